From an optimization exercise on the open Yosys and OpenROAD flow, aimed at small area; shortcuts taken in it are not production practice.
Only simulation tests tie the RTL to the original design; equivalence was not proved.
Runs are listed by start time; runs that overlapped did not see each other's results, and the first one shown may already differ from the original design.
Not every run is shown, and edits may drop behaviour that the tests do not exercise.

--- design.v ---
module IP_Iact_DATA_Spad_BRAM (
	input			clka,
	input			rsta,
	input			wea,
	input	[7:0]	addra,
	input	[12:0]	dina,
	output reg [12:0] douta
);
reg [12:0] mem [0:199];
always @(posedge clka) begin
	if (wea) mem[addra] <= dina;
end
always @(posedge clka) begin
	if (rsta)		douta <= 13'd0;
	else if (wea)	douta <= dina;
	else			douta <= mem[addra];
end
endmodule
module IP_Weight_DATA_Spad_BRAM (
	input			clka,
	input			rsta,
	input			wea,
	input	[6:0]	addra,
	input	[11:0]	dina,
	output reg [11:0] douta
);
reg [11:0] mem [0:126];
always @(posedge clka) begin
	if (wea) mem[addra] <= dina;
end
always @(posedge clka) begin
	if (rsta)		douta <= 12'd0;
	else if (wea)	douta <= dina;
	else			douta <= mem[addra];
end
endmodule
module IP_Psum_DATA_Spad_BRAM (
	input			clka,
	input			wea,
	input	[4:0]	addra,
	input	[20:0]	dina,
	input			clkb,
	input			rstb,
	input	[4:0]	addrb,
	output reg [20:0] doutb
);
reg [20:0] mem [0:31];
always @(posedge clka) begin
	if (wea) mem[addra] <= dina;
end
always @(posedge clkb) begin
	if (rstb)	doutb <= 21'd0;
	else		doutb <= mem[addrb];
end
endmodule
module PE_data_FIFO #(
	parameter DATA_IN_WIDTH = 4
	)
(
	input        				clock,
	input        				reset,
	output       				data_in_ready, 
	input        				data_in_valid,
	input  [DATA_IN_WIDTH-1:0] 	data_in,
	output       				data_out_valid, 
	output [DATA_IN_WIDTH-1:0] 	data_out
);
localparam BUFFER_DEPTH = 4;
reg [DATA_IN_WIDTH-1:0] buffer [0:BUFFER_DEPTH-1];
reg maybe_full;
reg [1:0] buffer_read_addr;
reg [1:0] buffer_write_addr;
wire [DATA_IN_WIDTH-1:0] buffer_data_out;
wire ptr_match 	= (buffer_write_addr == buffer_read_addr) ? 1'b1 : 1'b0;
wire empty 		= ptr_match & ~maybe_full;
wire write_en 	= empty ? 1'b0 : data_in_valid;
wire read_en  	= empty ? 1'b0 : data_out_valid;
assign buffer_data_out 	= buffer[buffer_read_addr];
assign data_in_ready 	= 1'b1;
assign data_out_valid 	= data_in_valid | (~empty);
assign data_out 		= empty ? data_in : buffer_data_out;
integer i;
always@(posedge clock) begin
	if(reset) begin
		for(i=0; i<BUFFER_DEPTH; i=i+1) begin
			buffer[i] <= 'd0;
		end
	end
	else if(~empty & data_in_valid) begin
		buffer[buffer_write_addr] <= data_in;
	end
end
always@(posedge clock) begin
	if(reset) begin
		buffer_write_addr <= 'd0;
	end 
	else if(write_en) begin
		buffer_write_addr <= buffer_write_addr + 'd1;
	end
end
always@(posedge clock) begin	
	if(reset) begin
		buffer_read_addr <= 'd0;
	end 
	else if(read_en) begin
		buffer_read_addr <= buffer_read_addr + 'd1;
	end
end
always@(posedge clock) begin
	if(reset) begin
		maybe_full <= 1'b0;
	end 
	else if(write_en != read_en) begin
		if(empty) begin
			maybe_full <= 1'b0;
		end 
		else begin
			maybe_full <= data_in_valid;
		end
	end
end
endmodule
module PE_psum_FIFO(
	input         			clock,
	input         			reset,
	output        			data_in_ready,
	input         			data_in_valid,
	input 	signed [20:0] 	data_in,
	input         			data_out_ready,
	output        			data_out_valid,
	output 	signed [20:0] 	data_out
);
localparam BUFFER_DEPTH = 4;
reg signed [20:0] buffer [0:BUFFER_DEPTH-1];
reg [1:0] buffer_read_addr;
reg [1:0] buffer_write_addr;
reg maybe_full;
wire ptr_match 		= (buffer_write_addr == buffer_read_addr) ? 1'b1 : 1'b0;
wire empty 			= 'd1;  
wire full  			= ptr_match &  maybe_full;
wire data_in_shake  = data_in_ready  & data_in_valid;
wire data_out_shake = data_out_ready & data_out_valid;
wire write_en 		= empty ? (~data_out_ready & data_in_shake) : data_in_shake;
wire read_en  		= empty ? 1'b0 : data_out_shake;
wire signed [20:0] buffer_data_out_wire = buffer[buffer_read_addr];
assign data_in_ready 	= data_out_ready | ~full;
assign data_out_valid 	= data_in_valid  | ~empty;
assign data_out 		= empty ? data_in : buffer_data_out_wire;
integer i;
always@(posedge clock) begin
	if(reset) begin
		for(i=0; i<BUFFER_DEPTH; i=i+1) begin
			buffer[i] <= 21'sd0;
		end
	end
    else if (write_en) begin
		buffer[buffer_write_addr] <= data_in;
    end
end
always@(posedge clock) begin
    if (reset) begin
		buffer_write_addr <= 2'd0;
    end 
	else if (write_en) begin
		buffer_write_addr <= buffer_write_addr + 2'd1;
    end
end	
always@(posedge clock) begin
    if (reset) begin
		buffer_read_addr <= 2'd0;
    end 
	else if (read_en) begin
		buffer_read_addr <= buffer_read_addr + 2'd1;
    end
end
always@(posedge clock) begin
    if (reset) begin
		maybe_full <= 1'b0;
    end 
	else if (write_en != read_en) begin
		if (empty) begin
			if (data_out_ready) begin
				maybe_full <= 1'b0;
			end 
			else begin
				maybe_full <= data_in_shake;
			end
		end 
		else begin
			maybe_full <= data_in_shake;
		end
    end
end
endmodule
module Former_Address_Spad(
	input        		clock,
	input        		reset,
	output       		data_in_ready,
	input        		data_in_valid,
	input  		[7:0] 	data_in,
	output 	 	[7:0] 	data_out,		 
	input        		write_en,
	output       		write_fin,
	input       		index_inc 		 
);
localparam SPAD_DEPTH = 12;
localparam SPAD_WIDTH = 8;
reg [SPAD_WIDTH-1:0] 	Iact_Address_Spad [0:SPAD_DEPTH-1];  
reg [3:0] 				data_write_addr;
reg [3:0] 				data_read_addr; 
wire  data_in_shake		= data_in_ready & data_in_valid & write_en; 
wire  read_fin 			= (data_out == 'd0) & index_inc; 
assign write_fin 		= (data_in == 'd0) & data_in_shake; 
assign data_in_ready 	= 1'b1; 
assign data_out 	 	= Iact_Address_Spad[data_read_addr]; 
integer i;
always@(posedge clock) begin
	if(reset) begin
		for(i=0; i<SPAD_DEPTH; i=i+1) begin
			Iact_Address_Spad[i] <= 'd0;
		end
	end
	else if(data_in_shake) begin
		Iact_Address_Spad[data_write_addr] <= data_in;
	end
end
always@(posedge clock) begin
	if(reset) begin 
		data_write_addr <= 'd0; 
	end 
	else if(data_in_shake) begin 
		if(write_fin) begin 
			data_write_addr <= 'd0;
		end 
		else begin
			data_write_addr <= data_write_addr + 'd1;
		end
	end
end
always@(posedge clock) begin  
	if(reset) begin
		data_read_addr <= 'd0; 
	end 
	else if(index_inc) begin 
		if(read_fin) begin 
			data_read_addr <= 'd0; 
		end 
		else begin
			data_read_addr <= data_read_addr + 'd1; 
		end
	end
end
endmodule
module Former_Data_Spad(
	input         		clock,
	input         		reset,
	output        		data_in_ready,
	input         		data_in_valid,
	input  		[12:0] 	data_in,
	output 		[12:0] 	data_out,		 
	output 		[7:0]  	column_num,		 
	input        		write_en,
	output        		write_fin,
	input         		index_inc 		 
);
localparam SPAD_DEPTH = 200;
localparam SPAD_WIDTH = 13;
reg [7:0] spad_write_addr;
reg [7:0] spad_read_addr; 
wire  data_in_shake = data_in_ready & data_in_valid & write_en; 
wire  read_fin 	 	= (data_out == 'd0) & index_inc; 
wire [7:0] next_data_read_addr = index_inc ? (read_fin ? 'd0 : (spad_read_addr + 'd1)) : spad_read_addr;
assign write_fin 	= (data_in  == 'd0) & data_in_shake; 
assign data_in_ready= 1'b1; 
assign column_num 	= spad_read_addr; 
always @(posedge clock) begin
	if (reset) begin
		spad_write_addr <= 'd0;
	end 
	else if (data_in_shake) begin 
		if (write_fin) begin 
			spad_write_addr <= 'd0;
		end 
		else begin
			spad_write_addr <= spad_write_addr + 'd1; 
		end
	end
end
always @(posedge clock) begin
	if (reset) begin 
		spad_read_addr <= 'd0; 
	end 
	else begin 
		spad_read_addr <= next_data_read_addr;
	end
end
wire 			IP_BRAM_write_en	= data_in_shake;
wire			IP_BRAM_read_en		= 'd1;
wire 	[7:0]	IP_BRAM_write_addr	= spad_write_addr;
wire 	[7:0]	IP_BRAM_read_addr	= next_data_read_addr;
wire	[12:0]	IP_BRAM_data_in		= data_in;
wire	[12:0]	IP_BRAM_data_out;
assign data_out	= IP_BRAM_data_out;
Iact_DATA_Spad_BRAM Iact_DATA_Spad_BRAM_inst (
    .clk			(clock					),
	.reset			(reset					),
	.write_en       (IP_BRAM_write_en       ),
	.read_en        (IP_BRAM_read_en        ),
	.write_addr     (IP_BRAM_write_addr     ),
	.read_addr      (IP_BRAM_read_addr      ),
	.data_in        (IP_BRAM_data_in        ),
	.data_out       (IP_BRAM_data_out       )
);
endmodule
module Iact_DATA_Spad_BRAM(
    input 			clk,
	input			reset,
	input 			write_en,
	input			read_en,
	input 	[7:0]	write_addr,
	input 	[7:0]	read_addr,
	input	[12:0]	data_in,
	output	[12:0]	data_out
);
wire		wr;
wire [7:0] 	addra;
wire [12:0] dina;
wire [12:0] douta;
IP_Iact_DATA_Spad_BRAM u0 (   	
  .clka		(clk	),    	
  .rsta		(reset	),
  .wea		(wr		),      	
  .addra	(addra	),  	
  .dina		(dina	),    	
  .douta	(douta	)  	
);
reg	[6:0]	clear_count;
reg 		clear_flag;
always @(posedge clk) begin
	if (reset) begin
		clear_flag <= 'd1; 
	end
	else if(clear_count == 'd99) begin
		clear_flag <= 'd0; 
	end
end
always @(posedge clk) begin
	if (reset) begin
		clear_count <= 'd0; 
	end
	else if(clear_flag) begin
		clear_count <= (clear_count == 'd99) ? 'd0 : (clear_count + 'd1); 
	end
end
assign wr		= write_en | clear_flag;
assign addra 	= write_en ? write_addr	: (clear_flag ? clear_count : read_addr);
assign dina 	= write_en ? data_in 	: 'd0;
assign data_out = ~write_en	? douta		: 'd0;
endmodule
module Later_Address_Spad(
	input        		clock,
	input        		reset,
	output       		data_in_ready,
	input        		data_in_valid,
	input  		[6:0] 	data_in,
	output 		[6:0]	data_out,			 
	input        		write_en,
	output       		write_fin,
	input  		[4:0] 	read_idx,
	input        		read_idx_en,
	input        		addr_read_inc
);
localparam SPAD_DEPTH = 32;
localparam SPAD_WIDTH = 7;
reg [SPAD_WIDTH-1:0] 	Weight_Address_Spad [0:SPAD_DEPTH-1];  
reg [4:0] 				spad_write_addr;
reg [4:0] 				spad_read_addr;
wire  data_in_shake = data_in_ready & data_in_valid & write_en;
wire  read_fin   	= (data_out == 'd0) & addr_read_inc;
assign write_fin 		= (data_in == 'd0) & data_in_shake;
assign data_in_ready	= 1'd1;
assign data_out  		= Weight_Address_Spad[spad_read_addr];
integer i;
always @(posedge clock) begin
	if (reset) begin
		for(i=0; i<SPAD_DEPTH; i=i+1) begin
			Weight_Address_Spad[i] <= 7'd127;
		end
	end
	else if(data_in_shake) begin
		Weight_Address_Spad[spad_write_addr] <= data_in;
	end
end
always @(posedge clock) begin
    if (reset) begin
		spad_write_addr <= 'd0;
    end 
	else if (data_in_shake) begin
		if (write_fin) begin
			spad_write_addr <= 'd0;
		end 
		else begin
			spad_write_addr <= spad_write_addr + 'd1;
		end
    end
end
always @(posedge clock) begin	
    if (reset) begin
		spad_read_addr <= 'd0;
    end 
	else if (read_idx_en) begin
		spad_read_addr <= read_idx;
    end 
	else if (addr_read_inc) begin
		if (read_fin) begin
			spad_read_addr <= 'd0;
		end 
		else begin
			spad_read_addr <= spad_read_addr + 'd1;
		end
    end
end
endmodule
module Later_Data_Spad(
	input         		clock,
	input         		reset,
	output        		data_in_ready,
	input         		data_in_valid,
	input  		[11:0] 	data_in,
	output 		[11:0] 	data_out,		 
	output reg 	[6:0]  	column_num,		 
	input         		write_en,
	output        		write_fin,
	input         		read_en,
	input  		[6:0]  	read_idx,
	input         		index_inc,
	input         		read_idx_en
);
localparam SPAD_DEPTH = 100;
localparam SPAD_WIDTH = 12;
reg [6:0] spad_write_addr;
reg [6:0] spad_read_addr;
wire  data_in_shake = data_in_ready & data_in_valid & write_en;
wire  read_fin   	= (data_out == 'd0) & index_inc;
wire [6:0] next_data_read_addr = read_en ? column_num : spad_read_addr;
assign write_fin 		= (data_in == 'd0) & data_in_shake;
assign data_in_ready 	= 1'd1;
always @(posedge clock) begin
	if(reset) begin
		spad_read_addr <= 'd0;
	end
	else begin 
		spad_read_addr <= next_data_read_addr;
	end
end
always @(posedge clock) begin
	if (reset) begin
		spad_write_addr <= 'd0;
	end 
	else if (data_in_shake) begin
		if (write_fin) begin
			spad_write_addr <= 'd0;
		end 
		else begin
			spad_write_addr <= spad_write_addr + 'd1;
		end
	end
end
always @(posedge clock) begin	
	if (reset) begin
		column_num <= 'd0;
	end 
	else if (read_idx_en) begin
		column_num <= read_idx;
	end 
	else if (index_inc) begin
		if (read_fin) begin
			column_num <= 'd0;
		end 
		else begin
			column_num <= column_num + 'd1;
		end
	end
end
wire 			IP_BRAM_write_en	= data_in_shake;
wire			IP_BRAM_read_en		= 'd1;
wire 	[6:0]	IP_BRAM_write_addr	= spad_write_addr;
wire 	[6:0]	IP_BRAM_read_addr	= next_data_read_addr;
wire	[11:0]	IP_BRAM_data_in		= data_in;
wire	[11:0]	IP_BRAM_data_out;
assign data_out	= IP_BRAM_data_out;
Weight_DATA_Spad_BRAM Weight_DATA_Spad_BRAM_inst (
    .clk			(clock					),
	.reset			(reset					),
	.write_en       (IP_BRAM_write_en       ),
	.read_en        (IP_BRAM_read_en        ),
	.write_addr     (IP_BRAM_write_addr     ),
	.read_addr      (IP_BRAM_read_addr      ),
	.data_in        (IP_BRAM_data_in        ),
	.data_out       (IP_BRAM_data_out       )
);
endmodule
module Weight_DATA_Spad_BRAM (
    input 			clk,
	input			reset,
	input 			write_en,
	input			read_en,
	input 	[6:0]	write_addr,
	input 	[6:0]	read_addr,
	input	[11:0]	data_in,
	output	[11:0]	data_out
);
wire		wr;
wire [6:0] 	addra;
wire [11:0] dina;
wire [11:0] douta;
IP_Weight_DATA_Spad_BRAM u0 (   	
  .clka		(clk	),    	
  .rsta		(reset	),
  .wea		(wr		),      	
  .addra	(addra	),  	
  .dina		(dina	),    	
  .douta	(douta	)  	
);
reg	[6:0]	clear_count;
reg 		clear_flag;
always @(posedge clk) begin
	if (reset) begin
		clear_flag <= 'd1; 
	end
	else if(clear_count == 'd99) begin
		clear_flag <= 'd0; 
	end
end
always @(posedge clk) begin
	if (reset) begin
		clear_count <= 'd0; 
	end
	else if(clear_flag) begin
		clear_count <= (clear_count == 'd99) ? 'd0 : (clear_count + 'd1); 
	end
end
assign wr		= write_en | clear_flag;
assign addra 	= wr ? (clear_flag ? clear_count : write_addr) : read_addr;
assign dina 	= clear_flag ? 'd0 : data_in;
assign data_out = douta;
endmodule
module Psum_Spad (
	input         			clock,
	input         			reset,
	output        			psum_in_ready,
	input         			psum_in_valid,
	input 	signed 	[20:0] 	psum_in,
	input         			psum_out_ready,
	output        			psum_out_vaild,
	output 	signed 	[20:0] 	psum_out,
	input  			[4:0]  	read_idx,
	input  			[4:0]  	write_idx,
	input					psum_spad_clear	
);
localparam SPAD_DEPTH = 32;  
localparam SPAD_WIDTH = 21;
wire  data_in_shake = psum_in_ready & psum_in_valid;
assign psum_in_ready 	= ~psum_out_ready; 
assign psum_out_vaild 	= ~psum_in_valid; 
wire					IP_BRAM_reset		= reset | psum_spad_clear;
wire 					IP_BRAM_write_en	= data_in_shake;
wire 			[4:0]	IP_BRAM_write_addr	= write_idx;
wire 			[4:0]	IP_BRAM_read_addr	= read_idx;
wire	signed	[20:0]	IP_BRAM_data_in		= psum_in;
wire	signed	[20:0]	IP_BRAM_data_out;
assign psum_out	= IP_BRAM_data_out;
Psum_DATA_Spad_BRAM Psum_DATA_Spad_BRAM_inst (
    .clk			(clock					),
	.reset			(IP_BRAM_reset			),
	.write_en       (IP_BRAM_write_en       ),
	.write_addr     (IP_BRAM_write_addr     ),
	.read_addr      (IP_BRAM_read_addr      ),
	.data_in        (IP_BRAM_data_in        ),
	.data_out       (IP_BRAM_data_out       )
);
endmodule
module Psum_DATA_Spad_BRAM (
    input 					clk,
	input					reset,
	input 					write_en,
	input 			[4:0]	write_addr,
	input 			[4:0]	read_addr,
	input	signed	[20:0]	data_in,
	output	signed	[20:0]	data_out
);
wire					wr;
wire 			[4:0] 	addra;
wire	signed	[20:0] 	dina;
wire 			[4:0] 	addrb;
wire	signed	[20:0] 	doutb;
IP_Psum_DATA_Spad_BRAM u0 (   	
  .clka		(clk	),  
  .wea		(wr		),     	
  .addra	(addra	),  	
  .dina		(dina	),  
  .clkb		(clk	),  
  .rstb		(reset	),     
  .addrb	(addrb	),  	  
  .doutb	(doutb	)  	
);
reg			[4:0] 	clear_count;
reg 				clear_flag;
reg					wr_reg;
reg	signed	[20:0] 	data_out_reg;
always @(posedge clk) begin
	if (reset) begin
		clear_flag <= 'd1; 
	end
	else if(clear_count == 'd31) begin
		clear_flag <= 'd0; 
	end
end
always @(posedge clk) begin
	if (reset) begin
		clear_count <= 'd0; 
	end
	else if(clear_flag) begin
		clear_count <= clear_count + 'd1; 
	end
end
always @(posedge clk) begin
	if (reset) begin
		wr_reg <= 'd0; 
	end
	else begin
		wr_reg <= wr; 
	end
end
always @(posedge clk) begin
	if (reset) begin
		data_out_reg <= 'd0; 
	end
	else begin
		data_out_reg <= doutb; 
	end
end
assign addra 	= clear_flag ? clear_count : write_addr;
assign addrb 	= read_addr;
assign dina 	= clear_flag ? 'd0 : data_in;
assign wr		= write_en | clear_flag;
assign data_out = wr_reg ? data_out_reg : doutb;
endmodule
module Processing_Element_Controller (
	input   clock,
	input   reset,
	output  mac_en,
	output  from_top_psum_enq_en,
	output  from_top_do_load_en,
	input   from_top_cal_fin,
	input   top_psum_enq_en,
	input   top_do_load_en,
	output  top_cal_fin,
	input   top_write_fin
);
localparam IDLE = 2'b00;
localparam LOAD = 2'b01;
localparam CAL  = 2'b10;
reg [1:0] PE_state, next_PE_state;
assign mac_en 				= (PE_state == CAL) ? 1'b1 : 1'b0;
assign from_top_psum_enq_en = top_psum_enq_en;
assign from_top_do_load_en  = top_do_load_en;
assign top_cal_fin 			= from_top_cal_fin & (PE_state == CAL);
always@(*) begin
	case(PE_state)
		IDLE    : next_PE_state = top_do_load_en 	? LOAD : IDLE;
		LOAD    : next_PE_state = top_write_fin 	? CAL  : LOAD;
		CAL     : next_PE_state = from_top_cal_fin 	? IDLE : CAL;
		default : next_PE_state = IDLE;
	endcase
end
always@(posedge clock) begin
    if(reset) begin
		PE_state <= IDLE;
	end
	else begin
		PE_state <= next_PE_state;
	end
end
endmodule
module Processing_Element_core (
	input         			clock,
	input         			reset,
	output        			psum_in_ready,	
	input         			psum_in_valid,
	input 	signed 	[20:0] 	psum_in,
	input  			       	psum_out_ready,
	output 			       	psum_out_valid,
	output 	signed	[20:0] 	psum_out,
	input  			       	former_address_in_valid,
	input  			[7:0]  	former_address_in,
	input  			       	former_data_in_valid,
	input  			[12:0] 	former_data_in,
	input  			       	later_address_in_valid,
	input  			[6:0]  	later_address_in,
	input  			       	later_data_in_valid,
	input  			[11:0] 	later_data_in,
	input         			mac_en,
	input         			psum_enq_en,
	input         			load_en,
	output        			cal_fin,
	output 			       	former_address_write_fin,
	output 			       	former_data_write_fin,
	output 			       	later_address_write_fin,
	output 			       	later_data_write_fin,
	output 			       	psum_acc_fin,
	input			[4:0]	PSUM_DEPTH,
	input					psum_spad_clear
);
wire					Psum_Spad_psum_in_ready; 
wire					Psum_Spad_psum_in_valid; 
wire	signed [20:0] 	Psum_Spad_psum_in; 
wire  					Psum_Spad_psum_out_ready; 
wire  					Psum_Spad_psum_out_valid; 
wire 	signed	[20:0] 	Psum_Spad_psum_out; 
wire 			[4:0] 	Psum_Spad_read_idx; 
wire 			[4:0] 	Psum_Spad_write_idx; 
wire 			[7:0] 	former_address_spad_data_out;
wire 			 		former_address_spad_data_in_ready; 
wire 			 		former_address_spad_data_in_valid; 
wire 			[7:0] 	former_address_spad_data_in; 
wire 			 		former_address_spad_write_en; 
wire 			 		former_address_spad_write_fin;
wire 			 		former_address_spad_idx_inc;
wire 			[7:0] 	former_data_spad_col_num; 
wire 			[12:0] 	former_data_spad_data_out;
wire 			 		former_data_spad_data_in_ready; 
wire 			 		former_data_spad_data_in_valid; 
wire 			[12:0] 	former_data_spad_data_in; 
wire 			 		former_data_spad_write_en; 
wire 			 		former_data_spad_write_fin;
wire 			 		former_data_spad_idx_inc;
wire 			[6:0] 	later_address_spad_data_out; 
wire 			 		later_address_spad_data_in_ready;
wire 			 		later_address_spad_data_in_valid;
wire 			[6:0] 	later_address_spad_data_in; 
wire 			 		later_address_spad_write_en; 
wire 			 		later_address_spad_write_fin;
wire 			[4:0] 	later_address_spad_read_idx;
wire 			 		later_address_spad_idx_inc; 
wire 			 		later_address_spad_read_idx_en; 
wire 			[6:0] 	later_data_spad_col_num;
wire 			[11:0] 	later_data_spad_data_out;
wire 			 		later_data_spad_data_in_ready; 
wire 			 		later_data_spad_data_in_valid; 
wire 			[11:0] 	later_data_spad_data_in; 
wire 			 		later_data_spad_write_en; 
wire 			 		later_data_spad_write_fin;
wire 			 		later_data_spad_read_en; 
wire 			[6:0] 	later_data_spad_read_idx; 
wire 			 		later_data_spad_read_idx_inc;
wire 			 		later_data_spad_read_idx_en;
Psum_Spad Psum_Spad_inst ( 
	.clock			(clock						),
	.reset			(reset						),
	.psum_in_ready	(Psum_Spad_psum_in_ready	),
	.psum_in_valid	(Psum_Spad_psum_in_valid	),
	.psum_in		(Psum_Spad_psum_in			),
	.psum_out_ready	(Psum_Spad_psum_out_ready	),
	.psum_out_vaild	(Psum_Spad_psum_out_valid	),
	.psum_out		(Psum_Spad_psum_out			),
	.read_idx		(Psum_Spad_read_idx			),
	.write_idx		(Psum_Spad_write_idx		),
	.psum_spad_clear(psum_spad_clear			)
);
Former_Address_Spad Former_Address_Spad_inst ( 
	.clock			(clock								),
	.reset			(reset								),
	.data_out		(former_address_spad_data_out		),
	.data_in_ready	(former_address_spad_data_in_ready	),
	.data_in_valid	(former_address_spad_data_in_valid	),
	.data_in		(former_address_spad_data_in		),
	.write_en		(former_address_spad_write_en		),
	.write_fin		(former_address_spad_write_fin		),
	.index_inc		(former_address_spad_idx_inc		)
);
Former_Data_Spad Former_Data_Spad_inst ( 
	.clock			(clock								),
	.reset			(reset								),
	.column_num		(former_data_spad_col_num			),
	.data_out		(former_data_spad_data_out			),
	.data_in_ready	(former_data_spad_data_in_ready		),
	.data_in_valid	(former_data_spad_data_in_valid		),
	.data_in		(former_data_spad_data_in			),
	.write_en		(former_data_spad_write_en			),
	.write_fin		(former_data_spad_write_fin			),
	.index_inc		(former_data_spad_idx_inc			)
);
Later_Address_Spad Later_Address_Spad_inst ( 
	.clock			(clock								),
	.reset			(reset								),
	.data_out		(later_address_spad_data_out		),
	.data_in_ready	(later_address_spad_data_in_ready	),
	.data_in_valid	(later_address_spad_data_in_valid	),
	.data_in		(later_address_spad_data_in			),
	.write_en		(later_address_spad_write_en		),
	.write_fin		(later_address_spad_write_fin		),
	.read_idx		(later_address_spad_read_idx		),
	.addr_read_inc	(later_address_spad_idx_inc			),
	.read_idx_en	(later_address_spad_read_idx_en		)
);
Later_Data_Spad Later_Data_Spad_inst (
	.clock			(clock							),
	.reset			(reset							),
	.column_num		(later_data_spad_col_num		),
	.data_out		(later_data_spad_data_out		),
	.data_in_ready	(later_data_spad_data_in_ready	),
	.data_in_valid	(later_data_spad_data_in_valid	),
	.data_in		(later_data_spad_data_in		),
	.write_en		(later_data_spad_write_en		),
	.write_fin		(later_data_spad_write_fin		),
	.read_en		(later_data_spad_read_en		),
	.read_idx		(later_data_spad_read_idx		),
	.index_inc		(later_data_spad_read_idx_inc	),
	.read_idx_en	(later_data_spad_read_idx_en	)
);
parameter WEIGHT_MATRIX_ROW = 4;
localparam IDLE 				= 3'd0;			 
localparam READ_FORMER_ADDRESS 	= 3'd1;			 
localparam READ_FORMER_DATA 	= 3'd2;			 
localparam READ_LATER_ADDRESS 	= 3'd3;			 
localparam READ_LATER_DATA_1 	= 3'd4;			 
localparam READ_LATER_DATA_2 	= 3'd5;			 
localparam DO_MAC 				= 3'd6;			 
localparam WRITE_BACK 			= 3'd7;			 
reg 		[2:0]	PE_state, next_PE_state;	 
reg 		[3:0] 	former_matrix_col_reg; 
reg 				former_matrix_inc_reg;
reg  				former_data_first_read_reg; 
reg 				later_data_first_read_reg; 
reg signed 	[20:0]	product_reg;    						 
reg signed 	[20:0] 	psum_load_reg;							 
reg  				psum_load_state;						 
reg 		[4:0] 	psum_read_idx_reg, next_psum_read_idx;	 
wire IDLE_wire 					= PE_state == IDLE;
wire READ_FORMER_ADDRESS_wire 	= PE_state == READ_FORMER_ADDRESS;
wire READ_FORMER_DATA_wire 		= PE_state == READ_FORMER_DATA;
wire READ_LATER_ADDRESS_wire 	= PE_state == READ_LATER_ADDRESS;
wire READ_LATER_DATA_1_wire 	= PE_state == READ_LATER_DATA_1;
wire READ_LATER_DATA_2_wire 	= PE_state == READ_LATER_DATA_2;
wire DO_MAC_wire 				= PE_state == DO_MAC;			
wire WRITE_BACK_wire 			= PE_state == WRITE_BACK;		
wire 		[4:0] 	former_matrix_row_wire	= former_data_spad_data_out	[4:0];
wire signed [7:0] 	former_matrix_data_wire	= former_data_spad_data_out	[12:5];
wire 		[3:0] 	later_matrix_row_wire	= later_data_spad_data_out	[3:0];  
wire signed [7:0] 	later_matrix_data_wire	= later_data_spad_data_out	[11:4];
wire former_zero_col_wire  					= former_address_spad_data_out 	== 8'd255;
wire later_zero_col_wire					= later_address_spad_data_out	== 7'd127;
wire read_later_zero_col_wire 				= former_matrix_row_wire == later_address_spad_data_out;
wire later_matrix_read_first_col_wire 		= former_matrix_row_wire == 5'd0; 
wire signed [20:0]	product_wire 			= (later_matrix_row_wire == 'd15) ? 'sd0 : (later_matrix_data_wire * former_matrix_data_wire);   
wire signed [20:0] 	psum_load_wire 		 	= Psum_Spad_psum_out;
wire signed [20:0] 	psum_acc_result_wire 	= psum_load_state ? (psum_load_wire + psum_in) : (psum_load_reg + product_reg);
wire 		[4:0]  	psum_write_idx_wire  	= later_matrix_row_wire + (former_matrix_col_reg-1) * WEIGHT_MATRIX_ROW; 
wire				psum_read_fin_wire		= psum_read_idx_reg == PSUM_DEPTH;
wire former_data_spad_idx_inc_wire 			= former_address_spad_data_out == (former_data_spad_col_num + 'd1);
wire Iact_Data_Spad_read_fin_wire			= (former_matrix_data_wire == 'd0) & (~former_data_first_read_reg);
wire later_data_spad_read_fin_wire   		= (later_matrix_data_wire == 'd0); 
wire later_data_spad_idx_inc_wire   		= (later_address_spad_data_out == (later_data_spad_col_num + 'd1)) | later_data_spad_read_fin_wire;
wire later_address_spad_read_fin_wire 		= (later_address_spad_data_out == 'd0) ? 1'b1 : 1'b0;
wire Psum_Spad_read_valid_wire 				= psum_in_valid & psum_load_state;
wire Psum_Spad_read_idx_inc_wire 			= psum_out_ready & psum_out_valid;
wire Psum_Spad_read_fin_wire 				= (READ_FORMER_DATA_wire 	& Iact_Data_Spad_read_fin_wire)	|
											  (WRITE_BACK_wire 			& Iact_Data_Spad_read_fin_wire) | 
											  (psum_read_fin_wire 		& Psum_Spad_read_idx_inc_wire);
assign cal_fin 						= Iact_Data_Spad_read_fin_wire & ~IDLE_wire;
assign psum_in_ready 				= psum_out_ready & psum_load_state;
assign psum_out_valid 				= Psum_Spad_psum_out_ready & Psum_Spad_psum_out_valid & Psum_Spad_read_valid_wire;
assign psum_out 					= psum_acc_result_wire;
assign psum_acc_fin 				= Psum_Spad_read_fin_wire & psum_load_state;
assign former_address_write_fin		= former_address_spad_write_fin;
assign former_data_write_fin 		= former_data_spad_write_fin;
assign later_address_write_fin 		= later_address_spad_write_fin;
assign later_data_write_fin 		= later_data_spad_write_fin;
assign Psum_Spad_psum_in_valid 				= WRITE_BACK_wire;
assign Psum_Spad_psum_in 					= WRITE_BACK_wire ? psum_acc_result_wire : 21'sd0;
assign Psum_Spad_psum_out_ready 			= DO_MAC_wire | Psum_Spad_read_valid_wire;
assign Psum_Spad_read_idx 					= next_psum_read_idx;
assign Psum_Spad_write_idx 					= psum_write_idx_wire;
assign former_address_spad_data_in_valid	= former_address_in_valid;
assign former_address_spad_data_in 			= former_address_in;
assign former_address_spad_write_en 		= load_en;
assign former_address_spad_idx_inc 			= (READ_FORMER_ADDRESS_wire && former_zero_col_wire) 												|| 
											  (READ_LATER_ADDRESS_wire 	&& former_data_spad_idx_inc_wire	&& later_zero_col_wire) 			|| 
											  (WRITE_BACK_wire 			&& former_data_spad_idx_inc_wire	&& later_data_spad_idx_inc_wire) 	|| 
											  (~IDLE_wire 				&& cal_fin);
assign former_data_spad_data_in_valid 		= former_data_in_valid;
assign former_data_spad_data_in 			= former_data_in;
assign former_data_spad_write_en 			= load_en;	
assign former_data_spad_idx_inc 			= (READ_FORMER_ADDRESS_wire && (~former_zero_col_wire | ~former_data_spad_idx_inc_wire) && (~former_data_first_read_reg)) 	|| 
											  (READ_LATER_ADDRESS_wire 	&& later_zero_col_wire && (~former_data_spad_idx_inc_wire)) 									|| 
											  (WRITE_BACK_wire 			&& later_data_spad_idx_inc_wire && (~former_data_spad_idx_inc_wire)) 							|| 
											  (~IDLE_wire 				&& Iact_Data_Spad_read_fin_wire);
assign later_address_spad_data_in_valid		= later_address_in_valid;
assign later_address_spad_data_in 			= later_address_in;
assign later_address_spad_write_en 			= load_en;
assign later_address_spad_read_idx 			= (READ_FORMER_DATA_wire & later_data_first_read_reg 	& (~later_matrix_read_first_col_wire)) ? (former_matrix_row_wire - 4'd1) : former_matrix_row_wire;
assign later_address_spad_read_idx_en 		= (READ_FORMER_DATA_wire 	| READ_LATER_ADDRESS_wire) 	& later_data_first_read_reg;
assign later_address_spad_idx_inc 			= (READ_LATER_DATA_1_wire 	| DO_MAC_wire) 				& later_zero_col_wire;
assign later_data_spad_data_in_valid 		= later_data_in_valid;
assign later_data_spad_data_in 				= later_data_in;
assign later_data_spad_write_en 			= load_en;
assign later_data_spad_read_en 				= READ_LATER_DATA_1_wire;
assign later_data_spad_read_idx 			= later_matrix_read_first_col_wire ? 'd0 : later_address_spad_data_out;
assign later_data_spad_read_idx_en 			= (READ_LATER_ADDRESS_wire) & later_data_first_read_reg 	& (~later_zero_col_wire);
assign later_data_spad_read_idx_inc 		= (READ_LATER_ADDRESS_wire 	& (~later_zero_col_wire) 		& (~later_data_first_read_reg)) | 
											  (WRITE_BACK_wire 			& (~later_data_spad_idx_inc_wire));
wire former_address_read_done_wire	= ~(former_data_spad_idx_inc_wire & former_zero_col_wire);
wire former_data_read_done_wire 	= Iact_Data_Spad_read_fin_wire;
wire later_data_read_done 			= later_data_spad_idx_inc_wire 	| later_address_spad_read_fin_wire;
wire former_one_col_read_done		= former_data_spad_idx_inc_wire | later_address_spad_read_fin_wire;
always@(*) begin
	case(PE_state)
		IDLE 				: next_PE_state = mac_en 						? READ_FORMER_ADDRESS 	: IDLE;
		READ_FORMER_ADDRESS : next_PE_state = former_address_read_done_wire ? READ_FORMER_DATA 		: READ_FORMER_ADDRESS;
		READ_FORMER_DATA 	: next_PE_state = former_data_read_done_wire 	? IDLE 					: READ_LATER_ADDRESS;
		READ_LATER_ADDRESS 	: next_PE_state = ~later_zero_col_wire 			? READ_LATER_DATA_1 	: 
											  former_data_spad_idx_inc_wire ? READ_FORMER_ADDRESS 	: READ_FORMER_DATA;
		READ_LATER_DATA_1 	: next_PE_state = READ_LATER_DATA_2;
		READ_LATER_DATA_2 	: next_PE_state = DO_MAC;
		DO_MAC 				: next_PE_state = WRITE_BACK;
		WRITE_BACK 	        : next_PE_state = former_data_read_done_wire 	? IDLE 					: 
											  ~later_data_read_done 		? READ_LATER_DATA_1 	: 
											  former_one_col_read_done 		? READ_FORMER_ADDRESS 	: READ_FORMER_DATA;
		default				: next_PE_state = IDLE;
	endcase
end
always@(posedge clock) begin
	if(reset) begin
		PE_state <= IDLE;
	end
	else begin
		PE_state <= next_PE_state;
	end
end	
always@(posedge clock) begin
	if(reset) begin
		former_matrix_inc_reg <= 1'b0;
	end
	else if(READ_FORMER_ADDRESS_wire)begin
		former_matrix_inc_reg <= former_zero_col_wire;
	end
end
always@(posedge clock) begin
	if(reset) begin
		former_matrix_col_reg <= 'd0;
	end
	else if(psum_enq_en)begin
		former_matrix_col_reg <= 'd0;
	end
	else if(READ_FORMER_ADDRESS_wire)begin
		former_matrix_col_reg <= former_matrix_col_reg + former_matrix_inc_reg + 'd1;
	end
end
always@(posedge clock) begin
	if(reset) begin
		former_data_first_read_reg <= 1'b1;
	end 
	else begin
		if(READ_FORMER_DATA_wire | WRITE_BACK_wire) begin
			former_data_first_read_reg <= Iact_Data_Spad_read_fin_wire | former_data_first_read_reg;
		end
		else if(READ_LATER_ADDRESS_wire) begin
			former_data_first_read_reg <= 1'b0;
		end
	end
end	
always@(posedge clock) begin
	if(reset) begin
		later_data_first_read_reg <= 1'b1;
	end 
	else begin
	    if(IDLE_wire) begin
			later_data_first_read_reg <= mac_en | later_data_first_read_reg;
		end
		else if(READ_LATER_ADDRESS_wire) begin
			later_data_first_read_reg <= later_zero_col_wire | later_data_first_read_reg;
		end
		else if(WRITE_BACK_wire && !Iact_Data_Spad_read_fin_wire) begin
			later_data_first_read_reg <= later_data_spad_idx_inc_wire | later_address_spad_read_fin_wire;
		end
	end
end
always@(posedge clock) begin	
	if(reset) begin
		product_reg <= 21'sd0;
	end 
	else begin
		if(DO_MAC_wire) begin
			product_reg <= product_wire;	 
		end
	end
end
always@(posedge clock) begin
	if(reset) begin
		psum_load_reg <= 21'sd0;
	end 
	else begin
		psum_load_reg <= psum_load_wire;
	end
end
always@(posedge clock) begin
	if(reset) begin
		psum_load_state <= 1'b0; 
	end 
	else if(psum_acc_fin) begin
		psum_load_state <= 1'b0;
	end 
	else begin
		psum_load_state <= psum_enq_en | psum_load_state;
	end
end
always@(posedge clock) begin	
	if(reset) begin 
		psum_read_idx_reg <= 5'd0; 
	end 
	else begin 
		psum_read_idx_reg <= next_psum_read_idx;
	end 
end
always@(*) begin	
	if(READ_LATER_DATA_2_wire) begin 
		next_psum_read_idx <= Psum_Spad_write_idx;
	end 
	else if (Psum_Spad_read_fin_wire) begin 
		next_psum_read_idx <= 5'd0;
	end 
	else if (Psum_Spad_read_idx_inc_wire) begin 
		next_psum_read_idx <= psum_read_idx_reg + 5'd1;
	end
	else begin
		next_psum_read_idx <= psum_read_idx_reg;
	end
end
endmodule
module ProcessingElement (
	input         			clock,
	input         			reset,
	output        			psum_in_ready,
	input         			psum_in_valid,
	input 	signed 	[20:0] 	psum_in,
	input         			psum_out_ready,
	output        			psum_out_valid,
	output 	signed 	[20:0] 	psum_out,
	input         			iact_address_in_valid,
	input  			[7:0]  	iact_address_in,
	input  			       	iact_data_in_valid,
	input  			[12:0] 	iact_data_in,
	input  			       	weight_address_in_valid,
	input  			[6:0]  	weight_address_in,
	input  			       	weight_data_in_valid,
	input  			[11:0] 	weight_data_in,
	output 			       	iact_address_write_fin,
	output 			       	iact_data_write_fin,
	output 			       	psum_add_fin,
	input  			       	psum_enq_en,
	input  			       	do_load_en,
	output 			       	cal_fin,
	input					iact_write_fin_clear,
	input					weight_write_fin_clear,
	output 					all_write_fin,
	input			[4:0]	PSUM_DEPTH,
	input					psum_spad_clear
);
wire  				PE_ctrl_do_mac_en; 
wire  				PE_ctrl_fromTop_psum_enq_en; 
wire  				PE_ctrl_fromTop_do_load_en; 
wire  				PE_ctrl_fromTop_cal_fin; 
wire  				PE_ctrl_Top_psum_enq_en; 
wire  				PE_ctrl_Top_do_load_en; 
wire  				PE_ctrl_Top_cal_fin; 
wire  				PE_ctrl_Top_write_fin; 
wire  				PE_pad_do_mac_en; 
wire  				PE_pad_psum_enq_en; 
wire  				PE_pad_do_load_en; 
wire  				PE_pad_cal_fin; 
wire  				PE_pad_psum_in_ready; 
wire  				PE_pad_psum_in_valid; 
wire signed [20:0] 	PE_pad_psum_in; 
wire  				PE_pad_psum_out_ready; 
wire  				PE_pad_psum_out_valid; 
wire signed [20:0] 	PE_pad_psum_out; 
wire		 		PE_pad_former_address_in_valid; 
wire		[7:0] 	PE_pad_former_address_in; 
wire		 		PE_pad_former_data_in_valid; 
wire		[12:0] 	PE_pad_former_data_in; 
wire		 		PE_pad_later_address_in_valid; 
wire		[6:0] 	PE_pad_later_address_in; 
wire		 		PE_pad_later_data_in_valid; 
wire		[11:0] 	PE_pad_later_data_in;
wire		 		PE_pad_former_address_write_fin; 
wire		 		PE_pad_former_data_write_fin; 
wire		 		PE_pad_later_address_write_fin; 
wire		 		PE_pad_later_data_write_fin; 
wire		 		PE_pad_psum_add_fin; 
wire 				FIFO_former_address_in_ready; 
wire 				FIFO_former_address_in_valid; 
wire 		[7:0] 	FIFO_former_address_in; 
wire 		 		FIFO_former_address_out_valid; 
wire 		[7:0] 	FIFO_former_address_out; 
wire 		 		FIFO_former_data_in_ready; 
wire 		 		FIFO_former_data_in_valid; 
wire 		[12:0] 	FIFO_former_data_in;
wire 		 		FIFO_former_data_out_valid; 
wire 		[12:0] 	FIFO_former_data_out;
wire 		 		FIFO_later_address_in_ready; 
wire 		 		FIFO_later_address_in_valid; 
wire 		[6:0] 	FIFO_later_address_in; 
wire 		 		FIFO_later_address_out_valid; 
wire 		[6:0] 	FIFO_later_address_out; 
wire 		 		FIFO_later_data_in_ready; 
wire 		 		FIFO_later_data_in_valid; 
wire 		[11:0] 	FIFO_later_data_in;
wire 		 		FIFO_later_data_out_valid; 
wire 		[11:0] 	FIFO_later_data_out;
wire  				FIFO_in_psum_in_ready; 
wire  				FIFO_in_psum_in_valid; 
wire signed [20:0] 	FIFO_in_psum_in; 
wire  				FIFO_in_psum_out_ready; 
wire  				FIFO_in_psum_out_valid; 
wire signed [20:0] 	FIFO_in_psum_out; 
wire  				FIFO_out_psum_in_ready; 
wire  				FIFO_out_psum_in_valid; 
wire signed [20:0] 	FIFO_out_psum_in;
wire  				FIFO_out_psum_out_ready; 
wire  				FIFO_out_psum_out_valid; 
wire signed [20:0] 	FIFO_out_psum_out;
Processing_Element_Controller Processing_Element_Controller_inst ( 
	.clock					(clock						),
	.reset					(reset						),
	.mac_en					(PE_ctrl_do_mac_en			),
	.from_top_psum_enq_en	(PE_ctrl_fromTop_psum_enq_en),  
	.from_top_do_load_en	(PE_ctrl_fromTop_do_load_en	),    
	.from_top_cal_fin		(PE_ctrl_fromTop_cal_fin	),          
	.top_psum_enq_en		(PE_ctrl_Top_psum_enq_en	),          
	.top_do_load_en			(PE_ctrl_Top_do_load_en		),            
	.top_cal_fin			(PE_ctrl_Top_cal_fin		),                  
	.top_write_fin			(PE_ctrl_Top_write_fin		)
);
Processing_Element_core Processing_Element_core_inst (
	.clock						(clock),                                           
	.reset						(reset							),                                           
	.mac_en						(PE_pad_do_mac_en				),                            
	.psum_enq_en				(PE_pad_psum_enq_en				),                        
	.load_en					(PE_pad_do_load_en				),                             
	.cal_fin					(PE_pad_cal_fin					),                                
	.psum_in_ready				(PE_pad_psum_in_ready			),                    
	.psum_in_valid				(PE_pad_psum_in_valid			),                    
	.psum_in					(PE_pad_psum_in					),                                
	.psum_out_ready				(PE_pad_psum_out_ready			),                  
	.psum_out_valid				(PE_pad_psum_out_valid			),                  
	.psum_out					(PE_pad_psum_out				),                              
	.former_address_in_valid	(PE_pad_former_address_in_valid	), 
	.former_address_in			(PE_pad_former_address_in		),             
	.former_data_in_valid		(PE_pad_former_data_in_valid	),       
	.former_data_in				(PE_pad_former_data_in			),                   
	.later_address_in_valid		(PE_pad_later_address_in_valid	),      
	.later_address_in			(PE_pad_later_address_in		),           
	.later_data_in_valid		(PE_pad_later_data_in_valid		),     
	.later_data_in				(PE_pad_later_data_in			),
	.former_address_write_fin	(PE_pad_former_address_write_fin), 
	.former_data_write_fin		(PE_pad_former_data_write_fin	),       
	.later_address_write_fin	(PE_pad_later_address_write_fin	),            
	.later_data_write_fin		(PE_pad_later_data_write_fin	),              
	.psum_acc_fin				(PE_pad_psum_add_fin			),
	.PSUM_DEPTH					(PSUM_DEPTH						),
	.psum_spad_clear			(psum_spad_clear				)
);                                                                                  
parameter FORMER_ADDR_DATA_WIDTH 	= 8;	 
parameter FORMER_DATA_DATA_WIDTH 	= 13;	 
parameter LATER_ADDR_DATA_WIDTH 	= 7;	 
parameter LATER_DATA_DATA_WIDTH 	= 12;	 
PE_data_FIFO #(
	.DATA_IN_WIDTH (FORMER_ADDR_DATA_WIDTH)
	)
former_addr_FIFO (                          
  .clock			(clock							),                                                                  
  .reset			(reset							),                                                                  
  .data_in_ready	(FIFO_former_address_in_ready	),      
  .data_in_valid	(FIFO_former_address_in_valid	),      
  .data_in			(FIFO_former_address_in			),             
  .data_out_valid	(FIFO_former_address_out_valid	),     
  .data_out			(FIFO_former_address_out		)             
);                                             
PE_data_FIFO #(
	.DATA_IN_WIDTH(FORMER_DATA_DATA_WIDTH)
	)
former_data_FIFO (
  .clock			(clock						),
  .reset			(reset						),
  .data_in_ready	(FIFO_former_data_in_ready	),
  .data_in_valid	(FIFO_former_data_in_valid	),
  .data_in			(FIFO_former_data_in		),
  .data_out_valid	(FIFO_former_data_out_valid	),
  .data_out			(FIFO_former_data_out		)
);
PE_data_FIFO #(
	.DATA_IN_WIDTH(LATER_ADDR_DATA_WIDTH)
	)
later_addr_FIFO ( 
  .clock			(clock							),
  .reset			(reset							),
  .data_in_ready	(FIFO_later_address_in_ready	),
  .data_in_valid	(FIFO_later_address_in_valid	),
  .data_in			(FIFO_later_address_in			),
  .data_out_valid	(FIFO_later_address_out_valid	),
  .data_out			(FIFO_later_address_out			)
);
PE_data_FIFO #(
	.DATA_IN_WIDTH(LATER_DATA_DATA_WIDTH)
	)
later_data_FIFO ( 
  .clock			(clock						),
  .reset			(reset						),
  .data_in_ready	(FIFO_later_data_in_ready	),
  .data_in_valid	(FIFO_later_data_in_valid	),
  .data_in			(FIFO_later_data_in			),
  .data_out_valid	(FIFO_later_data_out_valid	),
  .data_out			(FIFO_later_data_out		)
);
PE_psum_FIFO psum_in_FIFO ( 
  .clock			(clock					),                                
  .reset			(reset					),                                
  .data_in_ready	(FIFO_in_psum_in_ready	),            
  .data_in_valid	(FIFO_in_psum_in_valid	),            
  .data_in			(FIFO_in_psum_in		),                      
  .data_out_ready	(FIFO_in_psum_out_ready	),              
  .data_out_valid	(FIFO_in_psum_out_valid	),              
  .data_out			(FIFO_in_psum_out		)                      
);                                                      
PE_psum_FIFO psum_out_FIFO ( 
  .clock			(clock					),
  .reset			(reset					),
  .data_in_ready	(FIFO_out_psum_in_ready	),
  .data_in_valid	(FIFO_out_psum_in_valid	),
  .data_in			(FIFO_out_psum_in		),
  .data_out_ready	(FIFO_out_psum_out_ready),
  .data_out_valid	(FIFO_out_psum_out_valid),
  .data_out			(FIFO_out_psum_out		)
);
reg  former_addr_write_fin_reg; 
reg  former_data_write_fin_reg; 
reg  later_addr_write_fin_reg; 
reg  later_data_write_fin_reg; 
assign all_write_fin 					= former_addr_write_fin_reg & former_data_write_fin_reg & later_addr_write_fin_reg & later_data_write_fin_reg;
assign psum_in_ready 					= FIFO_in_psum_in_ready;
assign psum_out_valid 					= FIFO_out_psum_out_valid;
assign psum_out 						= FIFO_out_psum_out;
assign iact_address_write_fin 			= PE_pad_former_address_write_fin;
assign iact_data_write_fin 				= PE_pad_former_data_write_fin;
assign psum_add_fin 					= PE_pad_psum_add_fin;
assign cal_fin 							= PE_ctrl_Top_cal_fin;
assign PE_ctrl_fromTop_cal_fin 			= PE_pad_cal_fin;
assign PE_ctrl_Top_psum_enq_en 			= psum_enq_en;
assign PE_ctrl_Top_do_load_en 			= do_load_en;
assign PE_ctrl_Top_write_fin 			= former_addr_write_fin_reg & former_data_write_fin_reg & later_addr_write_fin_reg & later_data_write_fin_reg;
assign PE_pad_do_mac_en 				= PE_ctrl_do_mac_en;
assign PE_pad_psum_enq_en 				= PE_ctrl_fromTop_psum_enq_en;
assign PE_pad_do_load_en 				= PE_ctrl_fromTop_do_load_en;
assign PE_pad_psum_in_valid 			= FIFO_in_psum_out_valid;
assign PE_pad_psum_in 					= FIFO_in_psum_out;
assign PE_pad_psum_out_ready 			= FIFO_out_psum_in_ready;
assign PE_pad_former_address_in_valid 	= FIFO_former_address_out_valid;
assign PE_pad_former_address_in 		= FIFO_former_address_out;
assign PE_pad_former_data_in_valid 		= FIFO_former_data_out_valid;
assign PE_pad_former_data_in 			= FIFO_former_data_out;
assign PE_pad_later_address_in_valid 	= FIFO_later_address_out_valid;
assign PE_pad_later_address_in 			= FIFO_later_address_out;
assign PE_pad_later_data_in_valid 		= FIFO_later_data_out_valid;
assign PE_pad_later_data_in 			= FIFO_later_data_out;
assign FIFO_former_address_in_valid 	= iact_address_in_valid;
assign FIFO_former_address_in 			= iact_address_in;
assign FIFO_former_data_in_valid 		= iact_data_in_valid;
assign FIFO_former_data_in 				= iact_data_in;
assign FIFO_later_address_in_valid 		= weight_address_in_valid;
assign FIFO_later_address_in 			= weight_address_in;
assign FIFO_later_data_in_valid 		= weight_data_in_valid;
assign FIFO_later_data_in 				= weight_data_in;
assign FIFO_in_psum_in_valid 			= psum_in_valid;
assign FIFO_in_psum_in 					= psum_in;
assign FIFO_in_psum_out_ready 			= PE_pad_psum_in_ready;
assign FIFO_out_psum_in_valid 			= PE_pad_psum_out_valid;
assign FIFO_out_psum_in 				= PE_pad_psum_out;
assign FIFO_out_psum_out_ready 			= psum_out_ready;
always@(posedge clock) begin
	if (reset) begin 
		former_addr_write_fin_reg <= 1'b0; 
		former_data_write_fin_reg <= 1'b0; 
	end 
	else if (iact_write_fin_clear) begin 
		former_addr_write_fin_reg <= 1'b0;
		former_data_write_fin_reg <= 1'b0;
	end 
	else begin
		former_addr_write_fin_reg <= PE_pad_former_address_write_fin | former_addr_write_fin_reg;
		former_data_write_fin_reg <= PE_pad_former_data_write_fin 	 | former_data_write_fin_reg;
	end
end
always@(posedge clock) begin	
	if (reset) begin 
		later_addr_write_fin_reg <= 1'b0; 
		later_data_write_fin_reg <= 1'b0; 
	end 
	else if (all_write_fin & weight_write_fin_clear) begin 
		later_addr_write_fin_reg <= 1'b0;
		later_data_write_fin_reg <= 1'b0;
	end 
	else begin
		later_addr_write_fin_reg <= PE_pad_later_address_write_fin	| later_addr_write_fin_reg;
		later_data_write_fin_reg <= PE_pad_later_data_write_fin 	| later_data_write_fin_reg;
	end
end
endmodule
--- run.sh ---
#!/bin/bash
# synth_recipe.tcl (not shown) runs the flow's synth.tcl, then flattens the netlist and writes it again
# the make line also repeats each setting of config.mk as NAME=value (left out here)
make -C /OpenROAD-flow-scripts/flow DESIGN_CONFIG=/design/flow/config.mk WORK_HOME=/design/flow/orfs CLKGATE_MAP_FILE= SYNTH_SCRIPT=/design/flow/synth_recipe.tcl finish
--- config.mk ---
export PLATFORM = sky130hd
export DESIGN_NAME = ProcessingElement
export DESIGN_NICKNAME = ProcessingElement
export VERILOG_FILES = /design/flow/design.v
export SDC_FILE = /design/flow/constraint.sdc
export NUM_CORES = 4
export LEC_CHECK = 0
export CAP_MARGIN = 20
export CELL_PAD_IN_SITES_DETAIL_PLACEMENT = 1
export CELL_PAD_IN_SITES_GLOBAL_PLACEMENT = 2
export CORE_MARGIN = 2
export CORE_UTILIZATION = 25
export PLACE_DENSITY = 0.35
export SLEW_MARGIN = 20
--- constraint.sdc ---
create_clock -name core_clock -period 12.0 [get_ports {clock}]
set_input_delay 2.4000 -clock core_clock [delete_from_list [all_inputs] [get_ports {clock}]]
set_output_delay 2.4000 -clock core_clock [all_outputs]
set_load 0.01 [all_outputs]
==> flow_metrics.tcl, run 1 <==
set metrics [dict create \
    drv_cap 0 \
    grt_pass1_vias 152000 \
    start_util 0.250 \
    synth_edf_count 5308 \
    fillers 94500 \
    cp-end-kind "register" \
    dpl.hpwl_microns 647000 \
    met1Wirelength_microns 482000 \
    synth_top_family_by_area "simple AND/OR/NAND/NOR gates" \
    drive_above_1_share 0.135 \
    top_layer_used "met5" \
    nNetsFinal 17100 \
    ios 107 \
    rows 349 \
    slew_headroom 0.0755 \
    post-route-min-period_ps 9870 \
    synth_nets 16500 \
    yosysTopAreaCellShare 0.706 \
    seqCellArea_sq_um 164000 \
    antenna_found_initial 134 \
    crit_buf_inv 3 \
    vias 146000 \
    worstPathRequired_ps 12950 \
    clk_pin_slew_worst_paths_ps 50 \
    wl_met3_microns 36900 \
    drc 0 \
    setup_viol 0 \
    via_per_inst 4.95 \
    routed_wl_microns 1010000 \
    place_ws_ps 1290 \
    synth-xor-area-share 0.00516 \
    detail-route-antenna-nets 0 \
    hold_depth 1 \
    numCtsBuffers 691 \
    routed-wl-met2_microns 478000 \
    tightest_slew_ps 1390 \
    r2r_cells 18 \
    arrival_ps 10820 \
    clock_latency_ps 1170 \
    place_congestion 0.779 \
    synth-simple-area-share 0.108 \
    cts_root_buf "clkbuf_16" \
    tns_ps 0 \
    core_area_sq_um 902000 \
    dieArea_sq_um 911000 \
    cts_hold_buf 0 \
    critical_path.max_fanout 53 \
    drtIter0Drc 11900 \
    fin_skew_ps 86.7 \
    ys_top_cells_by_area "edfxtp_1 (71%), nand2_1 (5.1%), mux2i_1 (2.3%)" \
    async_flop_share 0 \
    synth_top_cell_by_area "edfxtp_1" \
    globalRouteTotalUtil 0.216 \
    yosysWarnings 18 \
    fmax_mhz 101 \
    path_cells "buf_4, mux4_2, a221oi_1, a31oi_1, nand4b_1, nor4_4, o21ai_2, a41oi_2, nand3_4, buf_12, buf_12, a21oi_1, a211oi_1, a22o_1, a211oi_1, o22ai_1, o31ai_1, a31oi_1" \
    die_w_microns 954 \
    grt_pass1_wl_microns 1370000 \
    path_class "reg2reg" \
    syn_to_final_growth_pct 18.9 \
    max_stage_delay_ps 1060 \
    synth_ff_type "edfxtp_1" \
    rsz0062_at_grt "false" \
    outcome "timing/DRC/antenna clean" \
    synth_area_per_cell_sq_um 13.9 \
    cts-htree-levels 6 \
    path_delay_family "compound AO/OA/AOI/OAI gates" \
    synthAdderAreaFrac 0.0104 \
    synthMuxAreaShare 0.0366 \
    port_buffers 106 \
    synthMostInstantiatedCell "edfxtp_1" \
    grt_max_degree 129 \
    synthDistinctLibCells 106 \
    drt-pass1-iter-count 28 \
    netlist_instances 16300 \
    worst-path-stages 18 \
    fin_crit_sh 0.823 \
    synth_seq_cells 5554 \
    grt-ovfl-total 0 \
    rrSetupSlack_ps 2130 \
    die_y_microns 954 \
    crit_slowest_cell "o31ai_1" \
    cts_tree "yes" \
    synthesis.area_sq_um 226000 \
    cp-start-kind "register" \
    ys_seq_area_frac 0.728 \
    synth_compound_area_frac 0.0873 \
    maxSlewViolCount 0 \
    finalInstanceArea_sq_um 268000 \
    hold_viol_final 0 \
    cts.sinks 5554 \
    setup_ws_ps 2130 \
    clockBufferDepth 4 \
    wl_per_cell_microns 34.5 \
    cts_resized 0 \
    cts_setup_buffers 0 \
    netlist_top_cells_count "edfxtp_1 (5308), nand2_1 (3051), nor2_1 (932), a21oi_1 (773), nand3_1 (754)" \
    hp-class "reg2reg" \
    placed_cell_area_sq_um 246000 \
    multi_input_area_sq_um 57500 \
]
-- logic make-up (layout without fill, tap and decap cells) --
| kind of cell | count (synthesis) | count (layout) |
|---|---|---|
| and+or+nand+nor | 5634 | 5634 |
| DFF | 5554 | 5554 |
| AOI/OAI and AO/OA | 2857 | 2857 |
| buffers and inverters | 1249 | 2446 |
| muxes | 677 | 677 |
| adders and majority gates | 153 | 153 |
| xor gates and xnor gates | 133 | 133 |
| other | 0 | 40 |
-- area by class of cell --
class | instances | share of cell area
sequential | 5554 | 0.612
multi-input combinational | 9454 | 0.214
clock buffer | 902 | 0.0688
tap | 11900 | 0.0556
timing repair buffer | 988 | 0.0322
clock inverter | 360 | 0.0135
inverter | 196 | 0.00278
antenna | 40 | 0.000373
-- cells in the final DEF (no fill, tap or decap), drive strengths merged, types with 279 or more instances in the layout --
cell | synthesis | layout
clkinv | 0 | 286
nand3 | 756 | 756
a211oi | 526 | 526
nand2 | 3051 | 3051
a22oi | 279 | 279
clkbuf | 561 | 903
nor2 | 935 | 935
and2 | 294 | 294
edfxtp | 5308 | 5308
a21oi | 777 | 777
buf | 492 | 882
mux2i | 512 | 512
-- layer usage --
metal,global-route usage,up-vias
met3,0.0227,898
met4,0.0356,6
met2,0.359,3062
met1,0.311,78800
met5,0,-
li1,-,62900
-- worst max-delay path by stage --
stage | start | slack [ps] | to
2_1_floorplan | iact_data_in_valid | 3060 | register
3_3_place_gp | do_load_en | 660 | register
3_5_place_dp | do_load_en | 1290 | register
4_1_cts | register | 1810 | register
5_1_grt | register | 1670 | register
6_report | register | 2130 | register
-- through the flow --
stage	instances	utilization	hold WS (ps)
2_1_floorplan	16300	-	414
3_3_place_gp	28100	0.272	432
3_5_place_dp	28100	0.273	445
4_1_cts	29400	0.297	454
5_1_grt	29400	0.298	486
6_report	29400	0.298	457
Power of run 1 is not shown: the default activity estimate is doubtful for this run.
==> inputs of run 2 (changes only) <==
==> design.v (replaced) <==
module ProcessingElement (
	input         			clock,
	input         			reset,
	output        			psum_in_ready,
	input         			psum_in_valid,
	input 	signed 	[20:0] 	psum_in,
	input         			psum_out_ready,
	output        			psum_out_valid,
	output 	signed 	[20:0] 	psum_out,
	input         			iact_address_in_valid,
	input  			[7:0]  	iact_address_in,
	input  			       	iact_data_in_valid,
	input  			[12:0] 	iact_data_in,
	input  			       	weight_address_in_valid,
	input  			[6:0]  	weight_address_in,
	input  			       	weight_data_in_valid,
	input  			[11:0] 	weight_data_in,
	output 			       	iact_address_write_fin,
	output 			       	iact_data_write_fin,
	output 			       	psum_add_fin,
	input  			       	psum_enq_en,
	input  			       	do_load_en,
	output 			       	cal_fin,
	input					iact_write_fin_clear,
	input					weight_write_fin_clear,
	output 					all_write_fin,
	input			[4:0]	PSUM_DEPTH,
	input					psum_spad_clear
);
localparam IDLE 				= 3'd0;
localparam READ_FORMER_ADDRESS 	= 3'd1;
localparam READ_FORMER_DATA 	= 3'd2;
localparam READ_LATER_ADDRESS 	= 3'd3;
localparam READ_LATER_DATA_1 	= 3'd4;
localparam READ_LATER_DATA_2 	= 3'd5;
localparam DO_MAC 				= 3'd6;
localparam WRITE_BACK 			= 3'd7;
reg [2:0] PE_state;
wire st_idle = PE_state == IDLE;
wire st_rfa  = PE_state == READ_FORMER_ADDRESS;
wire st_rfd  = PE_state == READ_FORMER_DATA;
wire st_rla  = PE_state == READ_LATER_ADDRESS;
wire st_rld1 = PE_state == READ_LATER_DATA_1;
wire st_rld2 = PE_state == READ_LATER_DATA_2;
wire st_do_mac = PE_state == DO_MAC;
wire st_wb   = PE_state == WRITE_BACK;
wire fa_shake = iact_address_in_valid   & do_load_en;
wire fd_shake = iact_data_in_valid      & do_load_en;
wire la_shake = weight_address_in_valid & do_load_en;
wire ld_shake = weight_data_in_valid    & do_load_en;
wire fa_wfin  = fa_shake & (iact_address_in   == 8'd0);
wire fd_wfin  = fd_shake & (iact_data_in      == 13'd0);
wire la_wfin  = la_shake & (weight_address_in == 7'd0);
wire ld_wfin  = ld_shake & (weight_data_in    == 12'd0);
assign iact_address_write_fin = fa_wfin;
assign iact_data_write_fin    = fd_wfin;
reg fa_fin_r, fd_fin_r, la_fin_r, ld_fin_r;
assign all_write_fin = fa_fin_r & fd_fin_r & la_fin_r & ld_fin_r;
always @(posedge clock) begin
	if (reset | iact_write_fin_clear) begin
		fa_fin_r <= 1'b0;
		fd_fin_r <= 1'b0;
	end
	else begin
		fa_fin_r <= fa_wfin | fa_fin_r;
		fd_fin_r <= fd_wfin | fd_fin_r;
	end
end
always @(posedge clock) begin
	if (reset | (all_write_fin & weight_write_fin_clear)) begin
		la_fin_r <= 1'b0;
		ld_fin_r <= 1'b0;
	end
	else begin
		la_fin_r <= la_wfin | la_fin_r;
		ld_fin_r <= ld_wfin | ld_fin_r;
	end
end
reg [1:0] ctrl_state;
wire mac_en = ctrl_state == 2'd2;
wire core_cal_fin;
assign cal_fin = core_cal_fin & mac_en;
always @(posedge clock) begin
	if (reset) ctrl_state <= 2'd0;
	else case (ctrl_state)
		2'd0    : ctrl_state <= do_load_en    ? 2'd1 : 2'd0;
		2'd1    : ctrl_state <= all_write_fin ? 2'd2 : 2'd1;
		2'd2    : ctrl_state <= core_cal_fin  ? 2'd0 : 2'd2;
		default : ctrl_state <= 2'd0;
	endcase
end
reg [7:0] fa_mem [0:7];
reg [2:0] fa_wa, fa_ra;
wire      fa_idx_inc;
wire [7:0] fa_out = fa_mem[fa_ra];
genvar ga;
generate
	for (ga = 0; ga < 8; ga = ga + 1) begin : g_fa
		always @(posedge clock) begin
			if (reset | (fa_shake & (fa_wa == ga)))
				fa_mem[ga] <= reset ? 8'd0 : iact_address_in;
		end
	end
endgenerate
always @(posedge clock) begin
	if (reset) fa_wa <= 3'd0;
	else if (fa_shake) fa_wa <= fa_wfin ? 3'd0 : fa_wa + 3'd1;
end
always @(posedge clock) begin
	if (reset) fa_ra <= 3'd0;
	else if (fa_idx_inc) fa_ra <= (fa_out == 8'd0) ? 3'd0 : fa_ra + 3'd1;
end
reg  [12:0] fd_mem [0:198];
reg  [12:0] fd_douta;
reg  [7:0]  fd_wa, fd_ra;
wire        fd_idx_inc;
wire [12:0] fd_out   = fd_shake ? 13'd0 : fd_douta;
wire        fd_rfin  = (fd_out == 13'd0) & fd_idx_inc;
wire [7:0]  fd_nra   = fd_idx_inc ? (fd_rfin ? 8'd0 : fd_ra + 8'd1) : fd_ra;
wire [12:0] fd_rdata = (fd_nra > 8'd198) ? 13'd0 : fd_mem[fd_nra];
always @(posedge clock) begin
	if (fd_shake) fd_mem[fd_wa] <= iact_data_in;
end
always @(posedge clock) begin
	if (reset) fd_douta <= 13'd0;
	else if (fd_shake) fd_douta <= iact_data_in;
	else fd_douta <= fd_rdata;
end
always @(posedge clock) begin
	if (reset) fd_wa <= 8'd0;
	else if (fd_shake) fd_wa <= fd_wfin ? 8'd0 : fd_wa + 8'd1;
end
always @(posedge clock) begin
	if (reset) fd_ra <= 8'd0;
	else fd_ra <= fd_nra;
end
reg [6:0] la_mem [0:24];
reg [4:0] la_wa, la_ra;
wire [6:0] la_out = (la_ra > 5'd24) ? 7'd127 : la_mem[la_ra];
genvar gl;
generate
	for (gl = 0; gl < 25; gl = gl + 1) begin : g_la
		always @(posedge clock) begin
			if (reset | (la_shake & (la_wa == gl)))
				la_mem[gl] <= reset ? 7'd127 : weight_address_in;
		end
	end
endgenerate
always @(posedge clock) begin
	if (reset) la_wa <= 5'd0;
	else if (la_shake) la_wa <= la_wfin ? 5'd0 : la_wa + 5'd1;
end
reg  [9:0] ld_mem [0:100];
reg  [9:0] ld_douta;
reg  [6:0] ld_wa, ld_ra, ld_col;
wire [9:0] ld_din   = {weight_data_in[3] ? 8'd0 : weight_data_in[11:4], weight_data_in[1:0]};
wire       ld_read_en;
wire [6:0] ld_nra   = ld_read_en ? ld_col : ld_ra;
wire [9:0] ld_rdata = (ld_nra > 7'd100) ? 10'd0 : ld_mem[ld_nra];
always @(posedge clock) begin
	if (ld_shake) ld_mem[ld_wa] <= ld_din;
end
always @(posedge clock) begin
	if (reset) ld_douta <= 10'd0;
	else if (ld_shake) ld_douta <= ld_din;
	else ld_douta <= ld_rdata;
end
always @(posedge clock) begin
	if (reset) ld_wa <= 7'd0;
	else if (ld_shake) ld_wa <= ld_wfin ? 7'd0 : ld_wa + 7'd1;
end
always @(posedge clock) begin
	if (reset) ld_ra <= 7'd0;
	else ld_ra <= ld_nra;
end
wire [7:0]  ld_val  = ld_douta[9:2];
wire [11:0] ld_out  = (ld_val != 8'd0) ? {ld_val, 2'b00, ld_douta[1:0]} :
					  ld_douta[0] ? {8'd1, 4'd15} : 12'd0;
reg [3:0]  former_matrix_col_reg;
reg        former_data_first_read_reg;
reg        later_data_first_read_reg;
reg        psum_load_state;
reg [4:0]  psum_read_idx_reg;
reg [15:0] product_reg;
reg [20:0] psum_load_reg;
wire [4:0] former_row   = fd_out[4:0];
wire [7:0] former_val   = fd_out[12:5];
wire [3:0] later_row    = ld_out[3:0];
wire fdsi               = ({1'b0, fa_out} == ({1'b0, fd_ra} + 9'd1));
wire iact_fin           = (former_val == 8'd0) & ~former_data_first_read_reg;
wire ld_rfin_w          = ld_out[11:4] == 8'd0;
wire ldsi               = ({1'b0, la_out} == ({1'b0, ld_col} + 8'd1)) | ld_rfin_w;
wire la_rfin_w          = la_out == 7'd0;
wire lzc                = la_out == 7'd127;	 
wire later_data_read_done     = ldsi | la_rfin_w;
wire former_one_col_read_done = fdsi | la_rfin_w;
wire later_first_col    = former_row == 5'd0;
assign core_cal_fin     = iact_fin & ~st_idle;
assign fa_idx_inc       = (st_rla & fdsi & lzc) | (st_wb & fdsi & ldsi) | core_cal_fin;
assign fd_idx_inc       = (st_rfa & ~former_data_first_read_reg) | (st_rla & lzc & ~fdsi) | (st_wb & ldsi & ~fdsi) | core_cal_fin;
wire [4:0] la_read_idx  = (st_rfd & later_data_first_read_reg & ~later_first_col) ? (former_row - 5'd1) : former_row;
wire       la_read_idx_en = (st_rfd | st_rla) & later_data_first_read_reg;
wire       la_idx_inc   = (st_rld1 | st_do_mac) & lzc;
wire [6:0] ld_read_idx  = later_first_col ? 7'd0 : la_out;
wire       ld_read_idx_en = st_rla & later_data_first_read_reg & ~lzc;
wire       ld_idx_inc   = (st_rla & ~lzc & ~later_data_first_read_reg) | (st_wb & ~ldsi);
assign     ld_read_en   = st_rld1;
reg [2:0] next_PE_state;
always @(*) begin
	case (PE_state)
		IDLE 				: next_PE_state = mac_en   ? READ_FORMER_ADDRESS : IDLE;
		READ_FORMER_ADDRESS : next_PE_state = READ_FORMER_DATA;
		READ_FORMER_DATA 	: next_PE_state = iact_fin ? IDLE : READ_LATER_ADDRESS;
		READ_LATER_ADDRESS 	: next_PE_state = ~lzc ? READ_LATER_DATA_1 : fdsi ? READ_FORMER_ADDRESS : READ_FORMER_DATA;
		READ_LATER_DATA_1 	: next_PE_state = READ_LATER_DATA_2;
		READ_LATER_DATA_2 	: next_PE_state = DO_MAC;
		DO_MAC 				: next_PE_state = WRITE_BACK;
		default 	        : next_PE_state = iact_fin                  ? IDLE :
											  ~later_data_read_done     ? READ_LATER_DATA_1 :
											  former_one_col_read_done  ? READ_FORMER_ADDRESS : READ_FORMER_DATA;
	endcase
end
always @(posedge clock) begin
	if (reset) PE_state <= IDLE;
	else       PE_state <= next_PE_state;
end
always @(posedge clock) begin
	if (reset | psum_enq_en) former_matrix_col_reg <= 4'd0;
	else if (st_rfa) former_matrix_col_reg <= former_matrix_col_reg + 4'd1;
end
always @(posedge clock) begin
	if (reset) former_data_first_read_reg <= 1'b1;
	else if (st_rfd | st_wb) former_data_first_read_reg <= iact_fin | former_data_first_read_reg;
	else if (st_rla) former_data_first_read_reg <= 1'b0;
end
always @(posedge clock) begin
	if (reset) later_data_first_read_reg <= 1'b1;
	else if (st_idle) later_data_first_read_reg <= mac_en | later_data_first_read_reg;
	else if (st_rla) later_data_first_read_reg <= lzc | later_data_first_read_reg;
	else if (st_wb & ~iact_fin) later_data_first_read_reg <= later_data_read_done;
end
always @(posedge clock) begin
	if (reset) la_ra <= 5'd0;
	else if (la_read_idx_en) la_ra <= la_read_idx;
	else if (la_idx_inc) la_ra <= (la_out == 7'd0) ? 5'd0 : la_ra + 5'd1;
end
always @(posedge clock) begin
	if (reset) ld_col <= 7'd0;
	else if (ld_read_idx_en) ld_col <= ld_read_idx;
	else if (ld_idx_inc) ld_col <= (ld_out == 12'd0) ? 7'd0 : ld_col + 7'd1;
end
reg  [1:0]  fin_wa, fout_wa;		 
reg         fin_mf, fout_mf;		 
wire        fin_full  = (fin_wa  == 2'd0) & fin_mf;
wire        fout_full = (fout_wa == 2'd0) & fout_mf;
wire        core_out_ready = psum_out_ready | ~fout_full;
wire        core_in_ready  = core_out_ready & psum_load_state;
wire        rd_valid       = psum_in_valid & psum_load_state;
wire        core_out_valid = rd_valid & ~st_wb;
wire        rd_idx_inc     = core_out_ready & core_out_valid;
wire        p_read_fin     = ((st_rfd | st_wb) & iact_fin) | ((psum_read_idx_reg == PSUM_DEPTH) & rd_idx_inc);
wire        p_acc_fin      = p_read_fin & psum_load_state;
assign psum_in_ready  = core_in_ready | ~fin_full;
assign psum_out_valid = core_out_valid;
assign psum_add_fin   = p_acc_fin;
reg  [20:0] pm [0:31];
reg  [20:0] p_doutb, p_dout_reg;
reg         p_wr_reg;
reg         pclr;
reg  [4:0]  pclr_cnt;
wire        p_rst   = reset | psum_spad_clear;
wire signed [7:0]  mul_a = ld_val;
wire signed [7:0]  mul_b = former_val;
wire signed [15:0] product_w = mul_a * mul_b;
wire signed [20:0] psum_load_w = p_wr_reg ? p_dout_reg : p_doutb;
wire signed [20:0] acc = psum_load_state ? (psum_load_w + psum_in)
										 : (psum_load_reg + {{5{product_reg[15]}}, product_reg});
assign psum_out = acc;
wire [4:0] psum_write_idx = later_row + (former_matrix_col_reg - 4'd1) * 5'd4;
reg  [4:0] next_psum_read_idx;
always @(*) begin
	if (st_rld2)          next_psum_read_idx = psum_write_idx;
	else if (p_read_fin)  next_psum_read_idx = 5'd0;
	else if (rd_idx_inc)  next_psum_read_idx = psum_read_idx_reg + 5'd1;
	else                  next_psum_read_idx = psum_read_idx_reg;
end
wire        p_wen = st_wb & ~(st_do_mac | rd_valid);
wire        p_wr  = p_wen | pclr;
wire [4:0]  p_wa  = pclr ? pclr_cnt : psum_write_idx;
wire [20:0] p_wd  = pclr ? 21'd0 : acc;
always @(posedge clock) begin
	if (p_wr) pm[p_wa] <= p_wd;
end
always @(posedge clock) begin
	if (p_rst) begin
		p_doutb    <= 21'd0;
		p_dout_reg <= 21'd0;
		p_wr_reg   <= 1'b0;
	end
	else begin
		p_doutb    <= pm[next_psum_read_idx];
		p_dout_reg <= p_doutb;
		p_wr_reg   <= p_wr;
	end
end
always @(posedge clock) begin
	if (p_rst) pclr <= 1'b1;
	else if (pclr_cnt == 5'd31) pclr <= 1'b0;
end
always @(posedge clock) begin
	if (p_rst) pclr_cnt <= 5'd0;
	else if (pclr) pclr_cnt <= pclr_cnt + 5'd1;
end
always @(posedge clock) begin
	if (reset) product_reg <= 16'd0;
	else if (st_do_mac) product_reg <= (later_row == 4'd15) ? 16'd0 : product_w;
end
always @(posedge clock) begin
	if (reset) psum_load_reg <= 21'd0;
	else psum_load_reg <= psum_load_w;
end
always @(posedge clock) begin
	if (reset) psum_load_state <= 1'b0;
	else if (p_acc_fin) psum_load_state <= 1'b0;
	else psum_load_state <= psum_enq_en | psum_load_state;
end
always @(posedge clock) begin
	if (reset) psum_read_idx_reg <= 5'd0;
	else psum_read_idx_reg <= next_psum_read_idx;
end
wire fin_we  = ~core_in_ready  & psum_in_ready & psum_in_valid;
wire fout_we = ~psum_out_ready & core_out_ready & core_out_valid;
always @(posedge clock) begin
	if (reset) begin
		fin_wa <= 2'd0;
		fin_mf <= 1'b0;
	end
	else if (fin_we) begin
		fin_wa <= fin_wa + 2'd1;
		fin_mf <= 1'b1;
	end
end
always @(posedge clock) begin
	if (reset) begin
		fout_wa <= 2'd0;
		fout_mf <= 1'b0;
	end
	else if (fout_we) begin
		fout_wa <= fout_wa + 2'd1;
		fout_mf <= 1'b1;
	end
end
endmodule
==> run 2 against run 1 <==
Still clean on timing, DRC and antenna. Hold slack got worse by 9.9 ps. Worst setup slack gained 220 ps. First-iteration DRC count shrank 27%. Clock skew is 36 ps lower. Non-clock buffer count fell by 151. Final cell count decreased by 15%. Via count fell by 17%. Final area down 15%. Synthesized cell count is 15% lower. Sequential cell count decreased by 858. Register-to-register slack gained 220 ps.
==> flow_metrics.tcl, run 2 <==
set metrics [dict create \
    worstHoldStart "p_doutb[0]" \
    slew_headroom 0.185 \
    arrival_ps 10670 \
    drtIter0Drc 8760 \
    r2r_cells 21 \
    rsz0062_at_grt "false" \
    fin_crit_sh 0.804 \
    cp-end-kind "register" \
    grt-ovfl-total 0 \
    rows 321 \
    synthesis.area_sq_um 191000 \
    drive_above_1_share 0.134 \
    place_congestion 0.772 \
    grt_pass1_wl_microns 1110000 \
    final_cell_mix "edfxtp_1 (4508), nand2_1 (3019), nand3_1 (971)" \
    path_common_cell "buf_4" \
    ys_top_cells_by_area "edfxtp_1 (71%), nand2_1 (5.9%), mux2i_1 (2.6%)" \
    cts_hold_buf 0 \
    globalRouteTotalUtil 0.205 \
    critical_path.max_fanout 59 \
    grt_max_degree 130 \
    synthDistinctLibCells 105 \
    synth_area_per_cell_sq_um 13.8 \
    worstReg2RegEnd "fd_douta[0]" \
    ios 107 \
    routed_wl_microns 817000 \
    die_y_microns 879 \
    cts_setup_buffers 0 \
    dieArea_sq_um 772000 \
    vias 122000 \
    yosysWarnings 3 \
    hold_depth 1 \
    max_stage_delay_ps 900 \
    drt-pass1-iter-count 6 \
    hp-class "reg2reg" \
    dpl.hpwl_microns 514000 \
    synth_ff_type "edfxtp_1" \
    hold_path_end "p_dout_reg[0]" \
    maxSlewViolCount 0 \
    cts_root_buf "clkbuf_16" \
    cts_tree "yes" \
    ys_seq_area_frac 0.727 \
    via_per_inst 4.85 \
    hold_viol_final 0 \
    outcome "timing/DRC/antenna clean" \
    worstPathRequired_ps 13020 \
    port_buffers 106 \
    detail-route-antenna-nets 0 \
    nNetsFinal 14600 \
    syn_to_final_growth_pct 19.1 \
    path_cells "buf_4, inv_2, ha_1, a2111oi_0, nor4bb_1, o2111a_1, xnor2_1, nand4_1, and3_1, o21ai_4, nand2_8, buf_12, buf_4, buf_4, mux2i_1, a32oi_1, a31oi_1, nor4_1, nand4_1, o211ai_1, or3_1" \
    core_area_sq_um 764000 \
    fillers 80100 \
    tns_ps 0 \
    largest_reg_flops 2587 \
    fmax_mhz 104 \
    wl_per_cell_microns 32.6 \
    regMostFlops "fd_mem" \
    critical_path.startpoint "la_ra[4]" \
    async_flop_share 0 \
    fin_skew_ps 50.7 \
    start_util 0.251 \
    synth_seq_cells 4696 \
    synth_edf_count 4508 \
    clk_pin_slew_worst_paths_ps 60 \
    synth_nets 14100 \
    die_w_microns 879 \
    r2r_start "la_ra[4]" \
    drv_cap 0 \
    path_class "reg2reg" \
    cts.sinks 4696 \
    numCtsBuffers 599 \
    post-route-min-period_ps 9650 \
    yosysTopAreaCellShare 0.707 \
    layout_commonest_cell "edfxtp_1" \
    cp-start-kind "register" \
    clockBufferDepth 4 \
    netlist_top_cells_count "edfxtp_1 (4508), nand2_1 (3021), nand3_1 (981), a21oi_1 (562), nor2_1 (506)" \
    tightest_slew_ps 1220 \
    top_regs "fd_mem: 2587 flops, ld_mem: 1010 flops, pm: 672 flops" \
    drc 0 \
    netlist_instances 13900 \
    antenna_found_initial 87 \
    cts-htree-levels 6 \
    setup_viol 0 \
    crit_slowest_cell "nor4_1" \
    rrSetupSlack_ps 2350 \
    grt_pass1_vias 126000 \
    clock_latency_ps 1100 \
    synthMostInstantiatedCell "edfxtp_1" \
    cts_resized 0 \
    synth_top_cell_by_area "edfxtp_1" \
]
-- run 2: changes by cell type after synthesis, sizes merged, moves of 72 or more --
cell	change
and2	-131
a22o	-74
buf	-91
nand4	-75
nor2	-425
a221oi	-120
a311oi	+227
nand3	+226
a211oi	-362
a31oi	-72
a22oi	-159
edfxtp	-800
a21oi	-214
-- run 2: per-stage QoR --
stage / hold slack [ps] / worst slack [ps] / area, sq um / std cells / util
after global placement: 433 / 1510 / 208000 / 23900 / 0.273
after CTS: 450 / 2230 / 228000 / 25000 / 0.298
after detailed placement: 444 / 1700 / 209000 / 24000 / 0.273
after global routing: 471 / 2050 / 228000 / 25000 / 0.298
after floorplan: 424 / 4030 / 191000 / 13900 / -
final: 447 / 2350 / 228000 / 25100 / 0.298
-- run 2: layout make-up --
type	instances	area, sq um	area share
antenna	35	87.6	0.000384
clock buffer	777	16200	0.0709
clock inverter	304	2730	0.0120
inverter	130	488	0.00214
multi-input combinational	8123	49000	0.215
sequential	4696	139000	0.611
tap	10200	12700	0.0559
timing repair buffer	837	7480	0.0328
-- run 2: cell families (layout without fill, tap and decap cells) --
kind of cell	after synthesis	count (layout)	share of synthesized area
AND/OR/NAND/NOR	5308	5308	0.121
multiplexers	653	653	0.0413
adder cells (fa/ha/maj)	165	165	0.0131
AO/OA/AOI/OAI	1893	1893	0.0691
XOR/XNOR	104	104	0.00476
buffers and inverters	1031	2048	0.0232
flip-flops	4696	4696	0.727
other	0	35	0
-- run 2: worst max path at each step --
stage	slack (ps)	endpoint	depth (start not counted)
floorplan	4030	psum_out[20]	19
global placement	1510	fd_douta[0]	17
detailed placement	1700	fd_douta[0]	19
CTS	2230	fd_douta[0]	21
global route	2050	fd_douta[0]	21
finish	2350	fd_douta[0]	21
-- run 2: critical path: cells and delay by family, from the launching register on --
family	cells	cell delay (ps)
compound gates	6	2500
simple gates	7	3800
fa+ha+maj	1	510
xor+xnor	1	180
buf+inv	5	1780
flops	1	300
mux	1	140
-- run 2: layer usage --
layer / track usage / vias to the layer above / wire (microns)
li1: - / 53400 / -
met1: 0.284 / 65100 / 376000
met2: 0.349 / 2277 / 395000
met3: 0.0198 / 827 / 26100
met4: 0.0448 / 2 / 19600
met5: 0 / - / 1
Power of run 2 is not shown: the default activity estimate is doubtful for this run.
==> inputs of run 3 (changes only) <==
--- a/design.v
+++ b/design.v
@@ -89,13 +89,19 @@
 		default : ctrl_state <= 2'd0;
 	endcase
 end
-reg [7:0] fa_mem [0:7];
+reg [7:0] fa_mem [0:6];
 reg [2:0] fa_wa, fa_ra;
 wire      fa_idx_inc;
-wire [7:0] fa_out = fa_mem[fa_ra];
+reg [7:0] fa_out;
+integer fi;
+always @(*) begin
+	fa_out = 8'd0;
+	for (fi = 0; fi < 7; fi = fi + 1)
+		fa_out = fa_out | ({8{fa_ra == fi}} & fa_mem[fi]);
+end
 genvar ga;
 generate
-	for (ga = 0; ga < 8; ga = ga + 1) begin : g_fa
+	for (ga = 0; ga < 7; ga = ga + 1) begin : g_fa
 		always @(posedge clock) begin
 			if (reset | (fa_shake & (fa_wa == ga)))
 				fa_mem[ga] <= reset ? 8'd0 : iact_address_in;
@@ -110,16 +116,22 @@
 	if (reset) fa_ra <= 3'd0;
 	else if (fa_idx_inc) fa_ra <= (fa_out == 8'd0) ? 3'd0 : fa_ra + 3'd1;
 end
-reg  [12:0] fd_mem [0:198];
+reg  [12:0] fd_mem [0:197];		 
 reg  [12:0] fd_douta;
 reg  [7:0]  fd_wa, fd_ra;
 wire        fd_idx_inc;
 wire [12:0] fd_out   = fd_shake ? 13'd0 : fd_douta;
 wire        fd_rfin  = (fd_out == 13'd0) & fd_idx_inc;
 wire [7:0]  fd_nra   = fd_idx_inc ? (fd_rfin ? 8'd0 : fd_ra + 8'd1) : fd_ra;
-wire [12:0] fd_rdata = (fd_nra > 8'd198) ? 13'd0 : fd_mem[fd_nra];
+reg  [12:0] fd_rdata;
+integer di;
+always @(*) begin
+	fd_rdata = 13'd0;
+	for (di = 0; di < 198; di = di + 1)
+		fd_rdata = fd_rdata | ({13{fd_nra == di}} & fd_mem[di]);
+end
 always @(posedge clock) begin
-	if (fd_shake) fd_mem[fd_wa] <= iact_data_in;
+	if (fd_shake & (fd_wa != 8'd198)) fd_mem[fd_wa] <= iact_data_in;
 end
 always @(posedge clock) begin
 	if (reset) fd_douta <= 13'd0;
@@ -134,12 +146,23 @@
 	if (reset) fd_ra <= 8'd0;
 	else fd_ra <= fd_nra;
 end
-reg [6:0] la_mem [0:24];
+reg [6:0] la_mem [0:23];
+reg       la_e24;					 
 reg [4:0] la_wa, la_ra;
-wire [6:0] la_out = (la_ra > 5'd24) ? 7'd127 : la_mem[la_ra];
+reg [6:0] la_out;
+integer li;
+always @(*) begin
+	la_out = ((la_ra == 5'd24) & la_e24) | (la_ra > 5'd24) ? 7'd127 : 7'd0;
+	for (li = 0; li < 24; li = li + 1)
+		la_out = la_out | ({7{la_ra == li}} & la_mem[li]);
+end
+always @(posedge clock) begin
+	if (reset) la_e24 <= 1'b1;
+	else if (la_shake & (la_wa == 5'd24)) la_e24 <= 1'b0;
+end
 genvar gl;
 generate
-	for (gl = 0; gl < 25; gl = gl + 1) begin : g_la
+	for (gl = 0; gl < 24; gl = gl + 1) begin : g_la
 		always @(posedge clock) begin
 			if (reset | (la_shake & (la_wa == gl)))
 				la_mem[gl] <= reset ? 7'd127 : weight_address_in;
@@ -150,15 +173,21 @@
 	if (reset) la_wa <= 5'd0;
 	else if (la_shake) la_wa <= la_wfin ? 5'd0 : la_wa + 5'd1;
 end
-reg  [9:0] ld_mem [0:100];
+reg  [9:0] ld_mem [0:99];			 
 reg  [9:0] ld_douta;
 reg  [6:0] ld_wa, ld_ra, ld_col;
 wire [9:0] ld_din   = {weight_data_in[3] ? 8'd0 : weight_data_in[11:4], weight_data_in[1:0]};
 wire       ld_read_en;
 wire [6:0] ld_nra   = ld_read_en ? ld_col : ld_ra;
-wire [9:0] ld_rdata = (ld_nra > 7'd100) ? 10'd0 : ld_mem[ld_nra];
+reg  [9:0] ld_rdata;
+integer wi;
+always @(*) begin
+	ld_rdata = 10'd0;
+	for (wi = 0; wi < 100; wi = wi + 1)
+		ld_rdata = ld_rdata | ({10{ld_nra == wi}} & ld_mem[wi]);
+end
 always @(posedge clock) begin
-	if (ld_shake) ld_mem[ld_wa] <= ld_din;
+	if (ld_shake & (ld_wa != 7'd100)) ld_mem[ld_wa] <= ld_din;
 end
 always @(posedge clock) begin
 	if (reset) ld_douta <= 10'd0;
@@ -273,8 +302,9 @@
 wire signed [7:0]  mul_b = former_val;
 wire signed [15:0] product_w = mul_a * mul_b;
 wire signed [20:0] psum_load_w = p_wr_reg ? p_dout_reg : p_doutb;
-wire signed [20:0] acc = psum_load_state ? (psum_load_w + psum_in)
-										 : (psum_load_reg + {{5{product_reg[15]}}, product_reg});
+wire [20:0] acc_a = psum_load_state ? psum_load_w : psum_load_reg;
+wire [20:0] acc_b = psum_load_state ? psum_in : {{5{product_reg[15]}}, product_reg};
+wire signed [20:0] acc = acc_a + acc_b;
 assign psum_out = acc;
 wire [4:0] psum_write_idx = later_row + (former_matrix_col_reg - 4'd1) * 5'd4;
 reg  [4:0] next_psum_read_idx;
@@ -291,6 +321,13 @@
 always @(posedge clock) begin
 	if (p_wr) pm[p_wa] <= p_wd;
 end
+reg [20:0] p_rdata;
+integer pi;
+always @(*) begin
+	p_rdata = 21'd0;
+	for (pi = 0; pi < 32; pi = pi + 1)
+		p_rdata = p_rdata | ({21{next_psum_read_idx == pi}} & pm[pi]);
+end
 always @(posedge clock) begin
 	if (p_rst) begin
 		p_doutb    <= 21'd0;
@@ -298,7 +335,7 @@
 		p_wr_reg   <= 1'b0;
 	end
 	else begin
-		p_doutb    <= pm[next_psum_read_idx];
+		p_doutb    <= p_rdata;
 		p_dout_reg <= p_doutb;
 		p_wr_reg   <= p_wr;
 	end
==> flow/run.sh (new file) <==
#!/bin/bash
set -euo pipefail
export CTS_ARGS="-sink_clustering_enable -repair_clock_nets -sink_clustering_size 30 -sink_clustering_max_diameter 60 -dont_use_dummy_load"
bash standard.sh > standard_flow.log 2>&1
==> standard.sh (new file) <==
#!/bin/bash
# synth_recipe.tcl (not shown) runs the flow's synth.tcl, then flattens the netlist and writes it again
# the make line also repeats each setting of config.mk as NAME=value (left out here)
make -C /OpenROAD-flow-scripts/flow DESIGN_CONFIG=/design/flow/config.mk WORK_HOME=/design/flow/orfs CLKGATE_MAP_FILE= SYNTH_SCRIPT=/design/flow/synth_recipe.tcl "${@:-finish}"
--- a/config.mk
+++ b/config.mk
@@ -9,6 +9,8 @@
 export CELL_PAD_IN_SITES_DETAIL_PLACEMENT = 1
 export CELL_PAD_IN_SITES_GLOBAL_PLACEMENT = 2
 export CORE_MARGIN = 2
-export CORE_UTILIZATION = 25
-export PLACE_DENSITY = 0.35
+export CORE_UTILIZATION = 40
+export CTS_CLUSTER_DIAMETER = 60
+export CTS_CLUSTER_SIZE = 30
+export PLACE_DENSITY = 0.5
 export SLEW_MARGIN = 20
removed: run.sh
==> run 3 against run 2 <==
Now fails the layout checks on max-capacitance violations, max-slew violations. Clock-buffer cell count decreased by 348. Area after synthesis decreased by 7.2%. Final area decreased by 9.2%. Worst setup slack got worse by 590 ps. Die area decreased by 42%. Synthesized cell count decreased by 24%. Final cell count decreased by 30%. Maximum frequency decreased by 5.8%. Via count increased by 12%. Critical path depth decreased by 1. Sequential cell count decreased by 37. Critical path type is now in2out.
==> flow_metrics.tcl, run 3 <==
set metrics [dict create \
    tightest_slew_ps 1550 \
    clock_latency_ps 1090 \
    numCtsBuffers 429 \
    clk_pin_slew_worst_paths_ps 60 \
    synth_top_cell_by_area "edfxtp_1" \
    yosysWarnings 3 \
    top_regs "fd_mem: 2574 flops, ld_mem: 1000 flops, pm: 672 flops" \
    synth_top_family_by_area "compound AO/OA/AOI/OAI gates" \
    cts_setup_buffers 0 \
    cts-htree-levels 5 \
    tns_ps 0 \
    dieArea_sq_um 449000 \
    regMostFlops "fd_mem" \
    hold_viol_final 0 \
    cp-start-kind "input pin" \
    core_area_sq_um 442000 \
    max_stage_delay_ps 580 \
    ys_seq_area_frac 0.777 \
    via_per_inst 7.69 \
    synth_seq_cells 4659 \
    path_common_cell "a21oi_1" \
    drc 0 \
    grt_max_degree 147 \
    path_class "in2out" \
    wl_per_cell_microns 62.2 \
    hp-class "reg2reg" \
    async_flop_share 0 \
    cts_resized 0 \
    fmax_mhz 97.7 \
    fin_crit_sh 0.853 \
    synthesis.area_sq_um 178000 \
    path_delay_family "compound AO/OA/AOI/OAI gates" \
    nNetsFinal 11800 \
    setup_viol 0 \
    cts_root_buf "clkbuf_16" \
    slew_headroom -0.0402 \
    final_cell_mix "edfxtp_1 (4470), buf_4 (910), a22o_1 (785)" \
    netlist_instances 10600 \
    ios 107 \
    drtIter0Drc 31300 \
    layout_commonest_cell "edfxtp_1" \
    rows 244 \
    vias 136000 \
    cp-end-kind "primary output" \
    netlist_top_cells_count "edfxtp_1 (4470), a221oi_1 (790), a22o_1 (785), nor2_1 (738), nand2_1 (575)" \
    grt_pass1_vias 119000 \
    synth_nets 10800 \
    detail-route-antenna-nets 0 \
    synth_ff_type "edfxtp_1" \
    grt-ovfl-total 0 \
    place_congestion 1.08 \
    arrival_ps 7840 \
    grt_pass1_wl_microns 1360000 \
    routed_wl_microns 1100000 \
    seqCellArea_sq_um 138000 \
    synth-simple-area-share 0.0599 \
    synth_area_per_cell_sq_um 16.8 \
    crit_slowest_cell "clkdlybuf4s50_1" \
    ys_top_cells_by_area "edfxtp_1 (76%), a221oi_1 (3.9%), a22o_1 (3.9%)" \
    drt-pass1-iter-count 8 \
    port_buffers 106 \
    violations "max-capacitance violations, max-slew violations" \
    outcome "complete, but fails checks" \
    cts_hold_buf 0 \
    synth-xor-area-share 0.00474 \
    critical_path.max_fanout 2 \
    synthMostInstantiatedCell "edfxtp_1" \
    maxSlewViolCount 2 \
    drive_above_1_share 0.185 \
    fillers 41400 \
    largest_reg_flops 2574 \
    synth_compound_area_frac 0.116 \
    die_y_microns 670 \
    dpl.hpwl_microns 715000 \
    drv_cap 1 \
    post-route-min-period_ps 10240 \
    die_w_microns 670 \
    crit_buf_inv 2 \
    fin_skew_ps 184 \
    worstPathRequired_ps 9600 \
    synthDistinctLibCells 89 \
    path_cells "clkdlybuf4s50_1, mux2_2, ha_1, fa_1, a21oi_1, nor2_1, nor2_1, o21bai_1, a21oi_1, o21bai_1, a21oi_1, o21bai_1, a21oi_1, nor2b_1, o41a_1, a41o_1, o41ai_1, o21ai_0, xnor2_1, clkdlybuf4s50_1" \
    yosysTopAreaCellShare 0.756 \
    clockBufferDepth 4 \
    syn_to_final_growth_pct 16.5 \
    globalRouteTotalUtil 0.476 \
    synth_edf_count 4470 \
    antenna_found_initial 204 \
    start_util 0.402 \
    synthAdderAreaFrac 0.0125 \
    rsz0062_at_grt "false" \
    cts_tree "yes" \
    synthMuxAreaShare 0.0148 \
    multi_input_area_sq_um 41100 \
    cts.sinks 4659 \
]
run 3: per-stage QoR:
| stage | util | hold WS, ps | instance area, sq um | setup slack, ps | std cells |
|---|---|---|---|---|---|
| after global routing | 0.467 | 459 | 206000 | 1510 | 17500 |
| final | 0.468 | 434 | 207000 | 1760 | 17600 |
| after detailed placement | 0.442 | 441 | 195000 | 1800 | 17000 |
| after floorplan | - | 429 | 178000 | 3680 | 10600 |
| after global placement | 0.441 | 439 | 195000 | 1190 | 17000 |
| after CTS | 0.466 | 429 | 206000 | 1780 | 17400 |
run 3: area by class of cell:
class                           count  share of cell area
Sequential cell                  4659               0.667
Timing Repair Buffer             1052              0.0415
Clock buffer                      429              0.0519
Tap cell                         5904              0.0357
Inverter                          124             0.00225
Multi-Input combinational cell   5278               0.199
Antenna cell                      186             0.00225
run 3: final timing paths:
path | slack (ps) | startpoint | endpoint | cells past startpoint
worst max-delay path | 1760 | psum_in[0] | psum_out[20] | 20
worst min-delay path | 430 | p_doutb[18] | p_dout_reg[18] | 1
worst max register to register | 1930 | fa_ra[2] | fd_douta[6] | 18
worst min register to register | 430 | p_doutb[18] | p_dout_reg[18] | 1
run 3: layer usage:
layer | part of all wire | up-vias | GRT usage | wire length (microns)
li1 | - | 45400 | - | -
met1 | 0.36 | 71400 | 0.602 | 390000
met2 | 0.39 | 15200 | 0.630 | 432000
met3 | 0.17 | 3601 | 0.239 | 184000
met4 | 0.082 | 54 | 0.326 | 90500
met5 | 0.00084 | - | 0.0145 | 918
run 3: cells by family (layout without fill, tap and decap cells):
kind of cell               count (synthesis)  in the layout
muxes                                    258            258
xor gates and xnor gates                  96             96
DFF                                     4659           4659
adders and majority gates                143            143
other                                      0            186
and+or+nand+nor                         2263           2263
buffers and inverters                    631           1605
AOI/OAI and AO/OA                       2518           2518
Power of run 3 is not shown: the default activity estimate is doubtful for this run.
==> inputs of run 4 (changes only) <==
==> config.mk (replaced) <==
export PLATFORM = sky130hd
export DESIGN_NAME = ProcessingElement
export DESIGN_NICKNAME = ProcessingElement
export VERILOG_FILES = /design/flow/design.v
export SDC_FILE = /design/flow/constraint.sdc
export NUM_CORES = 4
export LEC_CHECK = 0
export CAP_MARGIN = 30
export CELL_PAD_IN_SITES_DETAIL_PLACEMENT = 1
export CELL_PAD_IN_SITES_GLOBAL_PLACEMENT = 2
export CORE_MARGIN = 2
export CORE_UTILIZATION = 25
export CTS_CLUSTER_DIAMETER = 60
export CTS_CLUSTER_SIZE = 30
export PLACE_DENSITY = 0.35
export SLEW_MARGIN = 30
==> run 4 against run 3 <==
Now clean on timing, DRC and antenna. Highest routed layer unchanged. Critical path depth stayed put. Clock-buffer cell count is 120 higher. Routed wire length is 22% higher. Maximum frequency is 0.15% lower. Final area is 5.1% higher. Synthesized cell count stayed put.
==> flow_metrics.tcl, run 4 <==
set metrics [dict create \
    outcome "timing/DRC/antenna clean" \
    drv_cap 0 \
    synth_nets 10800 \
    regMostFlops "fd_mem" \
    hold_viol_final 0 \
    drc 0 \
    yosysWarnings 3 \
    synthDistinctLibCells 89 \
    numCtsBuffers 549 \
    finalInstanceArea_sq_um 217000 \
    fin_skew_ps 157 \
    detail-route-antenna-nets 0 \
    rrSetupSlack_ps 2180 \
    synth-simple-area-share 0.0599 \
    hp-class "reg2reg" \
    post-route-min-period_ps 10250 \
    globalRouteTotalUtil 0.361 \
    endpoint "psum_out[20]" \
    final_cell_mix "edfxtp_1 (4470), buf_4 (1089), a22o_1 (784)" \
    synth_seq_cells 4659 \
    routed_wl_microns 1340000 \
    cts-htree-levels 6 \
    async_flop_share 0 \
    synthMuxAreaShare 0.0148 \
    ys_seq_area_frac 0.777 \
    rsz0062_at_grt "false" \
    fin_crit_sh 0.854 \
    largest_reg_flops 2574 \
    cts_root_buf "clkbuf_16" \
    cts_setup_buffers 0 \
    worstReg2RegEnd "fd_douta[12]" \
    final_util 0.307 \
    path_cells "clkdlybuf4s50_1, mux2_2, ha_1, fa_1, a21oi_1, nor2_1, nor2_1, o21bai_1, a21oi_1, o21bai_1, a21oi_1, o21bai_1, a21oi_1, nor2b_1, o41a_1, a41o_1, o41ai_1, o21ai_0, xnor2_1, clkdlybuf4s50_1" \
    vias 134000 \
    cts_resized 0 \
    maxSlewViolCount 0 \
    start_util 0.251 \
    path_class "in2out" \
    synth_edf_count 4470 \
    place_congestion 0.978 \
    path_delay_family "compound AO/OA/AOI/OAI gates" \
    worst-path-stages 20 \
    die_y_microns 847 \
    critical_path.max_fanout 2 \
    r2r_cells 20 \
    path_common_cell "a21oi_1" \
    synthesis.area_sq_um 178000 \
    syn_to_final_growth_pct 22.4 \
    synthMostInstantiatedCell "edfxtp_1" \
    placed_cell_area_sq_um 203000 \
    tns_ps 0 \
    synth_top_family_by_area "compound AO/OA/AOI/OAI gates" \
    hold_depth 1 \
    layout_commonest_cell "edfxtp_1" \
    setup_viol 0 \
    cts_hold_buf 0 \
    netlist_instances 10600 \
    synth_area_per_cell_sq_um 16.8 \
    port_buffers 106 \
    crit_slowest_cell "clkdlybuf4s50_1" \
    grt-ovfl-total 0 \
    tightest_slew_ps 1330 \
    core_area_sq_um 708000 \
    netlist_top_cells_count "edfxtp_1 (4470), a221oi_1 (790), a22o_1 (785), nor2_1 (738), nand2_1 (575)" \
    rows 309 \
    drt-pass1-iter-count 7 \
    antenna_found_initial 361 \
    r2r_start "la_ra[4]" \
    ys_top_cells_by_area "edfxtp_1 (76%), a221oi_1 (3.9%), a22o_1 (3.9%)" \
    synth_top_cell_by_area "edfxtp_1" \
    drtIter0Drc 26400 \
    clk_pin_slew_worst_paths_ps 60 \
    critical_path.startpoint "psum_in[0]" \
    die_w_microns 847 \
    yosysTopAreaCellShare 0.756 \
    worstPathRequired_ps 9600 \
    max_stage_delay_ps 600 \
    crit_buf_inv 2 \
    via_per_inst 6.20 \
    fmax_mhz 97.5 \
    synth_compound_area_frac 0.116 \
    synthAdderAreaFrac 0.0125 \
    clock_latency_ps 1140 \
    cp-start-kind "input pin" \
    wl_per_cell_microns 62.0 \
    dpl.hpwl_microns 907000 \
    synth_ff_type "edfxtp_1" \
    nNetsFinal 12100 \
    cts.sinks 4659 \
    cts_tree "yes" \
    synth-xor-area-share 0.00474 \
    cp-end-kind "primary output" \
    grt_pass1_wl_microns 1610000 \
    arrival_ps 7850 \
    slew_headroom 0.105 \
    clockBufferDepth 4 \
    ios 107 \
    grt_pass1_vias 120000 \
    drive_above_1_share 0.210 \
    grt_max_degree 117 \
    top_regs "fd_mem: 2574 flops, ld_mem: 1000 flops, pm: 672 flops" \
    dieArea_sq_um 717000 \
]
## run 4: how the worst min path moves through the flow
| stage | startpoint | end | slack, ps |
|---|---|---|---|
| after floorplan | p_doutb[0] | p_dout_reg[0] | 430 |
| after global placement | ld_fin_r | ld_fin_r | 440 |
| after detailed placement | p_doutb[15] | p_dout_reg[15] | 450 |
| after CTS | p_doutb[18] | p_dout_reg[18] | 450 |
| after global routing | p_doutb[2] | p_dout_reg[2] | 480 |
| final | p_doutb[18] | p_dout_reg[18] | 440 |
## run 4: final cells by class
type | count | area (sq um)
antenna | 172 | 430
multi-input combinational | 5278 | 41900
clock buffer | 549 | 13700
tap | 9485 | 11900
timing repair buffer | 1291 | 10900
fill | 72000 | 491000
sequential | 4659 | 138000
inverter | 124 | 465
## run 4: logic make-up (layout without fill, tap and decap cells)
| family | count (synthesis) | count (layout) |
|---|---|---|
| other cells | 0 | 172 |
| compound gates | 2518 | 2518 |
| mux | 258 | 258 |
| fa+ha+maj | 143 | 143 |
| buf+inv | 631 | 1964 |
| flops | 4659 | 4659 |
| simple gates | 2263 | 2263 |
| xor+xnor | 96 | 96 |
## run 4: stage by stage
stage | std cells | hold slack (ps) | worst slack, ps
after floorplan | 10600 | 429 | 3680
after CTS | 21400 | 450 | 1680
after global placement | 20700 | 439 | 639
after detailed placement | 20800 | 446 | 1140
after global routing | 21400 | 478 | 1310
final | 21600 | 443 | 1750
## run 4: layer usage
layer  up-vias  routed length, microns  part of all wire  global-route usage
met5         -                     258           0.00019                   0
met4        38                   77800             0.058               0.186
met3      2275                  142000              0.11               0.102
met2     11100                  564000              0.42               0.524
met1     74100                  553000              0.41               0.492
li1      46100                       -                 -                   -
Power of run 4 is not shown: the default activity estimate is doubtful for this run.
==> inputs of run 5 (changes only) <==
==> flow/run.sh (replaced) <==
#!/bin/bash
set -euo pipefail
export CTS_ARGS="-sink_clustering_enable -repair_clock_nets -sink_clustering_size 30 -sink_clustering_max_diameter 80 -dont_use_dummy_load"
bash standard.sh > standard_flow.log 2>&1
--- a/config.mk
+++ b/config.mk
@@ -10,7 +10,7 @@
 export CELL_PAD_IN_SITES_GLOBAL_PLACEMENT = 2
 export CORE_MARGIN = 2
 export CORE_UTILIZATION = 25
-export CTS_CLUSTER_DIAMETER = 60
+export CTS_CLUSTER_DIAMETER = 80
 export CTS_CLUSTER_SIZE = 30
 export PLACE_DENSITY = 0.35
 export SLEW_MARGIN = 30
==> run 5 against run 4 <==
Still clean on timing, DRC and antenna. Global-route usage is 0.074 points lower. Area after synthesis did not move. Final cell count down 0.98%. Sequential share of layout area is 1.2 points higher. Via count down 1.5%. Die area did not move. Register-to-register slack improved by 180 ps. Non-clock buffer count did not move. Critical path depth did not move. Highest routed layer unchanged.
==> flow_metrics.tcl, run 5 <==
set metrics [dict create \
    outcome "timing/DRC/antenna clean" \
    cts.sinks 4659 \
    wl_per_cell_microns 62.5 \
    fin_skew_ps 159 \
    clock_latency_ps 1110 \
    nNetsFinal 12000 \
    hp-class "reg2reg" \
    slew_headroom 0.142 \
    drc 0 \
    ys_seq_area_frac 0.777 \
    async_flop_share 0 \
    netlist_top_cells_count "edfxtp_1 (4470), a221oi_1 (790), a22o_1 (785), nor2_1 (738), nand2_1 (575)" \
    synthMostInstantiatedCell "edfxtp_1" \
    fmax_mhz 97.3 \
    critical_path.max_fanout 2 \
    clk_pin_slew_worst_paths_ps 60 \
    cts_tree "yes" \
    layout_commonest_cell "edfxtp_1" \
    worstPathRequired_ps 9600 \
    detail-route-antenna-nets 0 \
    yosysWarnings 3 \
    grt_max_degree 117 \
    post-route-min-period_ps 10280 \
    synthDistinctLibCells 89 \
    cts_root_buf "clkbuf_16" \
    vias 132000 \
    largest_reg_flops 2574 \
    top_regs "fd_mem: 2574 flops, ld_mem: 1000 flops, pm: 672 flops" \
    hold_viol_final 0 \
    syn_to_final_growth_pct 20.1 \
    cts_setup_buffers 0 \
    die_w_microns 847 \
    arrival_ps 7880 \
    rows 309 \
    path_class "in2out" \
    synth_area_per_cell_sq_um 16.8 \
    cts_resized 0 \
    antenna_found_initial 341 \
    numCtsBuffers 390 \
    final_cell_mix "edfxtp_1 (4470), buf_4 (1089), a22o_1 (785)" \
    fin_crit_sh 0.856 \
    dpl.hpwl_microns 907000 \
    synth_edf_count 4470 \
    synth_ff_type "edfxtp_1" \
    setup_viol 0 \
    drv_cap 0 \
    yosysTopAreaCellShare 0.756 \
    netlist_instances 10600 \
    core_area_sq_um 708000 \
    synth_seq_cells 4659 \
    cp-start-kind "input pin" \
    ys_top_cells_by_area "edfxtp_1 (76%), a221oi_1 (3.9%), a22o_1 (3.9%)" \
    synth_top_cell_by_area "edfxtp_1" \
    maxSlewViolCount 0 \
    tightest_slew_ps 1280 \
    cts_hold_buf 0 \
    routed_wl_microns 1330000 \
    synth_nets 10800 \
    cp-end-kind "primary output" \
    grt-ovfl-total 0 \
    grt_pass1_vias 119000 \
    tns_ps 0 \
    start_util 0.251 \
    via_per_inst 6.17 \
    rsz0062_at_grt "false" \
    port_buffers 106 \
    drt-pass1-iter-count 6 \
    synthesis.area_sq_um 178000 \
    globalRouteTotalUtil 0.360 \
    place_congestion 0.978 \
    drtIter0Drc 26800 \
    grt_pass1_wl_microns 1610000 \
    ios 107 \
    regMostFlops "fd_mem" \
    cts-htree-levels 5 \
    clockBufferDepth 4 \
    die_y_microns 847 \
    dieArea_sq_um 717000 \
    drive_above_1_share 0.200 \
]
[run 5: final cells by class]
class	instances	area (sq um)
well taps	9485	11900
fillers	72200	495000
flip-flops and latches	4659	138000
clock buffers	390	9760
multi-input cells	5278	41900
inverters	124	465
repair buffers	1291	10900
diodes	120	300
[run 5: critical path: stages]
cell	delay [ps]
clkdlybuf4s50_1	440
mux2_2	280
ha_1	240
fa_1	510
a21oi_1	270
nor2_1	100
nor2_1	230
o21bai_1	100
a21oi_1	270
o21bai_1	110
a21oi_1	250
o21bai_1	100
a21oi_1	280
nor2b_1	110
o41a_1	360
a41o_1	300
o41ai_1	440
o21ai_0	220
xnor2_1	260
clkdlybuf4s50_1	600
[run 5: layer usage]
metal,GRT usage,vias up,part of all wire
met5,0,-,0.00044
met4,0.181,42,0.059
met3,0.0999,2069,0.10
met2,0.525,10300,0.42
met1,0.491,73500,0.41
li1,-,45700,-
[run 5: cell families (layout without fill, tap and decap cells)]
| logic type | Yosys count | after routing | synth area share |
|---|---|---|---|
| adders and majority gates | 143 | 143 | 0.0125 |
| buffers and inverters | 631 | 1805 | 0.0144 |
| xor gates and xnor gates | 96 | 96 | 0.00474 |
| muxes | 258 | 258 | 0.0148 |
| and+or+nand+nor | 2263 | 2263 | 0.0599 |
| AOI/OAI and AO/OA | 2518 | 2518 | 0.116 |
| other | 0 | 120 | 0 |
| DFF | 4659 | 4659 | 0.777 |
[run 5: path summary, 6_finish.rpt]
kind / cells past startpoint / slack (ps) / endpoint / startpoint
worst min-delay path: 1 / 460 / p_dout_reg[7] / p_doutb[7]
worst max register to register: 20 / 2360 / fd_douta[1] / la_ra[4]
worst min register to register: 1 / 460 / p_dout_reg[7] / p_doutb[7]
worst max-delay path: 20 / 1720 / psum_out[20] / psum_in[0]
[run 5: per-stage QoR]
step	area [sq um]	instances	setup slack, ps	util	hold WS [ps]
2_1_floorplan	178000	10600	3680	-	429
3_3_place_gp	201000	20700	639	0.284	439
3_5_place_dp	203000	20800	1140	0.287	446
4_1_cts	213000	21200	1680	0.301	464
5_1_grt	213000	21200	1310	0.301	481
6_report	213000	21300	1720	0.301	456
Power of run 5 is not shown: the default activity estimate is doubtful for this run.
==> inputs of run 6 (changes only) <==
==> flow/run.sh (replaced) <==
#!/bin/bash
set -euo pipefail
export CTS_ARGS="-sink_clustering_enable -repair_clock_nets -sink_clustering_size 30 -sink_clustering_max_diameter 70 -dont_use_dummy_load"
bash standard.sh > standard_flow.log 2>&1
--- a/config.mk
+++ b/config.mk
@@ -9,8 +9,8 @@
 export CELL_PAD_IN_SITES_DETAIL_PLACEMENT = 1
 export CELL_PAD_IN_SITES_GLOBAL_PLACEMENT = 2
 export CORE_MARGIN = 2
-export CORE_UTILIZATION = 25
-export CTS_CLUSTER_DIAMETER = 80
+export CORE_UTILIZATION = 30
+export CTS_CLUSTER_DIAMETER = 70
 export CTS_CLUSTER_SIZE = 30
-export PLACE_DENSITY = 0.35
+export PLACE_DENSITY = 0.4
 export SLEW_MARGIN = 30
==> run 6 against run 5 <==
Highest routed layer unchanged. Utilization grew 5.5 points. Global-route usage up 3.3 points. Critical endpoint unchanged. Die area down 17%. Sequential share of layout area grew 0.98 points. Maximum frequency is 1.3% higher. Worst setup slack improved by 130 ps. Final cell count decreased by 8.3%.
==> flow_metrics.tcl, run 6 <==
set metrics [dict create \
    globalRouteTotalUtil 0.393 \
    cts_setup_buffers 0 \
    dieArea_sq_um 598000 \
    start_util 0.301 \
    worstPathRequired_ps 9600 \
    grt_pass1_wl_microns 1480000 \
    maxSlewViolCount 0 \
    rows 282 \
    layout_commonest_cell "edfxtp_1" \
    r2r_cells 20 \
    setup_ws_ps 1860 \
    post-route-min-period_ps 10140 \
    outcome "timing/DRC/antenna clean" \
    grt_pass1_vias 117000 \
    synth_nets 10800 \
    cp-end-kind "primary output" \
    grt_max_degree 107 \
    regMostFlops "fd_mem" \
    drt-pass1-iter-count 8 \
    fmax_mhz 98.6 \
    final_cell_mix "edfxtp_1 (4470), buf_4 (985), a22o_1 (785)" \
    r2r_start "la_ra[4]" \
    fin_crit_sh 0.845 \
    netlist_top_cells_count "edfxtp_1 (4470), a221oi_1 (790), a22o_1 (785), nor2_1 (738), nand2_1 (575)" \
    hold_depth 1 \
    cp-start-kind "input pin" \
    die_w_microns 773 \
    routed_wl_microns 1210000 \
    async_flop_share 0 \
    fin_skew_ps 163 \
    worstHoldStart "p_doutb[17]" \
    synthDistinctLibCells 89 \
    synth_top_cell_by_area "edfxtp_1" \
    tightest_slew_ps 1240 \
    hold_path_end "p_dout_reg[17]" \
    ys_seq_area_frac 0.777 \
    drtIter0Drc 26600 \
    nNetsFinal 11900 \
    cts_hold_buf 0 \
    synth_area_per_cell_sq_um 16.8 \
    clock_latency_ps 1080 \
    detail-route-antenna-nets 0 \
    place_congestion 1.01 \
    grt-ovfl-total 0 \
    cts_root_buf "clkbuf_16" \
    place_ws_ps 1790 \
    synth_seq_cells 4659 \
    dpl.hpwl_microns 807000 \
    synthMostInstantiatedCell "edfxtp_1" \
    die_y_microns 773 \
    rrSetupSlack_ps 2150 \
    hold_viol_final 0 \
    netlist_instances 10600 \
    rsz0062_at_grt "false" \
    worstReg2RegEnd "fd_douta[5]" \
    wl_per_cell_microns 62.0 \
    port_buffers 106 \
    ios 107 \
    synth_ff_type "edfxtp_1" \
    clk_pin_slew_worst_paths_ps 60 \
    cts_tree "yes" \
    timing.hold.ws_ps 452 \
    yosysWarnings 3 \
    syn_to_final_growth_pct 18.3 \
    drive_above_1_share 0.191 \
    slew_headroom 0.170 \
    numCtsBuffers 416 \
    critical_path.max_fanout 2 \
    tns_ps 0 \
    vias 130000 \
    largest_reg_flops 2574 \
    clockBufferDepth 4 \
    top_regs "fd_mem: 2574 flops, ld_mem: 1000 flops, pm: 672 flops" \
    core_area_sq_um 590000 \
    via_per_inst 6.66 \
    synthesis.area_sq_um 178000 \
    synth_edf_count 4470 \
    path_class "in2out" \
    hp-class "reg2reg" \
    drv_cap 0 \
    cts_resized 0 \
    antenna_found_initial 278 \
    ys_top_cells_by_area "edfxtp_1 (76%), a221oi_1 (3.9%), a22o_1 (3.9%)" \
    drc 0 \
    cts-htree-levels 5 \
    setup_viol 0 \
    yosysTopAreaCellShare 0.756 \
    arrival_ps 7740 \
    cts.sinks 4659 \
]
==> run 6: cell counts after synthesis <==
Identical to the previous run, type by type.
==> run 6: final cells by class <==
cell class                 instances  area (sq um)
antenna                          130           325
fill                           58400        380000
multi-input combinational       5278         41600
inverter                         124           465
tap                             7810          9770
sequential                      4659        138000
clock buffer                     416         10400
timing repair buffer            1153          9500
==> run 6: through the flow <==
step           area, sq um   util  cells
3_3_place_gp        198000  0.336  19000
3_5_place_dp        199000  0.338  19000
5_1_grt             210000  0.356  19500
2_1_floorplan       178000      -  10600
6_report            210000  0.356  19600
4_1_cts             210000  0.356  19400
==> run 6: critical path, stage by stage <==
cell             delay (ps)
clkdlybuf4s50_1         400
mux2_2                  280
ha_1                    260
fa_1                    470
a21oi_1                 260
nor2_1                  110
nor2_1                  170
o21bai_1                 90
a21oi_1                 320
o21bai_1                100
a21oi_1                 240
o21bai_1                100
a21oi_1                 240
nor2b_1                 110
o41a_1                  350
a41o_1                  280
o41ai_1                 490
o21ai_0                 240
xnor2_1                 240
clkdlybuf4s50_1         580
==> run 6: cells by family (layout without fill, tap and decap cells) <==
logic type / after synthesis / after routing / synth area share
other: 0 / 130 / 0
adder cells (fa/ha/maj): 143 / 143 / 0.0125
XOR/XNOR: 96 / 96 / 0.00474
flip-flops: 4659 / 4659 / 0.777
AND/OR/NAND/NOR: 2263 / 2263 / 0.0599
buffers and inverters: 631 / 1693 / 0.0144
AO/OA/AOI/OAI: 2518 / 2518 / 0.116
multiplexers: 258 / 258 / 0.0148
==> run 6: metal layers <==
layer / vias to the layer above / wire length (microns) / GRT usage
met1: 71900 / 486000 / 0.531
met4: 66 / 72200 / 0.194
met3: 2171 / 147000 / 0.126
li1: 45500 / - / -
met5: - / 588 / 0.00175
met2: 10800 / 509000 / 0.568
==> run 6: worst max path at each step <==
stage,from,to,slack [ps],depth (start not counted)
after detailed placement,psum_in[0],psum_out[20],1790,20
final,psum_in[0],psum_out[20],1860,20
after global placement,do_load_en,fd_douta[9],920,16
after CTS,psum_in[0],psum_out[20],1760,20
after floorplan,psum_in[0],psum_out[20],3680,18
after global routing,psum_in[0],psum_out[20],1480,20
Power of run 6 is not shown: the default activity estimate is doubtful for this run.

## re-timing with driven ports
How much do the figures lean on ideal ports? The routed layouts below were timed once more, with nothing changed but the port constraints. Step 1: set_driving_cell puts a clkbuf_16 on clock and a buf_2 on each other input, an assumption about the parent block. Step 2 times the ports against the registers' clock, not the clock port: input delays grow and output delays shrink by t, the midpoint of the rising clock arrivals with the driver on. a / b / c = no drivers / after step 1 / after step 2; a / b = the first two.
run | t, ns | setup slack, ns | worst setup path after step 2 | clock arrival spread, ns | worst slew at a driven data input, ns
run 1 | 1.271 | 2.129 / 2.129 / 1.379 | input to register | 0.086 / 0.087 | 0.18
run 2 | 1.214 | 2.351 / 2.351 / 1.831 | input to register | 0.072 / 0.073 | 0.19
run 3 | 1.135 | 1.762 / 1.733 / 1.012 | input to register | 0.193 / 0.193 | 0.06
run 4 | 1.218 | 1.746 / 1.708 / 0.753 | input to register | 0.195 / 0.195 | 0.07
run 5 | 1.180 | 1.724 / 1.684 / 0.812 | input to register | 0.176 / 0.176 | 0.07
run 6 | 1.162 | 1.856 / 1.816 / 1.738 | input to register | 0.188 / 0.188 | 0.07
The setup slack of run 4, which loses most, moves by -0.038 ns with the drivers and by -0.993 ns with both steps.
